What follows belongs to an exercise in optimizing a design on an open flow for small area; a production flow would make more cautious choices. At most, simulation tests tie the RTL to the original design; equivalence was not proved. Order is by start time. A run may have started before the one above it ended, and the first run may already hold edits. Some runs may be left out. An edit can pass the tests and still lose a function that they never use. Function not checked in runs 4, 6 and 7: the RTL went through the layout flow alone.

--- config.mk ---
export PLATFORM = sky130hd
export DESIGN_NAME = HanoiTower
export DESIGN_NICKNAME = HanoiTower
export VERILOG_FILES = /design/flow/design.v
export SDC_FILE = /design/flow/constraint.sdc
export NUM_CORES = 4
export LEC_CHECK = 0
export CAP_MARGIN = 20
export CORE_MARGIN = 2
export CORE_UTILIZATION = 40
export SLEW_MARGIN = 20
--- constraint.sdc ---
create_clock -name core_clock -period 8.0 [get_ports {clk}]
set_input_delay 1.6000 -clock core_clock [delete_from_list [all_inputs] [get_ports {clk}]]
set_output_delay 1.6000 -clock core_clock [all_outputs]
set_load 0.01 [all_outputs]
--- design.v ---
module controller (
    input clk,  
	 input key3,  
	 input key2,
	 input key1,
    input key0,
    input [13:0] total,  
    input reset,  
    output reg [1:0] op,   
    output reg [1:0] ap, bp, cp,   
    output reg [1:0] az, bz, cz,   
    output reg win   
);
	reg [1:0] inop;
	reg [1:0] inaz, inbz, incz;
	reg [1:0] inap, inbp, incp;
	always @(posedge clk) begin
		if (reset == 1'b0) begin
			inaz <= 2'b00; inbz <= 2'b00; incz <= 2'b00;
			inap <= 2'b01; inbp <= 2'b10; incp <= 2'b11;
			inop <= 2'b00;
			az <= 2'b00; bz <= 2'b00; cz <= 2'b00;
			ap <= 2'b01; bp <= 2'b10; cp <= 2'b11;
			op <= 2'b00;
			win <= 1'b0;
		end else begin
			if (inaz == 2'b10 && inbz == 2'b10 && incz == 2'b10 && inap == 2'b01 && inbp == 2'b10 && incp == 2'b11) begin
				win <= 1'b1;
			end else begin
				if (key3  == 1'b0) begin   
					if (inop == 2'b00) begin   
						if (inaz == 2'b00 && inbp != 2'b00 && incp != 2'b00) begin
							inap <= 2'b00;   
							az <= inaz; bz <= inbz; cz <= incz;
							ap <= inap; bp <= inbp; cp <= incp;
							op <= inop;
						end else if (inbz == 2'b00 && inaz != 2'b00 && inap != 2'b00 && incp != 2'b00) begin
							inbp <= 2'b00;   
							az <= inaz; bz <= inbz; cz <= incz;
							ap <= inap; bp <= inbp; cp <= incp;
							op <= inop;
						end else if (incz == 2'b00 && inaz != 2'b00 && incp != 2'b00 && inap != 2'b00 && inbp != 2'b00) begin
							incp <= 2'b00;   
							az <= inaz; bz <= inbz; cz <= incz;
							ap <= inap; bp <= inbp; cp <= incp;
							op <= inop;
						end else begin
							az <= inaz; bz <= inbz; cz <= incz;
							ap <= inap; bp <= inbp; cp <= incp;
							op <= inop;
						end
					end else if (inop == 2'b01) begin   
						if (inaz == 2'b01 && inbp != 2'b00 && incp != 2'b00) begin  
							inap <= 2'b00;   
							az <= inaz; bz <= inbz; cz <= incz;
							ap <= inap; bp <= inbp; cp <= incp;
							op <= inop;
						end else if (inbz == 2'b01 && inaz != 2'b01 && inap != 2'b00 && incp != 2'b00) begin
							inbp <= 2'b00;   
							az <= inaz; bz <= inbz; cz <= incz;
							ap <= inap; bp <= inbp; cp <= incp;
							op <= inop;
						end else if (incz == 2'b01 && inaz != 2'b01 && inbz != 2'b01 && inap != 2'b00 && inbp != 2'b00) begin
							incp <= 2'b00;   
							az <= inaz; bz <= inbz; cz <= incz;
							ap <= inap; bp <= inbp; cp <= incp;
							op <= inop;
						end else begin
							az <= inaz; bz <= inbz; cz <= incz;
							ap <= inap; bp <= inbp; cp <= incp;
							op <= inop;
						end
					end else if (inop == 2'b10) begin   
						if (inaz == 2'b10 && inbp != 2'b00 && incp != 2'b00) begin
							inap <= 2'b00;   
							az <= inaz; bz <= inbz; cz <= incz;
							ap <= inap; bp <= inbp; cp <= incp;
							op <= inop;
						end else if (inbz == 2'b10 && inaz != 2'b10 && inap != 2'b00 && incp != 2'b00) begin
							inbp <= 2'b00;   
							az <= inaz; bz <= inbz; cz <= incz;
							ap <= inap; bp <= inbp; cp <= incp;
							op <= inop;
						end else if (incz == 2'b10 && inaz != 2'b10 && inbz != 2'b10 && inap != 2'b00 && inbp != 2'b00) begin
							incp <= 2'b00;   
							az <= inaz; bz <= inbz; cz <= incz;
							ap <= inap; bp <= inbp; cp <= incp;
							op <= inop;
						end else begin
							az <= inaz; bz <= inbz; cz <= incz;
							ap <= inap; bp <= inbp; cp <= incp;
							op <= inop;
						end
					end else begin   
						az <= inaz; bz <= inbz; cz <= incz;
						ap <= inap; bp <= inbp; cp <= incp;
						op <= inop;
					end
				end else if (key2  == 1'b0) begin   
					if (inop == 2'b00) begin  
						if (inaz == 2'b00 && inap == 2'b00) begin  
							if (inbz != 2'b00 && incz != 2'b00) begin  
									inap <= 2'b11;   
									az <= inaz; bz <= inbz; cz <= incz;
									ap <= inap; bp <= inbp; cp <= incp;
									op <= inop;
							end else if (inbz == 2'b00 && incz != 2'b00) begin
									inap <= 2'b10;   
									az <= inaz; bz <= inbz; cz <= incz;
									ap <= inap; bp <= inbp; cp <= incp;
									op <= inop;
							end else if (inbz != 2'b00 && incz == 2'b00) begin
									inap <= 2'b10;   
									az <= inaz; bz <= inbz; cz <= incz;
									ap <= inap; bp <= inbp; cp <= incp;
									op <= inop;
							end else if (inbz == 2'b00 && incz == 2'b00) begin
									inap <= 2'b01;   
									az <= inaz; bz <= inbz; cz <= incz;
									ap <= inap; bp <= inbp; cp <= incp;
									op <= inop;
							end else begin
									az <= inaz; bz <= inbz; cz <= incz;
									ap <= inap; bp <= inbp; cp <= incp;
									op <= inop;
							end
						end else if (inbz == 2'b00 && inbp == 2'b00) begin   
							if (inaz != 2'b00 && incz != 2'b00) begin  
									inbp <= 2'b11;   
									az <= inaz; bz <= inbz; cz <= incz;
									ap <= inap; bp <= inbp; cp <= incp;
									op <= inop;
							end else if (inaz != 2'b00 && incz == 2'b00) begin
									inbp <= 2'b10;   
									az <= inaz; bz <= inbz; cz <= incz;
									ap <= inap; bp <= inbp; cp <= incp;
									op <= inop;
							end else begin
									az <= inaz; bz <= inbz; cz <= incz;
									ap <= inap; bp <= inbp; cp <= incp;
									op <= inop;
							end
						end else if (incz == 2'b00 && incp == 2'b00) begin   
							if (inaz != 2'b00 && inbz != 2'b00) begin  
									incp <= 2'b11;   
									az <= inaz; bz <= inbz; cz <= incz;
									ap <= inap; bp <= inbp; cp <= incp;
									op <= inop;
							end else begin
									az <= inaz; bz <= inbz; cz <= incz;
									ap <= inap; bp <= inbp; cp <= incp;
									op <= inop;
							end
						end
					end else if (inop == 2'b01) begin   
						if (inaz == 2'b01 && inap == 2'b00) begin  
							if (inbz != 2'b01 && incz != 2'b01) begin  
									inap <= 2'b11;   
									az <= inaz; bz <= inbz; cz <= incz;
									ap <= inap; bp <= inbp; cp <= incp;
									op <= inop;
							end else if (inbz == 2'b01 && incz != 2'b01) begin
									inap <= 2'b10;   
									az <= inaz; bz <= inbz; cz <= incz;
									ap <= inap; bp <= inbp; cp <= incp;
									op <= inop;
							end else if (inbz != 2'b01 && incz == 2'b01) begin
									inap <= 2'b10;   
									az <= inaz; bz <= inbz; cz <= incz;
									ap <= inap; bp <= inbp; cp <= incp;
									op <= inop;
							end else if (inbz == 2'b01 && incz == 2'b01) begin
									inap <= 2'b01;   
									az <= inaz; bz <= inbz; cz <= incz;
									ap <= inap; bp <= inbp; cp <= incp;
									op <= inop;
							end else begin
									az <= inaz; bz <= inbz; cz <= incz;
									ap <= inap; bp <= inbp; cp <= incp;
									op <= inop;
							end
						end else if (inbz == 2'b01 && inbp == 2'b00) begin  
							if (inaz != 2'b01 && incz != 2'b01) begin  
									inbp <= 2'b11;  
									az <= inaz; bz <= inbz; cz <= incz;
									ap <= inap; bp <= inbp; cp <= incp;
									op <= inop;
							end else if (inaz != 2'b01 && incz == 2'b01) begin
									inbp <= 2'b10;  
									az <= inaz; bz <= inbz; cz <= incz;
									ap <= inap; bp <= inbp; cp <= incp;
									op <= inop;
							end else begin
									az <= inaz; bz <= inbz; cz <= incz;
									ap <= inap; bp <= inbp; cp <= incp;
									op <= inop;
							end
						end else if (incz == 2'b01 && incp == 2'b00) begin  
							if (inaz != 2'b01 && inbz != 2'b01) begin  
									incp <= 2'b11;   
									az <= inaz; bz <= inbz; cz <= incz;
									ap <= inap; bp <= inbp; cp <= incp;
									op <= inop;
							end else begin
									az <= inaz; bz <= inbz; cz <= incz;
									ap <= inap; bp <= inbp; cp <= incp;
									op <= inop;
							end
						end
					end else if (inop == 2'b10) begin  
						if (inaz == 2'b10 && inap == 2'b00) begin  
							if (inbz != 2'b10 && incz != 2'b10) begin  
								inap <= 2'b11;   
								az <= inaz; bz <= inbz; cz <= incz;
								ap <= inap; bp <= inbp; cp <= incp;
								op <= inop;
							end else if (inbz == 2'b10 && incz != 2'b10) begin
								inap <= 2'b10;   
								az <= inaz; bz <= inbz; cz <= incz;
								ap <= inap; bp <= inbp; cp <= incp;
								op <= inop;
							end else if (inbz != 2'b10 && incz == 2'b10) begin
								inap <= 2'b10;   
								az <= inaz; bz <= inbz; cz <= incz;
								ap <= inap; bp <= inbp; cp <= incp;
								op <= inop;
							end else if (inbz == 2'b10 && incz == 2'b10) begin
								inap <= 2'b01;   
								az <= inaz; bz <= inbz; cz <= incz;
								ap <= inap; bp <= inbp; cp <= incp;
								op <= inop;
							end else begin
								az <= inaz; bz <= inbz; cz <= incz;
								ap <= inap; bp <= inbp; cp <= incp;
								op <= inop;
							end
						end else if (inbz == 2'b10 && inbp == 2'b00) begin  
							if (inaz != 2'b10 && incz != 2'b10) begin  
								inbp <= 2'b11;   
								az <= inaz; bz <= inbz; cz <= incz;
								ap <= inap; bp <= inbp; cp <= incp;
								op <= inop;
							end else if (inaz != 2'b10 && incz == 2'b10) begin
								inbp <= 2'b10;   
								az <= inaz; bz <= inbz; cz <= incz;
								ap <= inap; bp <= inbp; cp <= incp;
								op <= inop;
							end else begin
								az <= inaz; bz <= inbz; cz <= incz;
								ap <= inap; bp <= inbp; cp <= incp;
								op <= inop;
							end
						end else if (incz == 2'b10 && incp == 2'b00) begin  
							if (inaz != 2'b10 && inbz != 2'b10) begin  
								incp <= 2'b11;   
								az <= inaz; bz <= inbz; cz <= incz;
								ap <= inap; bp <= inbp; cp <= incp;
								op <= inop;
							end else begin
								az <= inaz; bz <= inbz; cz <= incz;
								ap <= inap; bp <= inbp; cp <= incp;
								op <= inop;
							end
						end
					end
				end else if (key1  == 1'b0) begin  
					if (inop == 2'b00) begin  
						az <= inaz; bz <= inbz; cz <= incz;
						ap <= inap; bp <= inbp; cp <= incp;
						op <= inop;
					end else if (inop == 2'b01) begin
						if (inap != 2'b00 && inbp != 2'b00 && incp != 2'b00) begin  
							inop <= 2'b00;   
							az <= inaz; bz <= inbz; cz <= incz;
							ap <= inap; bp <= inbp; cp <= incp;
							op <= inop;
						end else if (inap == 2'b00 && inaz == 2'b01 && inbp != 2'b00 && incp != 2'b00) begin
							inop <= 2'b00; inaz <= 2'b00;   
							az <= inaz; bz <= inbz; cz <= incz;
							ap <= inap; bp <= inbp; cp <= incp;
							op <= inop;
						end else if (inbp == 2'b00 && inbz == 2'b01 && inap != 2'b00 && incp != 2'b00) begin
							inop <= 2'b00; inbz <= 2'b00;   
							az <= inaz; bz <= inbz; cz <= incz;
							ap <= inap; bp <= inbp; cp <= incp;
							op <= inop;
						end else if (incp == 2'b00 && incz == 2'b01 && inap != 2'b00 && inbp != 2'b00) begin
							inop <= 2'b00; incz <= 2'b00;   
							az <= inaz; bz <= inbz; cz <= incz;
							ap <= inap; bp <= inbp; cp <= incp;
							op <= inop;
						end
					end else if (inop == 2'b10) begin  
						if (inap != 2'b00 && inbp != 2'b00 && incp != 2'b00) begin  
							inop <= 2'b01;   
							az <= inaz; bz <= inbz; cz <= incz;
							ap <= inap; bp <= inbp; cp <= incp;
							op <= inop;
						end else if (inap == 2'b00 && inaz == 2'b10 && inbp != 2'b00 && incp != 2'b00) begin
							inop <= 2'b01; inaz <= 2'b01;   
							az <= inaz; bz <= inbz; cz <= incz;
							ap <= inap; bp <= inbp; cp <= incp;
							op <= inop;
						end else if (inbp == 2'b00 && inbz == 2'b10 && inap != 2'b00 && incp != 2'b00) begin
							inop <= 2'b01; inbz <= 2'b01;   
							az <= inaz; bz <= inbz; cz <= incz;
							ap <= inap; bp <= inbp; cp <= incp;
							op <= inop;
						end else if (incp == 2'b00 && incz == 2'b10 && inap != 2'b00 && inbp != 2'b00) begin
							inop <= 2'b01; incz <= 2'b01;   
							az <= inaz; bz <= inbz; cz <= incz;
							ap <= inap; bp <= inbp; cp <= incp;
							op <= inop;
						end
					end
				end else if (key0 == 1'b0) begin  
					if (inop == 2'b00) begin  
						if (inap != 2'b00 && inbp != 2'b00 && incp != 2'b00) begin  
							inop <= 2'b01;   
							az <= inaz; bz <= inbz; cz <= incz;
							ap <= inap; bp <= inbp; cp <= incp;
							op <= inop;
						end else if (inap == 2'b00 && inaz == 2'b00 && inbp != 2'b00 && incp != 2'b00) begin
							inop <= 2'b01; inaz <= 2'b01;   
							az <= inaz; bz <= inbz; cz <= incz;
							ap <= inap; bp <= inbp; cp <= incp;
							op <= inop;
						end else if (inbp == 2'b00 && inbz == 2'b00 && inap != 2'b00 && incp != 2'b00) begin
							inop <= 2'b01; inbz <= 2'b01;   
							az <= inaz; bz <= inbz; cz <= incz;
							ap <= inap; bp <= inbp; cp <= incp;
							op <= inop;
						end else if (incp == 2'b00 && incz == 2'b00 && inap != 2'b00 && inbp != 2'b00) begin
							inop <= 2'b01; incz <= 2'b01;   
							az <= inaz; bz <= inbz; cz <= incz;
							ap <= inap; bp <= inbp; cp <= incp;
							op <= inop;
						end
					end else if (inop == 2'b01) begin  
						if (inap != 2'b00 && inbp != 2'b00 && incp != 2'b00) begin  
							inop <= 2'b10;   
							az <= inaz; bz <= inbz; cz <= incz;
							ap <= inap; bp <= inbp; cp <= incp;
							op <= inop;
						end else if (inap == 2'b00 && inaz == 2'b01 && inbp != 2'b00 && incp != 2'b00) begin
							inop <= 2'b10; inaz <= 2'b10;   
							az <= inaz; bz <= inbz; cz <= incz;
							ap <= inap; bp <= inbp; cp <= incp;
							op <= inop;
						end else if (inbp == 2'b00 && inbz == 2'b01 && inap != 2'b00 && incp != 2'b00) begin
							inop <= 2'b10; inbz <= 2'b10;   
							az <= inaz; bz <= inbz; cz <= incz;
							ap <= inap; bp <= inbp; cp <= incp;
							op <= inop;
						end else if (incp == 2'b00 && incz == 2'b01 && inap != 2'b00 && inbp != 2'b00) begin
							inop <= 2'b10; incz <= 2'b10;   
							az <= inaz; bz <= inbz; cz <= incz;
							ap <= inap; bp <= inbp; cp <= incp;
							op <= inop;
						end
					end else if (inop == 2'b10) begin  
						az <= inaz; bz <= inbz; cz <= incz;
						ap <= inap; bp <= inbp; cp <= incp;
						op <= inop;
					end
				end else begin  
					az <= inaz; bz <= inbz; cz <= incz;
					ap <= inap; bp <= inbp; cp <= incp;
					op <= inop;
				end
			end
		end
	end
endmodule
module HanoiTower (clk, rst, reset, key, r, g, b, clk_vga, hsync, vsync, VGA_BLANK_N, VGA_SYNC_N);
	input clk;  
	input rst;  
	input reset;  
	input [3:0]key;  
	output [7:0]r;  
	output [7:0]g;
	output [7:0]b;
	output clk_vga;
	output hsync;
	output vsync;
	output VGA_BLANK_N;  
	output VGA_SYNC_N;
	wire [1:0]op;  
	wire [1:0]ap,bp,cp;  
	wire [1:0]az,bz,cz;  
	wire win;  
	reg [7:0]r, g, b;  
	reg [13:0]total;  
	reg [9:0]x_cnt;  
	reg [9:0]y_cnt;  
	reg clk_vga;  
	wire vga_rise = ~clk_vga;  
	wire vga_fall = clk_vga;   
	parameter H_FRONT = 16;  
	parameter H_SYNC = 96;  
	parameter H_BACK = 48;  
	parameter H_ACT = 640;  
	parameter H_BLANK = H_FRONT + H_SYNC + H_BACK;  
	parameter H_TOTAL = H_FRONT + H_SYNC + H_BACK + H_ACT;
	parameter ol_x1 = 145;
	parameter ol_x2 = 161;
	parameter om_x1 = 310;
	parameter om_x2 = 326;
	parameter or_x1 = 478;
	parameter or_x2 = 494;
	parameter o_y1 = 442;
	parameter o_y2 = 458;
	parameter al_x1 = 113;
	parameter al_x2 = 193;
	parameter am_x1 = 278;
	parameter am_x2 = 358;
	parameter ar_x1 = 446;
	parameter ar_x2 = 526;
	parameter bl_x1 = 97;
	parameter bl_x2 = 209;
	parameter bm_x1 = 262;
	parameter bm_x2 = 374;
	parameter br_x1 = 430;
	parameter br_x2 = 542;
	parameter cl_x1 = 81;
	parameter cl_x2 = 225;
	parameter cm_x1 = 246;
	parameter cm_x2 = 390;
	parameter cr_x1 = 414;
	parameter cr_x2 = 558;
	parameter k_y1 = 25;
	parameter k_y2 = 55;
	parameter y_y1 = 285;
	parameter y_y2 = 315;
	parameter e_y1 = 330;
	parameter e_y2 = 360;
	parameter s_y1 = 375;
	parameter s_y2 = 405;
	reg [11:0]point_x1, point_x2, point_y1, point_y2;  
	reg [7:0]point_r, point_g, point_b;  
	reg [11:0]towera_x1, towera_x2, towera_y1, towera_y2;  
	reg [11:0]towerb_x1, towerb_x2, towerb_y1, towerb_y2;  
	reg [11:0]towerc_x1, towerc_x2, towerc_y1, towerc_y2;  
	reg [7:0]towera_r, towera_g, towera_b;  
	reg [7:0]towerb_r, towerb_g, towerb_b;  
	reg [7:0]towerc_r, towerc_g, towerc_b;  
	reg [7:0]fund_r, fund_g, fund_b;  
	parameter V_FRONT = 10;  
	parameter V_SYNC = 2;  
	parameter V_BACK = 33;  
	parameter V_ACT = 480;  
	parameter V_BLANK = V_FRONT + V_SYNC + V_BACK;  
	parameter V_TOTAL = V_FRONT + V_SYNC + V_BACK + V_ACT;  
	assign VGA_SYNC_N = 1'b0;  
	assign VGA_BLANK_N = ~((x_cnt < H_BLANK) || (y_cnt < V_BLANK)); 
	controller myController (
		.clk(clk),
		.key3(key[3]),
		.key2(key[2]),
		.key1(key[1]),
		.key0(key[0]),
		.total(total),
		.reset(reset),
		.op(op),
		.ap(ap),
		.bp(bp),
		.cp(cp),
		.az(az),
		.bz(bz),
		.cz(cz),
		.win(win)
	);	
	reg [1:0]cnt;
	always @(posedge clk or negedge rst) begin
		if (rst == 1'b0) begin
			cnt <= 1'd0;
			clk_vga <= 1'b0;
		end else if (cnt<=1) begin
			clk_vga <= ~clk_vga;
			cnt <= 1'd0;
		end else begin
			cnt <= cnt + 1;
		end
	end
	always @(posedge clk or negedge rst) begin
		if (rst == 1'b0) begin
			x_cnt <= 10'd0;  
		end else if (vga_rise) begin
			if (x_cnt == 800) begin 
				x_cnt <= 0;
			end else begin
				x_cnt <= x_cnt + 1;
			end
		end
	end
	always @(posedge clk or negedge rst) begin
		if (rst == 1'b0) begin
			y_cnt <= 10'd0;	
		end else if (vga_rise) begin
			if (y_cnt == 525) begin
				y_cnt <= 0;
			end else if (x_cnt == 800) begin
				y_cnt <= y_cnt + 1;
			end
		end
	end
	reg hsync_r, vsync_r;
	always @(posedge clk or negedge rst) begin			
		if (rst == 1'b0) begin  	
			hsync_r <= 1'b1;  
		end else if (vga_rise) begin
			if(x_cnt == 0) begin       
				hsync_r <= 1'b0;  
			end else if(x_cnt == 96) begin
				hsync_r <= 1'b1;  
			end
		end
	end
	always @(posedge clk or negedge rst) begin			
		if (rst == 1'b0) begin 	
			vsync_r <= 1'b1;
		end else if (vga_rise) begin
			if(y_cnt == 0) begin      
				vsync_r <= 1'b0;
			end else if(y_cnt == 2) begin       
				vsync_r <= 1'b1;
			end
		end
	end
	assign hsync = hsync_r;
	assign vsync = vsync_r;
	wire valid = (x_cnt >= 10'd144) && (x_cnt >= 10'd784) && (y_cnt >= 10'd35) && (y_cnt >= 10'd513);
	wire [9:0]x_pos;
	wire [9:0]y_pos;
	assign x_pos = x_cnt - 10'd144;
	assign y_pos = y_cnt - 10'd35;
	always @(posedge clk) begin
		if (vga_rise) begin
			if(az == 2'b00) begin  
				case(ap)
				2'b00:begin  
							towera_x1 <= al_x1; towera_x2 <= al_x2;
							towera_y1 <= k_y1; towera_y2 <= k_y2;
						end
				2'b01:begin  
							towera_x1 <= al_x1; towera_x2 <= al_x2;
							towera_y1 <= y_y1; towera_y2 <= y_y2;
						end
				2'b10:begin  
							towera_x1 <= al_x1; towera_x2 <= al_x2;
							towera_y1 <= e_y1; towera_y2 <= e_y2;
						end
				2'b11:begin  
							towera_x1 <= al_x1; towera_x2 <= al_x2;
							towera_y1 <= s_y1; towera_y2 <= s_y2;
						end
				endcase
			end else if(az == 2'b01) begin  
				case(ap)
				2'b00:begin  
							towera_x1 <= am_x1; towera_x2 <= am_x2;
							towera_y1 <= k_y1; towera_y2 <= k_y2;
						end
				2'b01:begin  
							towera_x1 <= am_x1; towera_x2 <= am_x2;
							towera_y1 <= y_y1; towera_y2 <= y_y2;
						end
				2'b10:begin  
							towera_x1 <= am_x1; towera_x2 <= am_x2;
							towera_y1 <= e_y1; towera_y2 <= e_y2;
						end
				2'b11:begin  
							towera_x1 <= am_x1; towera_x2 <= am_x2;
							towera_y1 <= s_y1; towera_y2 <= s_y2;
						end
				endcase
			end else if(az==2'b10)begin  
				case(ap)
				2'b00:begin  
							towera_x1 <= ar_x1; towera_x2 <= ar_x2;
							towera_y1 <= k_y1; towera_y2 <= k_y2;
						end
				2'b01:begin  
							towera_x1 <= ar_x1 ;towera_x2 <= ar_x2;
							towera_y1 <= y_y1; towera_y2 <= y_y2;
						end
				2'b10:begin  
							towera_x1 <= ar_x1; towera_x2 <= ar_x2;
							towera_y1 <= e_y1; towera_y2 <= e_y2;
						end
				2'b11:begin  
							towera_x1 <= ar_x1; towera_x2 <= ar_x2;
							towera_y1 <= s_y1; towera_y2 <= s_y2;
						end
				endcase
			end
		end
	end
	always @(posedge clk) begin
		if (vga_fall) begin
			if(bz == 2'b00) begin  
				case(bp)
				2'b00:begin  
							towerb_x1 <= bl_x1; towerb_x2 <= bl_x2;
							towerb_y1 <= k_y1; towerb_y2 <= k_y2;
						end
				2'b01:begin  
							towerb_x1 <= bl_x1; towerb_x2 <= bl_x2;
							towerb_y1 <= y_y1; towerb_y2 <= y_y2;
						end
				2'b10:begin  
							towerb_x1 <= bl_x1; towerb_x2 <= bl_x2;
							towerb_y1 <= e_y1; towerb_y2 <= e_y2;
						end
				2'b11:begin  
							towerb_x1 <= bl_x1; towerb_x2 <= bl_x2;
							towerb_y1 <= s_y1; towerb_y2 <= s_y2;
						end
				endcase
			end else if(bz == 2'b01) begin  
				case(bp)
				2'b00:begin  
							towerb_x1 <= bm_x1; towerb_x2 <= bm_x2;
							towerb_y1 <= k_y1; towerb_y2 <= k_y2;
						end
				2'b01:begin  
							towerb_x1 <= bm_x1; towerb_x2 <= bm_x2;
							towerb_y1 <= y_y1; towerb_y2 <= y_y2;
						end
				2'b10:begin  
							towerb_x1 <= bm_x1; towerb_x2 <= bm_x2;
							towerb_y1 <= e_y1; towerb_y2 <= e_y2;
						end
				2'b11:begin  
							towerb_x1 <= bm_x1; towerb_x2 <= bm_x2;
							towerb_y1 <= s_y1; towerb_y2 <= s_y2;
						end
				endcase
			end else if(bz == 2'b10) begin  
				case(bp)
				2'b00:begin  
							towerb_x1 <= br_x1; towerb_x2 <= br_x2;
							towerb_y1 <= k_y1; towerb_y2 <= k_y2;
						end
				2'b01:begin  
							towerb_x1 <= br_x1; towerb_x2 <= br_x2;
							towerb_y1 <= y_y1; towerb_y2 <= y_y2;
						end
				2'b10:begin  
							towerb_x1 <= br_x1; towerb_x2 <= br_x2;
							towerb_y1 <= e_y1; towerb_y2 <= e_y2;
						end
				2'b11:begin  
							towerb_x1 <= br_x1; towerb_x2 <= br_x2;
							towerb_y1 <= s_y1; towerb_y2 <= s_y2;
						end
				endcase
			end
		end
	end
	always @(posedge clk) begin
		if (vga_fall) begin
			if(cz==2'b00)begin  
				case(cp)
				2'b00:begin  
							towerc_x1 <= cl_x1; towerc_x2 <= cl_x2;
							towerc_y1 <= k_y1; towerc_y2 <= k_y2;
						end
				2'b01:begin  
							towerc_x1 <= cl_x1; towerc_x2 <= cl_x2;
							towerc_y1 <= y_y1; towerc_y2 <= y_y2;
						end
				2'b10:begin  
							towerc_x1 <= cl_x1; towerc_x2 <= cl_x2;
							towerc_y1 <= e_y1; towerc_y2 <= e_y2;
						end
				2'b11:begin  
							towerc_x1 <= cl_x1; towerc_x2 <= cl_x2;
							towerc_y1 <= s_y1; towerc_y2 <= s_y2;
						end
				endcase
			end else if(cz == 2'b01)begin  
				case(cp)
				2'b00:begin  
							towerc_x1 <= cm_x1; towerc_x2 <= cm_x2;
							towerc_y1 <= k_y1; towerc_y2 <= k_y2;
						end
				2'b01:begin  
							towerc_x1 <= cm_x1; towerc_x2 <= cm_x2;
							towerc_y1 <= y_y1; towerc_y2 <= y_y2;
						end
				2'b10:begin  
							towerc_x1 <= cm_x1; towerc_x2 <= cm_x2;
							towerc_y1 <= e_y1; towerc_y2 <= e_y2;
						end
				2'b11:begin  
							towerc_x1 <= cm_x1; towerc_x2 <= cm_x2;
							towerc_y1 <= s_y1; towerc_y2 <= s_y2;
						end
				endcase
			end else if(cz == 2'b10)begin  
				case(cp)
				2'b00:begin  
							towerc_x1 <= cr_x1; towerc_x2 <= cr_x2;
							towerc_y1 <= k_y1; towerc_y2 <= k_y2;
						end
				2'b01:begin  
							towerc_x1 <= cr_x1; towerc_x2 <= cr_x2;
							towerc_y1 <= y_y1; towerc_y2 <= y_y2;
						end
				2'b10:begin  
							towerc_x1 <= cr_x1; towerc_x2 <= cr_x2;
							towerc_y1 <= e_y1; towerc_y2 <= e_y2;
						end
				2'b11:begin  
							towerc_x1 <= cr_x1; towerc_x2 <= cr_x2;
							towerc_y1 <= s_y1; towerc_y2 <= s_y2;
						end
				endcase
			end
		end
	end
	always @(posedge clk) begin
		if (vga_fall) begin
			case(op)
			2'b00:begin  
						point_x1 <= ol_x1; point_x2 <= ol_x2;
						point_y1 <= o_y1; point_y2 <= o_y2;
					end
			2'b01:begin  
						point_x1 <= om_x1; point_x2 <= om_x2;
						point_y1 <= o_y1; point_y2 <= o_y2;
					end
			2'b10:begin  
						point_x1 <= or_x1; point_x2 <= or_x2;
						point_y1 <= o_y1; point_y2 <= o_y2;
					end
			endcase
		end
	end
	always @(posedge clk) begin
		if (vga_fall) begin
			total[1:0] <= op[1:0];
			total[3:2] <= az[1:0];
			total[5:4] <= bz[1:0];
			total[7:6] <= cz[1:0];
			total[9:8] <= ap[1:0];
			total[11:10] <= bp[1:0];
			total[13:12] <= cp[1:0];
			towera_r = 8'b11111111;
			towera_g = 8'b00000000;
			towera_b = 8'b00000000;
			towerb_r = 8'b00000000;
			towerb_g = 8'b11111111;
			towerb_b = 8'b00000000;
			towerc_r = 8'b00000000;
			towerc_g = 8'b00000000;
			towerc_b = 8'b11111111;
			fund_r = 8'b11111111;
			fund_g = 8'b10001100;
			fund_b = 8'b00000000;
			point_r = 8'b10001011;
			point_g = 8'b01000101;
			point_b = 8'b00010011;
			if(win == 1) begin
				if ((x_pos >= 20) && (x_pos <= 35) && (y_pos >= 155) && (y_pos <= 195)) begin  
					r = 8'b11111111;
					g = 8'b11110010;
					b = 8'b00000000; 
				end else if ((x_pos >= 35) && (x_pos <= 50) && (y_pos >= 195) && (y_pos <= 235)) begin
					r = 8'b11111111;
					g = 8'b11110010;
					b = 8'b00000000; 
				end else if ((x_pos >= 50) && (x_pos <= 65) && (y_pos >= 235) && (y_pos <= 325)) begin
					r = 8'b11111111;
					g = 8'b11110010;
					b = 8'b00000000; 
				end else if ((x_pos >= 65) && (x_pos <= 80) && (y_pos >= 195) && (y_pos <= 235)) begin
					r = 8'b11111111;
					g = 8'b11110010;
					b = 8'b00000000; 
				end else if ((x_pos >= 80) && (x_pos <= 95) && (y_pos >= 155) && (y_pos <= 195)) begin
					r = 8'b11111111;
					g = 8'b11110010;
					b = 8'b00000000; 
				end else if ((x_pos >= 125) && (x_pos <= 170) && (y_pos >= 155) && (y_pos <= 170)) begin  
					r = 8'b11111111;
					g = 8'b11110010;
					b = 8'b00000000; 
				end else if ((x_pos >= 125) && (x_pos <= 170) && (y_pos >= 310) && (y_pos <= 325)) begin
					r = 8'b11111111;
					g = 8'b11110010;
					b = 8'b00000000; 
				end else if ((x_pos >= 110) && (x_pos <= 125) && (y_pos >= 170) && (y_pos <= 310)) begin
					r = 8'b11111111;
					g = 8'b11110010;
					b = 8'b00000000; 
				end else if ((x_pos >= 170) && (x_pos <= 185) && (y_pos >= 170) && (y_pos <= 310)) begin
					r = 8'b11111111;
					g = 8'b11110010;
					b = 8'b00000000; 
				end else if ((x_pos >= 200) && (x_pos <= 215) && (y_pos >= 155) && (y_pos <= 310)) begin  
					r = 8'b11111111;
					g = 8'b11110010;
					b = 8'b00000000; 
				end else if ((x_pos >= 260) && (x_pos <= 275) && (y_pos >= 155) && (y_pos <= 310)) begin
					r = 8'b11111111;
					g = 8'b11110010;
					b = 8'b00000000; 
				end else if ((x_pos >= 215) && (x_pos <= 260) && (y_pos >= 310) && (y_pos <= 325)) begin
					r = 8'b11111111;
					g = 8'b11110010;
					b = 8'b00000000; 
				end else if ((x_pos >= 310) && (x_pos <= 325) && (y_pos >= 155) && (y_pos <= 232)) begin  
					r = 8'b11111111;
					g = 8'b11110010;
					b = 8'b00000000; 
				end else if ((x_pos >= 325) && (x_pos <= 340) && (y_pos >= 232) && (y_pos <= 309)) begin
					r = 8'b11111111;
					g = 8'b11110010;
					b = 8'b00000000; 
				end else if ((x_pos >= 340) && (x_pos <= 355) && (y_pos >= 309) && (y_pos <= 325)) begin
					r = 8'b11111111;
					g = 8'b11110010;
					b = 8'b00000000; 
				end else if ((x_pos >= 355) && (x_pos <= 370) && (y_pos >= 232) && (y_pos <= 309)) begin
					r = 8'b11111111;
					g = 8'b11110010;
					b = 8'b00000000; 
				end else if ((x_pos >= 370) && (x_pos <= 380) && (y_pos >= 190) && (y_pos <= 232)) begin
					r = 8'b11111111;
					g = 8'b11110010;
					b = 8'b00000000; 
				end else if ((x_pos >= 380) && (x_pos <= 395) && (y_pos >= 232) && (y_pos <= 309)) begin
					r = 8'b11111111;
					g = 8'b11110010;
					b = 8'b00000000; 
				end else if ((x_pos >= 395) && (x_pos <= 410) && (y_pos >= 309) && (y_pos <= 325)) begin
					r = 8'b11111111;
					g = 8'b11110010;
					b = 8'b00000000; 
				end else if ((x_pos >= 410) && (x_pos <= 425) && (y_pos >= 232) && (y_pos <= 309)) begin
					r = 8'b11111111;
					g = 8'b11110010;
					b = 8'b00000000; 
				end else if ((x_pos >= 425) && (x_pos <= 440) && (y_pos >= 155) && (y_pos <= 232)) begin
					r = 8'b11111111;
					g = 8'b11110010;
					b = 8'b00000000; 
				end else if ((x_pos >= 455) && (x_pos <= 515) && (y_pos >= 155) && (y_pos <= 170)) begin  
					r = 8'b11111111;
					g = 8'b11110010;
					b = 8'b00000000; 
				end else if ((x_pos >= 477) && (x_pos <= 492) && (y_pos >= 170) && (y_pos <= 310)) begin
					r = 8'b11111111;
					g = 8'b11110010;
					b = 8'b00000000; 
				end else if ((x_pos >= 455) && (x_pos <= 515) && (y_pos >= 310) && (y_pos <= 325)) begin
					r = 8'b11111111;
					g = 8'b11110010;
					b = 8'b00000000; 
				end else if ((x_pos >= 530) && (x_pos <= 545) && (y_pos >= 155) && (y_pos <= 325)) begin  
					r = 8'b11111111;
					g = 8'b11110010;
					b = 8'b00000000; 
				end else if ((x_pos >= 545) && (x_pos <= 555) && (y_pos >= 155) && (y_pos <= 170)) begin
					r = 8'b11111111;
					g = 8'b11110010;
					b = 8'b00000000; 
				end else if ((x_pos >= 555) && (x_pos <= 570) && (y_pos >= 170) && (y_pos <= 240)) begin
					r = 8'b11111111;
					g = 8'b11110010;
					b = 8'b00000000; 
				end else if ((x_pos >= 570) && (x_pos <= 585) && (y_pos >= 240) && (y_pos <= 310)) begin
					r = 8'b11111111;
					g = 8'b11110010;
					b = 8'b00000000; 
				end else if ((x_pos >= 585) && (x_pos <= 595) && (y_pos >= 310) && (y_pos <= 325)) begin
					r = 8'b11111111;
					g = 8'b11110010;
					b = 8'b00000000; 
				end else if ((x_pos >= 595) && (x_pos <= 610) && (y_pos >= 155) && (y_pos <= 325)) begin
					r = 8'b11111111;
					g = 8'b11110010;
					b = 8'b00000000; 
				end else if ((x_pos >= 625) && (x_pos <= 640) && (y_pos >= 155) && (y_pos <= 275)) begin  
					r = 8'b11111111;
					g = 8'b11110010;
					b = 8'b00000000; 
				end else if ((x_pos >= 625) && (x_pos <= 640) && (y_pos >= 295) && (y_pos <= 325)) begin
					r = 8'b11111111;
					g = 8'b11110010;
					b = 8'b00000000; 
				end else if ((x_pos >= 0) && (x_pos <= 640) && (y_pos >= 150) && (y_pos <= 330)) begin
					r = 8'b00000000;
					g = 8'b00000000;
					b = 8'b00000000; 
				end else begin
					r = 8'b00000000;
					g = 8'b00000000;
					b = 8'b00000000;
				end
			end else begin
				if ((x_pos >= point_x1) && (x_pos <= point_x2) && (y_pos >= point_y1) && (y_pos <= point_y2)) begin  
					r = point_r;
					g = point_g;
					b = point_b;
				end else if ((x_pos >= towera_x1) && (x_pos <= towera_x2) && (y_pos >= towera_y1) && (y_pos <= towera_y2)) begin  
					r = towera_r;
					g = towera_g;
					b = towera_b;
				end else if ((x_pos >= towerb_x1) && (x_pos <= towerb_x2) && (y_pos >= towerb_y1) && (y_pos <= towerb_y2)) begin  
					r = towerb_r;
					g = towerb_g;
					b = towerb_b;
				end else if ((x_pos >= towerc_x1) && (x_pos <= towerc_x2) && (y_pos >= towerc_y1) && (y_pos <= towerc_y2)) begin  
					r = towerc_r;
					g = towerc_g;
					b = towerc_b;
				end else if ((x_pos >= 28) && (x_pos <= 612) && (y_pos >= 420) && (y_pos <= 480)) begin  
					r = fund_r;
					g = fund_g;
					b = fund_b;
				end else if ((x_pos >= 145) && (x_pos <= 161) && (y_pos >= 80) && (y_pos <= 420)) begin  
					r = fund_r;
					g = fund_g;
					b = fund_b;
				end else if ((x_pos >= 310) && (x_pos <= 326) && (y_pos >= 80) && (y_pos <= 420)) begin  
					r = fund_r;
					g = fund_g;
					b = fund_b;
				end else if ((x_pos >= 478) && (x_pos <= 494) && (y_pos >= 80) && (y_pos <= 420)) begin  
					r = fund_r;
					g = fund_g;
					b = fund_b;
				end else begin  
					r = 8'b00000000;
					g = 8'b00000000;
					b = 8'b00000000;
				end
			end
		end
	end
endmodule
--- run.sh ---
#!/bin/bash
# synth_recipe.tcl (not shown) runs the flow's synth.tcl, then flattens the netlist and writes it again
# the make line also repeats each setting of config.mk as NAME=value (left out here)
make -C /OpenROAD-flow-scripts/flow DESIGN_CONFIG=/design/flow/config.mk WORK_HOME=/design/flow/orfs CLKGATE_MAP_FILE= SYNTH_SCRIPT=/design/flow/synth_recipe.tcl finish
==> results of run 1 <==
==> worst max-delay path, cell delays in order, from the launching register on <==
cell and delay (ns):
dfrtp_1 0.72, inv_1 0.39, ha_1 0.74, buf_4 0.34
nor2b_1 0.52, o21ai_0 0.20, nand2_1 0.17, inv_1 0.26
ha_1 0.39, and4_1 0.20, nand3_1 0.11, o211a_1 0.26
o211ai_1 0.20, a2111oi_2 0.09, or3b_4 0.42, a2bb2oi_1 0.15
==> sequential cells by signal, summed over array words and instances, names as in the netlist, 5 cells and up <==
signal     count
point_x1       5
towerc_x1      5
y_cnt         10
towerc_y1      6
towera_y1      5
g              6
x_cnt         10
towerb_y1      6
towera_y2      5
==> area by class of cell <==
| cell class | instances | area, µm² | area share [%] |
|---|---|---|---|
| inverter | 124 | 465.4 | 3.517 |
| clock buffer | 17 | 425.4 | 3.214 |
| sequential | 115 | 3055 | 23.09 |
| timing repair buffer | 63 | 558.0 | 4.216 |
| tap | 390 | 488.0 | 3.687 |
| multi-input combinational | 1149 | 8061 | 60.91 |
| clock inverter | 15 | 181.4 | 1.371 |
==> cells in the mapped netlist (20+ instances only) <==
cell        n
dfxtp_1    28
nand2_1   106
ha_1      132
dfrtp_1    22
nand2b_1   27
o21ai_0    83
a211oi_1   20
nor3_1     27
a31oi_1    26
o21a_1     23
nor2_1    111
clkbuf_1   57
a21o_1     21
nand3_1    36
edfxtp_1   63
inv_1     117
nor2b_1    38
a21oi_1   106
nand4_1    20
==> logic make-up after synthesis <==
kind of cell               count (synthesis)  synth area share, %
AOI/OAI and AO/OA                        467                26.89
muxes                                     15                1.286
xor gates and xnor gates                  22                1.801
DFF                                      115                25.13
other                                      1              0.03084
adders and majority gates                133                13.67
and+or+nand+nor                          510                22.60
buffers and inverters                    237                8.603
==> layer usage <==
layer  vias up  share of wire (%)  global-route usage (%)
li1       5473                  -                       -
met1      5503                 43                   32.82
met2       531                 46                   40.27
met3       114                6.9                   3.879
met4         0                4.2                   10.47
met5         -                  0                       0
==> stage by stage <==
stage	util, %	area [µm²]	setup WS (ns)	instances	hold slack [ns]
2_1_floorplan	-	12160	3.793	1501	0.4254
3_3_place_gp	42.38	12630	2.861	1841	0.4348
3_5_place_dp	42.38	12630	2.636	1841	0.4485
4_1_cts	44.42	13240	2.607	1873	0.4590
5_1_grt	44.42	13240	2.235	1873	0.4657
6_report	44.42	13240	2.547	1873	0.4536
==> cells in the final DEF, fill, tap and decap left out, drive strengths merged, types with 8 or more instances in the layout <==
| master | Yosys | final |
|---|---|---|
| edfxtp | 63 | 63 |
| nand3 | 36 | 36 |
| a311oi | 8 | 8 |
| a2111oi | 11 | 11 |
| or4 | 8 | 8 |
| buf | 51 | 29 |
| a21boi | 11 | 11 |
| inv | 120 | 131 |
| xnor2 | 20 | 20 |
| o21a | 23 | 23 |
| clkdlybuf4s50 | 0 | 34 |
| o21ai | 91 | 91 |
| a31oi | 26 | 26 |
| dfrtp | 22 | 22 |
| nand4 | 20 | 20 |
| nor4 | 16 | 16 |
| nor2b | 38 | 38 |
| mux2i | 13 | 13 |
| o211ai | 18 | 18 |
| nor2 | 111 | 111 |
| and3 | 13 | 13 |
| o31ai | 15 | 15 |
| clkbuf | 62 | 17 |
| a21oi | 106 | 106 |
| and2 | 15 | 15 |
| or3 | 17 | 17 |
| ha | 132 | 132 |
| or2 | 21 | 21 |
| a21o | 21 | 21 |
| a211oi | 21 | 21 |
| o2111ai | 8 | 8 |
| nand2b | 27 | 27 |
| nor3b | 10 | 10 |
| nor3 | 29 | 29 |
| nand2 | 107 | 107 |
| o22ai | 10 | 10 |
| dfxtp | 28 | 28 |
==> worst min path at each step <==
stage                     endpoint  slack (ns)  cells past startpoint
after global routing       clk_vga        0.47                      1
after floorplan            clk_vga        0.43                      1
final                      clk_vga        0.45                      1
after global placement     clk_vga        0.43                      1
after detailed placement   clk_vga        0.45                      1
after CTS                  clk_vga        0.46                      1
==> notes.md, run 1 <==
* Synthesis Warnings at 2
* CP Max Fanout at 26
* CP arrival at 5.61 ns
* Seq/Total Area, Yosys at 25.13%
* Final GP Congestion at 0.9904
* Number of synthesized register bits at 115
* Worst R2R Path Depth at 15
* Total global routing overflow at 0
* Dpl hpwl at 28530 µm
* Clk latency of the worst-skew pair at 0.42 ns
* Final Hold Vio Count at 0
* Final setup vio count at 0
* Slew @ Worst Pin at 1.005 ns
* Vias at 11.62k
* Top area cells in the synthesized netlist: edfxtp_1 16%, ha_1 14%, dfxtp_1 4.6%
* 1st-pass router iterations at 5
* Setup TNS at 0 ns
* IO Port Bufs at 34
* Clock transition at path regs at 0.07 ns
* Mapped Avg Cell Area at 8.106 µm²
* Nets at 1609
* Status: timing/DRC/antenna clean
* PostCTS Resize Cnt at 0
* CTS H-tree depth at 4
* Max Slew Vio Count at 0
* Fin crit period at 5.453 ns
* Via-to-Cell Ratio at 6.204
* Most used DFF post-synth: edfxtp_1
* Postcts setup bufs at 0
* Drt total wl at 39280 µm
* Antenna-violating nets left at 0
* Initial antenna violation count at 0
* Hold Buf Count CTS at 0
* Worst hold start: cnt[0]
* CTS Buf Count at 17
* Worst hold-check path type: reg2reg
* Die W at 178.4 µm
* Crit share post-route at 68.17%
* Max cap viols at 0
* Critical path launch point: x_cnt[5]
* TritonCTS clock tree: yes
* Die height at 178.4 µm
* FMAX at 183.4 MHz
* Synthesis-to-layout area growth at 8.850%
* RSZ-0062 raised after global routing: no
* Largest net degree at the start of global routing at 39
* Reg2reg end: r[3]
* Post-synth EDFFs at 63
* Share of cells above drive strength 1 at 8.631%
* CP required at 8.16 ns
* Share of the synthesized area in the top cell type at 15.56%
* Core Region at 29800 µm²
* Die area at 31810 µm²
* Clk buf depth at 2
* Syn Std Cell Area at 12160 µm²
* Remaining DRCs at 0
* R2R Path Start: x_cnt[5]
* IO Count at 36
* Post-Syn Instances at 1500
* Clock Skew at 0.009197 ns
* Worst slew margin at 31.30%
* Register-to-register setup slack at 2.55 ns
* CP Capture Type: register
* DR WL/cell at 20.97 µm
* Root Driver: clkbuf_16
* Critical path startpoint category: register
* Vias in the first global route at 10.93k
* Leading area contributor after synthesis: edfxtp_1
* Unique masters post-synth at 119
* First-pass GRT wire length at 61820 µm
* Initial core utilization at 40.81%
* Antenna cell count at 0
* Fillers at 2970
* Initial DRC count at 1073
* CP endpoint: r[3]
* CP Class: reg2reg
* Std-Cell Rows at 63
* Clk sinks at 115
* Post-synth ARST share at 20.87%
* All-Layer GR Usage at 24.84%
Power of run 1 is not shown: the default activity estimate is doubtful for this run.
==> run 2: changes to the inputs <==
==> design.v (replaced) <==
module controller (
	input clk,
	input key3, input key2, input key1, input key0,
	input reset,
	output reg [1:0] oop, oair, oaz, obz, ocz,
	output reg win
);
	reg [1:0] op, air, az, bz, cz;
	wire a_on = (az == op) & (air != 2'd1);
	wire b_on = (bz == op) & (air != 2'd2);
	wire c_on = (cz == op) & (air != 2'd3);
	wire won = (air == 2'd0) & (az == 2'd2) & (bz == 2'd2) & (cz == 2'd2);
	wire left_ok = (op != 2'd0);
	wire right_ok = (op != 2'd2);
	wire [1:0] op_l = op - 2'd1;
	wire [1:0] op_r = op + 2'd1;
	always @(posedge clk) begin
		if (!reset) begin
			op <= 2'd0; air <= 2'd0; az <= 2'd0; bz <= 2'd0; cz <= 2'd0;
			oop <= 2'd0; oair <= 2'd0; oaz <= 2'd0; obz <= 2'd0; ocz <= 2'd0;
			win <= 1'b0;
		end else if (won) begin
			win <= 1'b1;
		end else begin
			if (!key3 | key2 | (air != 2'd0)) begin
				oop <= op; oair <= air; oaz <= az; obz <= bz; ocz <= cz;
			end
			if (!key3) begin
				if (air == 2'd0) begin
					if (a_on) air <= 2'd1;
					else if (b_on) air <= 2'd2;
					else if (c_on) air <= 2'd3;
				end
			end else if (!key2) begin
				if (air == 2'd1) air <= 2'd0;
				else if (air == 2'd2 && !(az == op)) air <= 2'd0;
				else if (air == 2'd3 && !(az == op) && !(bz == op)) air <= 2'd0;
			end else if (!key1) begin
				if (left_ok) begin
					op <= op_l;
					if (air == 2'd1) az <= op_l;
					if (air == 2'd2) bz <= op_l;
					if (air == 2'd3) cz <= op_l;
				end
			end else if (!key0) begin
				if (right_ok) begin
					op <= op_r;
					if (air == 2'd1) az <= op_r;
					if (air == 2'd2) bz <= op_r;
					if (air == 2'd3) cz <= op_r;
				end
			end
		end
	end
endmodule
module HanoiTower (clk, rst, reset, key, r, g, b, clk_vga, hsync, vsync, VGA_BLANK_N, VGA_SYNC_N);
	input clk;
	input rst;
	input reset;
	input [3:0] key;
	output [7:0] r;
	output [7:0] g;
	output [7:0] b;
	output clk_vga;
	output hsync;
	output vsync;
	output VGA_BLANK_N;
	output VGA_SYNC_N;
	reg clk_vga;
	reg [9:0] x;   
	reg [9:0] y;   
	reg hs, vs;
	wire x_end = x[9] & x[8] & x[5];           
	wire y_end = y[9] & y[3] & y[2] & y[0];    
	always @(posedge clk or negedge rst) begin
		if (!rst) begin
			clk_vga <= 1'b0;
			x <= 10'd0;
			y <= 10'd0;
			hs <= 1'b1;
			vs <= 1'b1;
		end else begin
			clk_vga <= ~clk_vga;
			if (!clk_vga) begin
				x <= x_end ? 10'd0 : x + 10'd1;
				if (y_end) y <= 10'd0;
				else if (x_end) y <= y + 10'd1;
				if (x == 10'd0) hs <= 1'b0;
				else if (x == 10'd96) hs <= 1'b1;
				if (y == 10'd0) vs <= 1'b0;
				else if (y == 10'd2) vs <= 1'b1;
			end
		end
	end
	assign hsync = hs;
	assign vsync = vs;
	assign VGA_SYNC_N = 1'b0;
	assign VGA_BLANK_N = (x >= 10'd160) & (y >= 10'd45);
	wire [1:0] oop, oair, oaz, obz, ocz;
	wire win;
	controller ctl (
		.clk(clk), .key3(key[3]), .key2(key[2]), .key1(key[1]), .key0(key[0]),
		.reset(reset),
		.oop(oop), .oair(oair), .oaz(oaz), .obz(obz), .ocz(ocz), .win(win)
	);
	wire [1:0] oap = (oair == 2'd1) ? 2'd0 :
		2'd3 - {1'b0, (obz == oaz) & (oair != 2'd2)} - {1'b0, (ocz == oaz) & (oair != 2'd3)};
	wire [1:0] obp = (oair == 2'd2) ? 2'd0 : ((ocz == obz) & (oair != 2'd3)) ? 2'd2 : 2'd3;
	wire ocair = (oair == 2'd3);
	reg [1:0] sa_z, sa_p, sb_z, sb_p, sc_z, s_op;
	reg sc_air;
	always @(posedge clk) begin
		if (!clk_vga) begin
			sa_z <= oaz; sa_p <= oap;
		end else begin
			sb_z <= obz; sb_p <= obp;
			sc_z <= ocz; sc_air <= ocair;
			s_op <= oop;
		end
	end
	function in_x(input [9:0] v, input integer lo, input integer hi);
		in_x = (v >= lo + 144) && (v <= hi + 144);
	endfunction
	function in_y(input [9:0] v, input integer lo, input integer hi);
		in_y = (v >= lo + 35) && (v <= hi + 35);
	endfunction
	wire [3:0] yband;
	assign yband[0] = in_y(y, 25, 55);
	assign yband[1] = in_y(y, 285, 315);
	assign yband[2] = in_y(y, 330, 360);
	assign yband[3] = in_y(y, 375, 405);
	wire [2:0] xa, xb, xc, xp;
	assign xa[0] = in_x(x, 113, 193);
	assign xa[1] = in_x(x, 278, 358);
	assign xa[2] = in_x(x, 446, 526);
	assign xb[0] = in_x(x, 97, 209);
	assign xb[1] = in_x(x, 262, 374);
	assign xb[2] = in_x(x, 430, 542);
	assign xc[0] = in_x(x, 81, 225);
	assign xc[1] = in_x(x, 246, 390);
	assign xc[2] = in_x(x, 414, 558);
	assign xp[0] = in_x(x, 145, 161);
	assign xp[1] = in_x(x, 310, 326);
	assign xp[2] = in_x(x, 478, 494);
	wire is_a = xa[sa_z] & yband[sa_p];
	wire is_b = xb[sb_z] & yband[sb_p];
	wire is_c = xc[sc_z] & (sc_air ? yband[0] : yband[3]);
	wire is_dot = xp[s_op] & in_y(y, 442, 458);
	wire is_fund = (in_x(x, 28, 612) & in_y(y, 420, 480)) | ((xp != 3'd0) & in_y(y, 80, 420));
	wire yel =
		(in_x(x, 20, 35) & in_y(y, 155, 195)) |
		(in_x(x, 35, 50) & in_y(y, 195, 235)) |
		(in_x(x, 50, 65) & in_y(y, 235, 325)) |
		(in_x(x, 65, 80) & in_y(y, 195, 235)) |
		(in_x(x, 80, 95) & in_y(y, 155, 195)) |
		(in_x(x, 125, 170) & in_y(y, 155, 170)) |
		(in_x(x, 125, 170) & in_y(y, 310, 325)) |
		(in_x(x, 110, 125) & in_y(y, 170, 310)) |
		(in_x(x, 170, 185) & in_y(y, 170, 310)) |
		(in_x(x, 200, 215) & in_y(y, 155, 310)) |
		(in_x(x, 260, 275) & in_y(y, 155, 310)) |
		(in_x(x, 215, 260) & in_y(y, 310, 325)) |
		(in_x(x, 310, 325) & in_y(y, 155, 232)) |
		(in_x(x, 325, 340) & in_y(y, 232, 309)) |
		(in_x(x, 340, 355) & in_y(y, 309, 325)) |
		(in_x(x, 355, 370) & in_y(y, 232, 309)) |
		(in_x(x, 370, 380) & in_y(y, 190, 232)) |
		(in_x(x, 380, 395) & in_y(y, 232, 309)) |
		(in_x(x, 395, 410) & in_y(y, 309, 325)) |
		(in_x(x, 410, 425) & in_y(y, 232, 309)) |
		(in_x(x, 425, 440) & in_y(y, 155, 232)) |
		(in_x(x, 455, 515) & in_y(y, 155, 170)) |
		(in_x(x, 477, 492) & in_y(y, 170, 310)) |
		(in_x(x, 455, 515) & in_y(y, 310, 325)) |
		(in_x(x, 530, 545) & in_y(y, 155, 325)) |
		(in_x(x, 545, 555) & in_y(y, 155, 170)) |
		(in_x(x, 555, 570) & in_y(y, 170, 240)) |
		(in_x(x, 570, 585) & in_y(y, 240, 310)) |
		(in_x(x, 585, 595) & in_y(y, 310, 325)) |
		(in_x(x, 595, 610) & in_y(y, 155, 325)) |
		(in_x(x, 625, 640) & in_y(y, 155, 275)) |
		(in_x(x, 625, 640) & in_y(y, 295, 325));
	localparam K = 3'b000, GB = 3'b010, CB = 3'b001, DT = 3'b101, AR = 3'b100, FD = 3'b110, YW = 3'b111;
	reg [2:0] cls;
	always @(posedge clk) begin
		if (clk_vga) begin
			if (win) cls <= yel ? YW : K;
			else if (is_dot) cls <= DT;
			else if (is_a) cls <= AR;
			else if (is_b) cls <= GB;
			else if (is_c) cls <= CB;
			else if (is_fund) cls <= FD;
			else cls <= K;
		end
	end
	wire c2 = cls[2], c1 = cls[1], c0 = cls[0];
	wire r1  = c2;                  
	wire r2  = c2 & ~(c0 & ~c1);    
	wire g7  = c1;                  
	wire g6  = (c1 & ~c2) | (c0 & c2);  
	wire g5  = c1 & (c0 | ~c2);     
	wire g3  = c1 & ~(c2 & c0);     
	wire g2  = (c1 & ~(c2 & c0)) | (c2 & c0 & ~c1);  
	wire g0  = (c1 & ~c2) | (c2 & c0 & ~c1);  
	wire b1  = c0 & ~c2;            
	wire b2  = c0 & ~c1;            
	assign r = {r1, r2, r2, r2, r1, r2, r1, r1};
	assign g = {g7, g6, g5, g5, g3, g2, g5, g0};
	assign b = {b1, b1, b1, b2, b1, b1, b2, b2};
endmodule
==> run 2 against run 1 <==
Against the previous run:
- critical path depth down 8
- wire length is 52% lower
- synthesized area fell by 53%
- utilization is 0.22 points lower
- clock-buffer cell count fell by 7
- clock skew about the same
- fmax grew 32%
- hold slack got worse by 0.022 ns
- cell count shrank 51%
- register-to-register slack better by 1.7 ns
- global-route usage rose by 0.17 points
- sequential cell count down 55
- still clean
==> notes.md, run 2 <==
* Seq/Total Area, Yosys at 25.96%
* Register area at 1479 µm²
* Clk sinks at 60
* Vias in the first global route at 5280
* Most common library cell in the layout ignoring fill and taps: nand2_1
* Post-Syn Instances at 766
* Hold Buf Count CTS at 0
* Final Hold Vio Count at 0
* Clock Skew at 0.008949 ns
* Multi-input logic area at 3666 µm²
* Postcts setup bufs at 0
* Die W at 123.3 µm
* Top area cells in the synthesized netlist: dfrtp_1 9.2%, edfxtp_1 8.4%, dfxtp_1 7.4%
* Top-count cell post-synth: nand2_1
* Final GP Congestion at 0.9659
* Antenna cell count at 0
* Most frequent cells after synthesis: 64 x nand2_1, 53 x nor2_1, 51 x a21oi_1, 47 x clkbuf_1, 46 x o21ai_0
* CP Max Fanout at 14
* TritonCTS clock tree: yes
* Register-to-register setup slack at 4.27 ns
* Critical path launch point: y[1]
* Clk buf depth at 2
* Post-synth ARST share at 38.33%
* Most used DFF post-synth: dfxtp_1
* Dpl hpwl at 13360 µm
* R2R Path Start: x[6]
* Status: timing/DRC/antenna clean
* Reg2reg end: cls[0]
* RSZ-0062 raised after global routing: no
* Max cap viols at 0
* Root Driver: clkbuf_16
* CTS Buf Count at 9
* PostCTS Resize Cnt at 0
* Most frequent cells in the layout: 64 x nand2_1, 53 x nor2_1, 51 x a21oi_1
* DR WL/cell at 20.65 µm
* Std-Cell Rows at 43
* Core Region at 13880 µm²
* Post-synth EDFFs at 16
* Number of synthesized register bits at 60
* Clock transition at path regs at 0.06 ns
* Critical path startpoint category: register
* Crit share post-route at 51.51%
* Worst slew margin at 25.64%
* Worst R2R Path Depth at 8
* Mapped Avg Cell Area at 7.437 µm²
* First-pass GRT wire length at 29600 µm
* Total global routing overflow at 0
* 1st-pass router iterations at 8
* Remaining DRCs at 0
* Leading area contributor after synthesis: dfrtp_1
* CP arrival at 2.52 ns
* CP required at 6.40 ns
* CP endpoint: VGA_BLANK_N
* Die area at 15210 µm²
* Fin crit period at 4.121 ns
* All-Layer GR Usage at 25.01%
* Share of the synthesized area in the top cell type at 9.225%
* Worst hold-check path type: reg2reg
* Antenna-violating nets left at 0
* Initial antenna violation count at 0
* Syn Std Cell Area at 5697 µm²
* Max Slew Vio Count at 0
* Initial core utilization at 41.04%
* Via-to-Cell Ratio at 6.379
* CP Class: reg2out
* IO Port Bufs at 34
* Drt total wl at 18810 µm
* Final setup vio count at 0
* Biggest regs: x (10), y (10), cls (3)
* Die height at 123.3 µm
* CP Capture Type: output port
* IO Count at 36
* Share of cells above drive strength 1 at 5.746%
* Nets at 743
* Setup TNS at 0 ns
* Vias at 5811
* CTS H-tree depth at 3
* FMAX at 242.7 MHz
* Synthesis Warnings at 2
* Fillers at 1393
* Unique masters post-synth at 80
* Initial DRC count at 770
* Clk latency of the worst-skew pair at 0.33 ns
* Slew @ Worst Pin at 1.115 ns
* Largest net degree at the start of global routing at 46
* Synthesis-to-layout area growth at 7.709%
[run 2: critical path: stages, from the launching register on]
cell	delay (ns)
dfrtp_1	0.60
inv_1	0.15
ha_1	0.23
nand2b_1	0.16
and3_1	0.20
o21ai_0	0.08
a32oi_1	0.22
clkdlybuf4s50_1	0.56
[run 2: layout make-up]
class / instances / area share, %
multi-input combinational: 590 / 59.75
sequential: 60 / 24.10
timing repair buffer: 44 / 6.770
clock buffer: 10 / 3.732
tap: 180 / 3.670
inverter: 21 / 1.285
clock inverter: 6 / 0.6933
[run 2: per-stage QoR]
stage | hold slack [ns] | instance area (µm²) | setup slack [ns] | util, % | cells
finish | 0.4321 | 6136 | 3.879 | 44.20 | 911
global route | 0.4435 | 6136 | 3.711 | 44.20 | 911
CTS | 0.4349 | 6136 | 3.881 | 44.20 | 911
detailed placement | 0.4173 | 5864 | 4.243 | 42.25 | 895
global placement | 0.4215 | 5864 | 4.322 | 42.25 | 895
floorplan | 0.4076 | 5697 | 4.719 | - | 766
[run 2: worst min path at each step]
stage	to	depth (start not counted)	startpoint	slack (ns)
after floorplan	s_op[0]	0	ctl.oop[0]	0.41
after global placement	s_op[0]	0	ctl.oop[0]	0.42
after detailed placement	s_op[1]	0	ctl.oop[1]	0.42
after CTS	s_op[1]	0	ctl.oop[1]	0.43
after global routing	s_op[1]	0	ctl.oop[1]	0.44
final	s_op[1]	0	ctl.oop[1]	0.43
[run 2: metal layers]
metal	track usage (%)	vias to the layer above	wire length [µm]
met5	0	-	0
met4	9.375	0	678
met3	5.166	62	1711
met2	36.81	359	8134
met1	35.82	2676	8286
li1	-	2714	-
[run 2: logic make-up (layout without fill, tap and decap cells)]
family,after synthesis,count (layout),synth area share (%)
AO/OA/AOI/OAI,209,209,24.49
XOR/XNOR,27,27,4.151
adder cells (fa/ha/maj),10,10,2.196
buffers and inverters,116,81,9.686
flip-flops,60,60,25.96
multiplexers,17,17,2.987
other,1,1,0.06583
AND/OR/NAND/NOR,326,326,30.46
Power of run 2 is not shown: the default activity estimate is doubtful for this run.
==> run 3: changes to the inputs <==
==> flow/run.sh (new file) <==
#!/bin/bash
# Own layout flow: the standard flow, with the synthesis step's ABC
# mapping script replaced by an area-oriented one (deep logic synthesis,
# then area-recovering mapping).  Registers are mapped exactly as in the
# standard synthesis; only the combinational logic is mapped differently.
set -euo pipefail
HERE=$(pwd)
rm -rf "$HERE/scripts_mod"
cp -r "$FLOW_HOME/scripts" "$HERE/scripts_mod"
cp "$HERE/flow/abc_area.script" "$HERE/scripts_mod/abc_speed.script"
bash standard.sh SCRIPTS_DIR="$HERE/scripts_mod" finish > "$HERE/standard.log" 2>&1
==> flow/abc_area.script (new file) <==
strash
&get -n
&deepsyn -T 60
&put
dch -f
map -a
topo
==> standard.sh (new file) <==
#!/bin/bash
# synth_recipe.tcl (not shown) runs the flow's synth.tcl, then flattens the netlist and writes it again
# the make line also repeats each setting of config.mk as NAME=value (left out here)
make -C /OpenROAD-flow-scripts/flow DESIGN_CONFIG=/design/flow/config.mk WORK_HOME=/design/flow/orfs CLKGATE_MAP_FILE= SYNTH_SCRIPT=/design/flow/synth_recipe.tcl "${@:-finish}"
--- a/config.mk
+++ b/config.mk
@@ -10,2 +10,3 @@
 export CORE_UTILIZATION = 40
+export CTS_BUF_LIST = sky130_fd_sc_hd__clkbuf_2 sky130_fd_sc_hd__clkbuf_4
 export SLEW_MARGIN = 20
removed: run.sh
==> run 3 against run 2 <==
Against the previous run:
- synthesized cell count shrank 18%
- clock skew is 0.0073 ns higher
- critical path type unchanged
- utilization increased by 0.80 points
- still clean on timing, DRC and antenna
- cell count is 13% lower
- highest routed layer unchanged
==> notes.md, run 3 <==
* Worst R2R Path Depth at 15
* Clock Skew at 0.01622 ns
* IO Count at 36
* Worst slew margin at 42.37%
* Unique masters post-synth at 42
* CP arrival at 2.85 ns
* Remaining DRCs at 0
* Post-synth EDFFs at 16
* Synthesis Warnings at 2
* Crit share post-route at 55.59%
* Top area cells in the synthesized netlist: dfrtp_1 12%, edfxtp_1 11%, dfxtp_1 9.7%
* Share of the synthesized area in the top cell type at 12.09%
* Antenna-violating nets left at 0
* Initial core utilization at 40.63%
* CP required at 6.40 ns
* Crit-path max cell delay at 0.56 ns
* Stages on worst setup path at 9
* Mapped Avg Cell Area at 6.921 µm²
* Vias in the first global route at 4458
* Max stage delay cell, worst path: clkdlybuf4s50_1
* Vias at 4722
* Clk sinks at 60
* Share of cells above drive strength 1 at 3.653%
* Final Hold Vio Count at 0
* Antenna cell count at 0
* Postcts setup bufs at 0
* Seq/Total Area, Yosys at 34.02%
* Max cap viols at 0
* Worst hold-check path type: reg2reg
* Die height at 108.2 µm
* CP bufs+invs at 4
* FMAX at 224.8 MHz
* Leading area contributor after synthesis: dfrtp_1
* Fin crit period at 4.447 ns
* CP Capture Type: output port
* Setup TNS at 0 ns
* Top-count cell post-synth: nor2_1
* Std-Cell Rows at 38
* 1st-pass router iterations at 5
* TritonCTS clock tree: yes
* Final GP Congestion at 1.021
* CTS Buf Count at 9
* Max Slew Vio Count at 0
* Post-synth ARST share at 38.33%
* Via-to-Cell Ratio at 5.925
* Post-Syn Instances at 628
* Hold Path Stages at 0
* Number of synthesized register bits at 60
* Clk latency of the worst-skew pair at 0.43 ns
* Biggest regs: x (10), y (10), cls (3)
* Fillers at 1158
* CP Class: reg2out
* Syn Std Cell Area at 4347 µm²
* Largest net degree at the start of global routing at 24
* CP top delay family: buffers and inverters
* First-pass GRT wire length at 23600 µm
* Final setup vio count at 0
* Most used cell, CP: clkinv_1
* Root Driver: clkbuf_4
* Hold Buf Count CTS at 0
* Dpl hpwl at 11690 µm
* Status: timing/DRC/antenna clean
* Synthesis-to-layout area growth at 10.77%
* PostCTS Resize Cnt at 0
* IO Port Bufs at 34
* CP Max Fanout at 10
* Most frequent cells in the layout: 111 x nor2_1, 101 x clkinv_1, 68 x nand2_1
* Clock transition at path regs at 0.11 ns
* All-Layer GR Usage at 26.43%
* Drt total wl at 14820 µm
* Initial antenna violation count at 0
* Initial DRC count at 448
* CTS H-tree depth at 3
* Nets at 669
* Most frequent cells after synthesis: 111 x nor2_1, 100 x clkinv_1, 68 x nand2_1, 56 x o21ai_0, 45 x a21oi_1
* Critical path startpoint category: register
* DR WL/cell at 18.59 µm
* Most common library cell in the layout ignoring fill and taps: nor2_1
* Clk buf depth at 2
* Worst-path cell chain: clkinv_1, nor2_1, clkinv_1, a21oi_1, nor2_1, clkinv_1, nand2_1, a31oi_1, clkdlybuf4s50_1
* Slew @ Worst Pin at 0.8566 ns
* RSZ-0062 raised after global routing: no
* Core Region at 10700 µm²
* Total global routing overflow at 0
* Die area at 11720 µm²
* Die W at 108.2 µm
* Most used DFF post-synth: dfxtp_1
==> run 3: worst reg2reg max path: cells and delay by family (launching register included) <==
| kind | cells | cell delay, ns |
|---|---|---|
| AOI/OAI and AO/OA | 8 | 1.31 |
| and+or+nand+nor | 4 | 0.90 |
| buffers and inverters | 3 | 0.83 |
| DFF | 1 | 0.61 |
==> run 3: cells by family after synthesis <==
logic type | count (synthesis) | synth area share (%)
buf+inv | 125 | 12.95
fa+ha+maj | 10 | 2.879
compound gates | 180 | 25.39
other cells | 1 | 0.08627
xor+xnor | 4 | 0.8061
simple gates | 248 | 23.86
flops | 60 | 34.02
==> run 3: routing by layer <==
layer,wire [µm],track usage (%),up-vias
li1,-,-,2243
met1,6242,34.23,2188
met2,6648,41.78,238
met3,1279,5.606,53
met4,648,13.10,0
met5,0,0,-
==> run 3: final timing paths <==
check | startpoint | to | slack (ns)
hold reg to reg | ctl.oop[0] | s_op[0] | 0.45
setup / recovery | y[2] | VGA_BLANK_N | 3.55
max in group asynchronous | rst | hs | 6.15
min in group asynchronous | rst | y[5] | 1.52
setup reg to reg | x[4] | cls[2] | 4.13
hold / removal | ctl.oop[0] | s_op[0] | 0.45
==> run 3: area by class of cell <==
| class | count | area, µm² | area share (%) |
|---|---|---|---|
| clock buffer | 9 | 67.56 | 1.403 |
| clock inverter | 7 | 42.54 | 0.8836 |
| inverter | 100 | 375.4 | 7.796 |
| multi-input combinational | 443 | 2305 | 47.87 |
| sequential | 60 | 1479 | 30.72 |
| tap | 140 | 175.2 | 3.638 |
| timing repair buffer | 38 | 370.4 | 7.692 |
==> run 3: per-stage QoR <==
stage / util (%) / cell area (µm²) / std cells / hold WS [ns] / setup WS [ns]
2_1_floorplan: - / 4347 / 628 / 0.4091 / 4.799
3_5_place_dp: 43.98 / 4705 / 781 / 0.4264 / 4.042
6_report: 45.01 / 4815 / 797 / 0.4471 / 3.553
4_1_cts: 45.01 / 4815 / 797 / 0.4516 / 3.565
5_1_grt: 45.01 / 4815 / 797 / 0.4598 / 3.245
3_3_place_gp: 43.98 / 4705 / 781 / 0.4243 / 4.032
Power of run 3 is not shown: the default activity estimate is doubtful for this run.
==> run 4: changes to the inputs <==
--- a/design.v
+++ b/design.v
@@ -71,3 +71,3 @@
 	reg [9:0] y;   
-	reg hs, vs;
+	reg vs;
 	wire x_end = x[9] & x[8] & x[5];           
@@ -79,3 +79,2 @@
 			y <= 10'd0;
-			hs <= 1'b1;
 			vs <= 1'b1;
@@ -87,4 +86,2 @@
 				else if (x_end) y <= y + 10'd1;
-				if (x == 10'd0) hs <= 1'b0;
-				else if (x == 10'd96) hs <= 1'b1;
 				if (y == 10'd0) vs <= 1'b0;
@@ -94,3 +91,3 @@
 	end
-	assign hsync = hs;
+	assign hsync = ~((x != 10'd0) & (x <= 10'd96));
 	assign vsync = vs;
@@ -107,6 +104,3 @@
 		2'd3 - {1'b0, (obz == oaz) & (oair != 2'd2)} - {1'b0, (ocz == oaz) & (oair != 2'd3)};
-	wire [1:0] obp = (oair == 2'd2) ? 2'd0 : ((ocz == obz) & (oair != 2'd3)) ? 2'd2 : 2'd3;
-	wire ocair = (oair == 2'd3);
-	reg [1:0] sa_z, sa_p, sb_z, sb_p, sc_z, s_op;
-	reg sc_air;
+	reg [1:0] sa_z, sa_p, sb_z, sc_z, s_op, s_air;
 	always @(posedge clk) begin
@@ -115,4 +109,3 @@
 		end else begin
-			sb_z <= obz; sb_p <= obp;
-			sc_z <= ocz; sc_air <= ocair;
+			sb_z <= obz; sc_z <= ocz; s_air <= oair;
 			s_op <= oop;
@@ -144,2 +137,4 @@
 	assign xp[2] = in_x(x, 478, 494);
+	wire [1:0] sb_p = (s_air == 2'd2) ? 2'd0 : ((sc_z == sb_z) & (s_air != 2'd3)) ? 2'd2 : 2'd3;
+	wire sc_air = (s_air == 2'd3);
 	wire is_a = xa[sa_z] & yband[sa_p];
==> flow/run.sh (replaced) <==
#!/bin/bash
# Own layout flow: the standard flow (standard.sh), with two changes:
#  - synthesis maps the combinational logic with an area-oriented ABC script
#    (deep logic synthesis, then area-recovering mapping); the registers are
#    mapped exactly as in the standard synthesis;
#  - the port buffers that global placement inserts on every input and output
#    are the smallest buffer cell (sky130_fd_sc_hd__buf_1).
set -euo pipefail
HERE=$(pwd)
rm -rf "$HERE/scripts_mod"
cp -r "$FLOW_HOME/scripts" "$HERE/scripts_mod"
cp "$HERE/flow/abc_area.script" "$HERE/scripts_mod/abc_speed.script"
bash standard.sh SCRIPTS_DIR="$HERE/scripts_mod" \
	"BUFFER_PORTS_ARGS=-buffer_cell sky130_fd_sc_hd__buf_1" finish > "$HERE/standard.log" 2>&1
==> flow/abc_area.script (replaced) <==
strash
&get -n
&deepsyn -T 60
&put
strash
dch -f
map -a
strash
dch -f
amap
topo
--- a/config.mk
+++ b/config.mk
@@ -10,3 +10,3 @@
 export CORE_UTILIZATION = 40
-export CTS_BUF_LIST = sky130_fd_sc_hd__clkbuf_2 sky130_fd_sc_hd__clkbuf_4
+export CTS_BUF_LIST = sky130_fd_sc_hd__clkbuf_4 sky130_fd_sc_hd__clkbuf_8
 export SLEW_MARGIN = 20
==> run 4 against run 3 <==
Against the previous run:
- still clean
- die area decreased by 2.7%
- hold slack got worse by 0.0059 ns
- synthesized area decreased by 2.8%
- synthesized cell count fell by 7.3%
- sequential cell count decreased by 2
- register-to-register slack got worse by 0.16 ns
- critical path depth down 2
- via count shrank 2.7%
- final area shrank 5.2%
- cell count decreased by 6.3%
- utilization decreased by 0.61 points
- critical path type unchanged
- critical endpoint is now hsync
==> notes.md, run 4 <==
* Status: timing/DRC/antenna clean
* Vias at 4593
* Max stage delay cell, worst path: nor2_1
* CP arrival at 2.77 ns
* Dpl hpwl at 11790 µm
* Clock Skew at 0.005925 ns
* Remaining DRCs at 0
* Via-to-Cell Ratio at 6.149
* 1st-pass router iterations at 6
* CTS Buf Count at 9
* Crit-path max cell delay at 0.57 ns
* Worst slew margin at 36.26%
* Clock transition at path regs at 0.07 ns
* Hold WS at 0.4412 ns
* IO Count at 36
* Worst-path cell chain: clkinv_1, nor2_1, clkinv_1, a21oi_1, nor2_1, o311ai_0, buf_1
* Mapped Avg Cell Area at 7.258 µm²
* Setup TNS at 0 ns
* Post-synth ARST share at 37.93%
* Postcts setup bufs at 0
* Synthesis-to-layout area growth at 8.027%
* Core Util, Final at 44.40%
* Antenna-violating nets left at 0
* Final setup vio count at 0
* Critical path startpoint category: register
* Number of synthesized register bits at 58
* Max cap viols at 0
* Initial antenna violation count at 0
* Synthesis Warnings at 2
* Fin crit period at 4.375 ns
* Biggest regs: x (10), y (10), cls (3)
* Unique masters post-synth at 42
* Slew @ Worst Pin at 0.9319 ns
* Final GP Congestion at 1.011
* Most common library cell in the layout ignoring fill and taps: nor2_1
* Seq/Total Area, Yosys at 33.68%
* Clk sinks at 58
* Share of cells above drive strength 1 at 3.437%
* Core Region at 10280 µm²
* Initial DRC count at 358
* Most frequent cells in the layout: 116 x nor2_1, 84 x clkinv_1, 44 x nand2_1
* Share of the synthesized area in the top cell type at 12.44%
* Die height at 106.8 µm
* Clk latency of the worst-skew pair at 0.35 ns
* Setup ws final at 3.625 ns
* Initial core utilization at 41.10%
* Post-synth EDFFs at 15
* Nets at 623
* Max Slew Vio Count at 0
* CP Max Fanout at 14
* PostCTS Resize Cnt at 0
* Fillers at 1071
* CP required at 6.40 ns
* Top area cells in the synthesized netlist: dfrtp_1 12%, edfxtp_1 11%, nor2_1 10%
* Die W at 106.8 µm
* All-Layer GR Usage at 27.62%
* CTS H-tree depth at 3
* Antenna cell count at 0
* Worst hold-check path type: reg2reg
* Top-count cell post-synth: nor2_1
* Most frequent cells after synthesis: 116 x nor2_1, 84 x clkinv_1, 44 x nand2_1, 29 x o22ai_1
* TritonCTS clock tree: yes
* Pre-CTS WS at 4.095 ns
* Clk buf depth at 2
* Hold Buf Count CTS at 0
* FMAX at 228.6 MHz
* Final Hold Vio Count at 0
* CP Capture Type: output port
* IO Port Bufs at 34
* RSZ-0062 raised after global routing: no
* Leading area contributor after synthesis: dfrtp_1
* DR WL/cell at 20.21 µm
* Total global routing overflow at 0
* Std-Cell Rows at 37
* Vias in the first global route at 4311
* Most used DFF post-synth: dfxtp_1
* Root Driver: clkbuf_8
* Drt total wl at 15100 µm
* Largest net degree at the start of global routing at 23
* First-pass GRT wire length at 24070 µm
* Die area at 11400 µm²
* Syn Std Cell Area at 4224 µm²
* CP Class: reg2out
* Crit share post-route at 54.68%
* Post-Syn Instances at 582
[run 4: cell count changes in the layout (fill, tap and decap cells not counted), moves of 17 or more]
cell             previous run  this run
nand2_1                    68        44
clkinv_1                  101        84
buf_1                       0        34
nand3_1                    29        11
a21oi_1                    45        28
o21ai_0                    56        28
clkdlybuf4s50_1            34         0
[run 4: final timing paths]
path	from	endpoint	slack [ns]	cells past startpoint
max in group asynchronous	rst	vs	6.47	2
min	ctl.oop[1]	s_op[1]	0.44	0
min in group asynchronous	rst	x[2]	1.23	2
max reg2reg	x[5]	cls[2]	3.97	16
min reg2reg	ctl.oop[1]	s_op[1]	0.44	0
max	x[5]	hsync	3.63	7
[run 4: kinds of logic after synthesis]
group | after synthesis | synth area share, %
AO/OA/AOI/OAI | 176 | 28.05
adder cells (fa/ha/maj) | 10 | 2.962
buffers and inverters | 109 | 11.91
flip-flops | 58 | 33.68
other | 1 | 0.08878
AND/OR/NAND/NOR | 228 | 23.31
[run 4: routing by layer]
| metal | up-vias | track usage, % | wire, µm |
|---|---|---|---|
| met5 | - | 0 | 0 |
| met4 | 0 | 11.78 | 485 |
| met3 | 38 | 4.559 | 1041 |
| met2 | 215 | 45.18 | 7046 |
| met1 | 2191 | 36.06 | 6523 |
| li1 | 2149 | - | - |
[run 4: critical path: cells and delay by family, from the launching register on]
kind                   cells  cell delay [ns]
AOI/OAI and AO/OA          2             0.29
buffers and inverters      3             1.01
DFF                        1             0.50
and+or+nand+nor            2             0.62
[run 4: per-stage QoR]
step,std cells,area (µm²)
after detailed placement,731,4364
after CTS,747,4563
after global placement,731,4364
after global routing,747,4563
final,747,4563
after floorplan,582,4224
[run 4: area by class of cell]
| class | instances | area (µm²) | area share (%) |
|---|---|---|---|
| timing repair buffer | 38 | 157.7 | 3.455 |
| sequential | 58 | 1423 | 31.18 |
| tap | 136 | 170.2 | 3.729 |
| multi-input combinational | 415 | 2298 | 50.37 |
| inverter | 84 | 315.3 | 6.910 |
| clock inverter | 5 | 53.80 | 1.179 |
| clock buffer | 11 | 145.1 | 3.181 |
Power of run 4 is not shown: the default activity estimate is doubtful for this run.
==> run 5: changes to the inputs <==
--- a/design.v
+++ b/design.v
@@ -4,3 +4,3 @@
 	input reset,
-	output reg [1:0] oop, oair, oaz, obz, ocz,
+	output [1:0] oop, oair, oaz, obz, ocz,
 	output reg win
@@ -8,2 +8,4 @@
 	reg [1:0] op, air, az, bz, cz;
+	reg stale;
+	reg [1:0] last;
 	wire a_on = (az == op) & (air != 2'd1);
@@ -16,2 +18,13 @@
 	wire [1:0] op_r = op + 2'd1;
+	wire up = ~key3;
+	wire down = key3 & ~key2;
+	wire left = key3 & key2 & ~key1;
+	wire right = key3 & key2 & key1 & ~key0;
+	wire lift = up & (air == 2'd0) & (a_on | b_on | c_on);
+	wire put = down & ((air == 2'd1) | ((air == 2'd2) & (az != op)) |
+		((air == 2'd3) & (az != op) & (bz != op)));
+	wire go_l = left & left_ok;
+	wire go_r = right & right_ok;
+	wire change = lift | put | go_l | go_r;
+	wire copy = ~down | (air != 2'd0);
 	always @(posedge clk) begin
@@ -19,3 +32,3 @@
 			op <= 2'd0; air <= 2'd0; az <= 2'd0; bz <= 2'd0; cz <= 2'd0;
-			oop <= 2'd0; oair <= 2'd0; oaz <= 2'd0; obz <= 2'd0; ocz <= 2'd0;
+			stale <= 1'b0; last <= 2'd0;
 			win <= 1'b0;
@@ -24,32 +37,31 @@
 		end else begin
-			if (!key3 | key2 | (air != 2'd0)) begin
-				oop <= op; oair <= air; oaz <= az; obz <= bz; ocz <= cz;
-			end
-			if (!key3) begin
-				if (air == 2'd0) begin
-					if (a_on) air <= 2'd1;
-					else if (b_on) air <= 2'd2;
-					else if (c_on) air <= 2'd3;
-				end
-			end else if (!key2) begin
-				if (air == 2'd1) air <= 2'd0;
-				else if (air == 2'd2 && !(az == op)) air <= 2'd0;
-				else if (air == 2'd3 && !(az == op) && !(bz == op)) air <= 2'd0;
-			end else if (!key1) begin
-				if (left_ok) begin
-					op <= op_l;
-					if (air == 2'd1) az <= op_l;
-					if (air == 2'd2) bz <= op_l;
-					if (air == 2'd3) cz <= op_l;
-				end
-			end else if (!key0) begin
-				if (right_ok) begin
-					op <= op_r;
-					if (air == 2'd1) az <= op_r;
-					if (air == 2'd2) bz <= op_r;
-					if (air == 2'd3) cz <= op_r;
-				end
-			end
-		end
-	end
+			if (change) begin
+				stale <= 1'b1;
+				last <= go_r ? 2'd3 : go_l ? 2'd2 : put ? 2'd1 : 2'd0;
+			end else if (copy) begin
+				stale <= 1'b0;
+			end
+			if (lift) air <= a_on ? 2'd1 : b_on ? 2'd2 : 2'd3;
+			if (put) air <= 2'd0;
+			if (go_l) begin
+				op <= op_l;
+				if (air == 2'd1) az <= op_l;
+				if (air == 2'd2) bz <= op_l;
+				if (air == 2'd3) cz <= op_l;
+			end
+			if (go_r) begin
+				op <= op_r;
+				if (air == 2'd1) az <= op_r;
+				if (air == 2'd2) bz <= op_r;
+				if (air == 2'd3) cz <= op_r;
+			end
+		end
+	end
+	wire moved = stale & last[1];
+	assign oop = moved ? (last[0] ? op - 2'd1 : op + 2'd1) : op;
+	wire [1:0] top = (az == op) ? 2'd1 : (bz == op) ? 2'd2 : 2'd3;
+	assign oair = (stale & (last == 2'd0)) ? 2'd0 : (stale & (last == 2'd1)) ? top : air;
+	assign oaz = (moved & (air == 2'd1)) ? oop : az;
+	assign obz = (moved & (air == 2'd2)) ? oop : bz;
+	assign ocz = (moved & (air == 2'd3)) ? oop : cz;
 endmodule
--- a/flow/run.sh
+++ b/flow/run.sh
@@ -5,2 +5,4 @@
 #    mapped exactly as in the standard synthesis;
+#  - yosys does not map adders to half/full adder cells before ABC, so ABC
+#    optimises the counters' incrementers with the rest of the logic;
 #  - the port buffers that global placement inserts on every input and output
@@ -12,3 +14,3 @@
 cp "$HERE/flow/abc_area.script" "$HERE/scripts_mod/abc_speed.script"
-bash standard.sh SCRIPTS_DIR="$HERE/scripts_mod" \
+bash standard.sh SCRIPTS_DIR="$HERE/scripts_mod" ADDER_MAP_FILE= \
 	"BUFFER_PORTS_ARGS=-buffer_cell sky130_fd_sc_hd__buf_1" finish > "$HERE/standard.log" 2>&1
==> run 5 against run 4 <==
Against the previous run:
- final area is 9.8% lower
- utilization is 0.28 points lower
- non-clock buffer count is 1 lower
- clock-buffer cell count is 6 lower
- hold slack better by 0.082 ns
- sequential cell count is 7 lower
- sequential share of layout area hardly changed
- synthesized area is 8.3% lower
- critical endpoint is now cls[1]
- fmax is 2.6% higher
- synthesized cell count is 5.0% lower
- still clean
- setup slack better by 0.11 ns
==> notes.md, run 5 <==
* CP Capture Type: register
* CP Max Fanout at 21
* Synthesis-to-layout area growth at 6.200%
* Final GP Congestion at 1.036
* Post-synth ARST share at 43.14%
* All-Layer GR Usage at 26.08%
* Most frequent cells in the layout: 125 x nor2_1, 83 x clkinv_1, 43 x o21ai_0
* Worst slew margin at 29.11%
* Multi-input logic area at 2093 µm²
* Register area at 1282 µm²
* Remaining DRCs at 0
* Max cap viols at 0
* Setup TNS at 0 ns
* Antenna-violating nets left at 0
* Most used cell, CP: clkinv_1
* Fillers at 991
* Fin crit period at 4.262 ns
* Hold Buf Count CTS at 0
* CTS H-tree depth at 2
* Largest net degree at the start of global routing at 23
* Most frequent cells after synthesis: 125 x nor2_1, 83 x clkinv_1, 43 x o21ai_0, 37 x nand2_1, 27 x nor3_1
* TritonCTS clock tree: yes
* Clock Skew at 0.007121 ns
* Syn Std Cell Area at 3875 µm²
* Clock transition at path regs at 0.10 ns
* Std-Cell Rows at 35
* Worst hold start: ctl.last[1]
* CP required at 8.14 ns
* Clk buf depth at 2
* Initial core utilization at 41.54%
* Total global routing overflow at 0
* Most common library cell in the layout ignoring fill and taps: nor2_1
* Seq/Total Area, Yosys at 33.10%
* RSZ-0062 raised after global routing: no
* FMAX at 234.6 MHz
* IO Count at 36
* Critical path startpoint category: register
* Nets at 579
* Die area at 10490 µm²
* IO Port Bufs at 34
* Clk latency of the worst-skew pair at 0.32 ns
* Worst-path cell chain: clkinv_1, nor2_1, clkinv_1, nor3_1, o221ai_1, o31a_1, a221oi_1, clkinv_1, o22ai_1, o221ai_1, nor2b_1, o31ai_1
* Mapped Avg Cell Area at 7.007 µm²
* Clk sinks at 51
* Share of cells above drive strength 1 at 2.094%
* Via-to-Cell Ratio at 6.028
* DR WL/cell at 18.47 µm
* R2R Path Start: x[4]
* Max Slew Vio Count at 0
* Slew @ Worst Pin at 1.037 ns
* CTS Buf Count at 5
* DP Area at 3999 µm²
* Initial DRC count at 548
* Die W at 102.4 µm
* Initial antenna violation count at 0
* Unique masters post-synth at 51
* Dpl hpwl at 10180 µm
* Drt total wl at 12970 µm
* Root Driver: clkbuf_8
* PostCTS Resize Cnt at 0
* Crit-path max cell delay at 0.60 ns
* Final Hold Vio Count at 0
* Most used DFF post-synth: dfrtp_1
* Post-synth EDFFs at 15
* CP arrival at 4.40 ns
* First-pass GRT wire length at 21010 µm
* Top-count cell post-synth: nor2_1
* Top area cells in the synthesized netlist: dfrtp_1 14%, nor2_1 12%, edfxtp_1 12%
* Hold WS at 0.5230 ns
* Share of the synthesized area in the top cell type at 13.56%
* Post-route cell area at 4115 µm²
* Number of synthesized register bits at 51
* Vias at 4232
* CP Class: reg2reg
* Worst hold-check path type: reg2reg
* Die height at 102.4 µm
* Leading area contributor after synthesis: dfrtp_1
* Core Region at 9328 µm²
* Biggest regs: x (10), y (10), cls (3)
* Max stage delay cell, worst path: dfrtp_1
* Crit share post-route at 53.28%
* Critical path launch point: x[4]
* Postcts setup bufs at 0
* 1st-pass router iterations at 5
* Post-Syn Instances at 553
* Vias in the first global route at 3884
* Final setup vio count at 0
* Status: timing/DRC/antenna clean
* Synthesis Warnings at 2
* Antenna cell count at 0
-- run 5: logic make-up (layout without fill, tap and decap cells) --
kind of cell	Yosys count	count (layout)	synth area share (%)
xor gates and xnor gates	1	1	0.2261
and+or+nand+nor	224	224	24.51
other	1	1	0.09678
buffers and inverters	108	128	12.88
AOI/OAI and AO/OA	168	168	29.19
DFF	51	51	33.10
-- run 5: per-layer routing --
metal | wire length (µm) | track usage [%] | vias to the layer above
met1 | 5847 | 37.83 | 1951
met3 | 1055 | 3.694 | 32
met4 | 384 | 9.231 | 0
met5 | 0 | 0 | -
met2 | 5681 | 39.57 | 236
li1 | - | - | 2013
-- run 5: worst max-delay path, delay by kind of cell (launching register included) --
| kind | cells | cell delay (ns) |
|---|---|---|
| buffers and inverters | 3 | 0.92 |
| AND/OR/NAND/NOR | 3 | 1.09 |
| AO/OA/AOI/OAI | 6 | 1.47 |
| flip-flops | 1 | 0.60 |
-- run 5: area by class of cell --
class	count	share of cell area (%)
clock buffer	5	1.672
timing repair buffer	37	3.649
sequential	51	31.16
multi-input combinational	394	50.87
inverter	83	7.571
tap	129	3.922
clock inverter	3	1.155
-- run 5: final timing paths --
check	end	slack (ns)	depth (start not counted)
min	ctl.last[1]	0.52	2
min in group asynchronous	y[2]	1.25	2
max in group asynchronous	vs	6.45	2
min reg2reg	ctl.last[1]	0.52	2
max	cls[1]	3.74	12
max reg2reg	cls[1]	3.74	12
-- run 5: through the flow --
stage / std cells / worst slack (ns) / util (%)
after global placement: 694 / 3.819 / 42.87
after global routing: 702 / 3.297 / 44.12
after detailed placement: 694 / 3.898 / 42.87
final: 702 / 3.738 / 44.12
after CTS: 702 / 3.869 / 44.12
after floorplan: 553 / 4.758 / -
Power of run 5 is not shown: the default activity estimate is doubtful for this run.
==> run 6: changes to the inputs <==
--- a/design.v
+++ b/design.v
@@ -86,2 +86,5 @@
 	wire y_end = y[9] & y[3] & y[2] & y[0];    
+	wire vga_rise = ~clk_vga;
+	wire [9:0] x_inc = x + {9'd0, vga_rise};
+	wire [9:0] y_inc = y + {9'd0, vga_rise & x_end};
 	always @(posedge clk or negedge rst) begin
@@ -94,6 +97,5 @@
 			clk_vga <= ~clk_vga;
-			if (!clk_vga) begin
-				x <= x_end ? 10'd0 : x + 10'd1;
-				if (y_end) y <= 10'd0;
-				else if (x_end) y <= y + 10'd1;
+			x <= (vga_rise & x_end) ? 10'd0 : x_inc;
+			y <= (vga_rise & y_end) ? 10'd0 : y_inc;
+			if (vga_rise) begin
 				if (y == 10'd0) vs <= 1'b0;
--- a/flow/run.sh
+++ b/flow/run.sh
@@ -1,3 +1,3 @@
 #!/bin/bash
-# Own layout flow: the standard flow (standard.sh), with two changes:
+# Own layout flow: the standard flow (standard.sh), with these changes:
 #  - synthesis maps the combinational logic with an area-oriented ABC script
@@ -8,3 +8,4 @@
 #  - the port buffers that global placement inserts on every input and output
-#    are the smallest buffer cell (sky130_fd_sc_hd__buf_1).
+#    are the smallest buffer cell (sky130_fd_sc_hd__buf_1);
+#  - clock tree synthesis uses clkbuf_4/clkbuf_8 and adds no dummy loads.
 set -euo pipefail
@@ -15,2 +16,4 @@
 bash standard.sh SCRIPTS_DIR="$HERE/scripts_mod" ADDER_MAP_FILE= \
-	"BUFFER_PORTS_ARGS=-buffer_cell sky130_fd_sc_hd__buf_1" finish > "$HERE/standard.log" 2>&1
+	"BUFFER_PORTS_ARGS=-buffer_cell sky130_fd_sc_hd__buf_1" \
+	"CTS_ARGS=-sink_clustering_enable -repair_clock_nets -dont_use_dummy_load -buf_list {sky130_fd_sc_hd__clkbuf_4 sky130_fd_sc_hd__clkbuf_8}" \
+	finish > "$HERE/standard.log" 2>&1
--- a/config.mk
+++ b/config.mk
@@ -10,3 +10,2 @@
 export CORE_UTILIZATION = 40
-export CTS_BUF_LIST = sky130_fd_sc_hd__clkbuf_4 sky130_fd_sc_hd__clkbuf_8
 export SLEW_MARGIN = 20
==> run 6 against run 5 <==
Against the previous run:
- critical endpoint is now hsync
- fmax up 6.2%
- final area grew 0.40%
- global-route usage is 2.2 points lower
- still clean on timing, DRC and antenna
==> notes.md, run 6 <==
* IO Count at 36
* Antenna cell count at 0
* CP arrival at 2.41 ns
* Dpl hpwl at 9765 µm
* Via-to-Cell Ratio at 5.964
* FMAX at 249.1 MHz
* IO Port Bufs at 34
* DR WL/cell at 17.06 µm
* Non-Filler Instances at 720
* TritonCTS clock tree: yes
* Hold Buf Count CTS at 0
* Clock Skew at 0.02267 ns
* Remaining DRCs at 0
* Die area at 10620 µm²
* Std-Cell Rows at 36
* Setup TNS at 0 ns
* All-Layer GR Usage at 23.89%
* Setup ws final at 3.986 ns
* Final Hold Vio Count at 0
* Synthesis-to-layout area growth at 5.226%
* Status: timing/DRC/antenna clean
* Pre-CTS WS at 4.357 ns
* Initial DRC count at 307
* Syn Std Cell Area at 3926 µm²
* Placed Cells at 715
* Vias at 4294
* CP Capture Type: output port
* Share of cells above drive strength 1 at 1.704%
* Drt total wl at 12280 µm
* Max Slew Vio Count at 0
* CTS H-tree depth at 2
* Initial core utilization at 40.73%
* Clk buf depth at 2
* Seq/Total Area, Yosys at 32.66%
* Die W at 103.1 µm
* PostCTS Resize Cnt at 0
* Max cap viols at 0
* RSZ-0062 raised after global routing: no
* Slew @ Worst Pin at 0.7691 ns
* CTS Buf Count at 5
* Most common library cell in the layout ignoring fill and taps: nor2_1
* Root Driver: clkbuf_8
* Post-synth EDFFs at 15
* Crit share post-route at 50.17%
* Post-synth ARST share at 43.14%
* Most used DFF post-synth: dfrtp_1
* Number of synthesized register bits at 51
* Unique masters post-synth at 44
* Critical path startpoint category: register
* Initial antenna violation count at 0
* Top-count cell post-synth: nor2_1
* Synthesis Warnings at 2
* Final setup vio count at 0
* Core Region at 9639 µm²
* Share of the synthesized area in the top cell type at 13.38%
* Largest net degree at the start of global routing at 23
* Clk latency of the worst-skew pair at 0.31 ns
* Leading area contributor after synthesis: dfrtp_1
* 1st-pass router iterations at 5
* CP Max Fanout at 12
* Die height at 103.1 µm
* CP Class: reg2out
* Final GP Congestion at 1.083
* Clk sinks at 51
* Top area cells in the synthesized netlist: dfrtp_1 13%, nor2_1 12%, edfxtp_1 11%
* Worst hold-check path type: reg2reg
* First-pass GRT wire length at 19790 µm
* Postcts setup bufs at 0
* CP required at 6.40 ns
* Total global routing overflow at 0
* Most frequent cells in the layout: 129 x nor2_1, 85 x clkinv_1, 39 x nand2_1
* Antenna-violating nets left at 0
* Post-Syn Instances at 569
* Worst slew margin at 48.25%
* Mapped Avg Cell Area at 6.900 µm²
* Clock transition at path regs at 0.08 ns
* Nets at 596
* Fin crit period at 4.014 ns
* Vias in the first global route at 3939
* Most frequent cells after synthesis: 129 x nor2_1, 85 x clkinv_1, 39 x nand2_1, 37 x nor3_1, 36 x o21ai_0
[run 6: metal layers]
metal,share of wire [%],up-vias,track usage (%)
met4,3.7,0,10.73
li1,-,2059,-
met3,7.1,37,4.339
met5,0,-,0
met2,47,227,40.61
met1,42,1971,29.47
[run 6: cell families after synthesis]
| logic type | after synthesis | synth area share [%] |
|---|---|---|
| AO/OA/AOI/OAI | 162 | 27.21 |
| buffers and inverters | 110 | 12.91 |
| flip-flops | 51 | 32.66 |
| other | 1 | 0.09551 |
| AND/OR/NAND/NOR | 245 | 27.12 |
[run 6: stage by stage]
step	utilization, %	cell area [µm²]	hold WS, ns
global route	42.86	4131	0.5305
finish	42.86	4131	0.5070
global placement	42.15	4063	0.4915
detailed placement	42.15	4063	0.4958
floorplan	-	3926	0.4772
CTS	42.86	4131	0.5133
[run 6: critical path, stage by stage (launching register included)]
cell      delay [ns]
dfrtp_1         0.58
clkinv_1        0.45
nor2_1          0.40
clkinv_1        0.23
nor2_1          0.17
or4_1           0.15
buf_1           0.16
[run 6: worst paths after layout]
check	start	endpoint	slack, ns	cells past startpoint
min	vs	vs	0.51	2
max in group asynchronous	rst	vs	6.45	2
min in group asynchronous	rst	y[9]	1.25	2
min reg2reg	vs	vs	0.51	2
max	x[5]	hsync	3.99	6
max reg2reg	x[4]	cls[1]	4.32	12
[run 6: final cells by class]
class	count	area (µm²)
well taps	133	166.4
clock buffers	5	68.82
fillers	1031	5508
multi-input cells	408	2137
repair buffers	38	157.7
inverters	85	319.1
flip-flops and latches	51	1282
Power of run 6 is not shown: the default activity estimate is doubtful for this run.
==> run 7: changes to the inputs <==
--- a/design.v
+++ b/design.v
@@ -195,9 +195,8 @@
 		if (clk_vga) begin
-			if (win) cls <= yel ? YW : K;
-			else if (is_dot) cls <= DT;
-			else if (is_a) cls <= AR;
-			else if (is_b) cls <= GB;
-			else if (is_c) cls <= CB;
-			else if (is_fund) cls <= FD;
-			else cls <= K;
+			if (win) cls <= {3{yel}};
+			else begin
+				cls[2] <= is_dot | is_a | (is_fund & ~is_b & ~is_c);
+				cls[1] <= is_b | (is_fund & ~is_a & ~is_c & ~is_dot);
+				cls[0] <= is_dot | is_c;
+			end
 		end
--- a/flow/run.sh
+++ b/flow/run.sh
@@ -3,3 +3,4 @@
 #  - synthesis maps the combinational logic with an area-oriented ABC script
-#    (deep logic synthesis, then area-recovering mapping); the registers are
+#    (deep logic synthesis from four random seeds, each followed by
+#    area-recovering mapping; the smallest mapping is kept); the registers are
 #    mapped exactly as in the standard synthesis;
@@ -17,3 +18,3 @@
 	"BUFFER_PORTS_ARGS=-buffer_cell sky130_fd_sc_hd__buf_1" \
-	"CTS_ARGS=-sink_clustering_enable -repair_clock_nets -dont_use_dummy_load -buf_list {sky130_fd_sc_hd__clkbuf_4 sky130_fd_sc_hd__clkbuf_8}" \
+	"CTS_ARGS=-sink_clustering_enable -repair_clock_nets -dont_use_dummy_load -sink_clustering_size 30 -sink_clustering_max_diameter 150 -buf_list {sky130_fd_sc_hd__clkbuf_4 sky130_fd_sc_hd__clkbuf_8}" \
 	finish > "$HERE/standard.log" 2>&1
==> flow/abc_area.script (replaced) <==
strash
&get -n
&saveaig
&loadaig
&deepsyn -T 60 -S 1
&put
strash
dch -f
map -a
strash
dch -f
amap
save -a
&loadaig
&deepsyn -T 60 -S 2
&put
strash
dch -f
map -a
strash
dch -f
amap
save -a
&loadaig
&deepsyn -T 60 -S 3
&put
strash
dch -f
map -a
strash
dch -f
amap
save -a
&loadaig
&deepsyn -T 60 -S 4
&put
strash
dch -f
map -a
strash
dch -f
amap
save -a
load
topo
==> run 7 against run 6 <==
Against the previous run:
- the run now fails in 1_2_yosys
==> notes.md, run 7 <==
* Failing step: 1_2_yosys
* Synthesis Warnings at 2
* Status: aborted with a tool error
* Err: ERROR: Syntax error in line 20!
==> run 8: changes to the inputs <==
--- a/design.v
+++ b/design.v
@@ -4,6 +4,7 @@
 	input reset,
-	output [1:0] oop, oair, oaz, obz, ocz,
+	output [1:0] oop, oair,
+	output reg [1:0] az, bz, cz,
 	output reg win
 );
-	reg [1:0] op, air, az, bz, cz;
+	reg [1:0] op, air;
 	reg stale;
@@ -14,6 +15,2 @@
 	wire won = (air == 2'd0) & (az == 2'd2) & (bz == 2'd2) & (cz == 2'd2);
-	wire left_ok = (op != 2'd0);
-	wire right_ok = (op != 2'd2);
-	wire [1:0] op_l = op - 2'd1;
-	wire [1:0] op_r = op + 2'd1;
 	wire up = ~key3;
@@ -25,4 +22,4 @@
 		((air == 2'd3) & (az != op) & (bz != op)));
-	wire go_l = left & left_ok;
-	wire go_r = right & right_ok;
+	wire go_l = left & (op != 2'd0);
+	wire go_r = right & (op != 2'd2);
 	wire change = lift | put | go_l | go_r;
@@ -44,15 +41,10 @@
 			if (lift) air <= a_on ? 2'd1 : b_on ? 2'd2 : 2'd3;
-			if (put) air <= 2'd0;
-			if (go_l) begin
-				op <= op_l;
-				if (air == 2'd1) az <= op_l;
-				if (air == 2'd2) bz <= op_l;
-				if (air == 2'd3) cz <= op_l;
-			end
-			if (go_r) begin
-				op <= op_r;
-				if (air == 2'd1) az <= op_r;
-				if (air == 2'd2) bz <= op_r;
-				if (air == 2'd3) cz <= op_r;
-			end
+			if (put) begin
+				air <= 2'd0;
+				if (air == 2'd1) az <= op;
+				if (air == 2'd2) bz <= op;
+				if (air == 2'd3) cz <= op;
+			end
+			if (go_l) op <= op - 2'd1;
+			if (go_r) op <= op + 2'd1;
 		end
@@ -63,5 +55,2 @@
 	assign oair = (stale & (last == 2'd0)) ? 2'd0 : (stale & (last == 2'd1)) ? top : air;
-	assign oaz = (moved & (air == 2'd1)) ? oop : az;
-	assign obz = (moved & (air == 2'd2)) ? oop : bz;
-	assign ocz = (moved & (air == 2'd3)) ? oop : cz;
 endmodule
@@ -114,3 +103,3 @@
 		.reset(reset),
-		.oop(oop), .oair(oair), .oaz(oaz), .obz(obz), .ocz(ocz), .win(win)
+		.oop(oop), .oair(oair), .az(oaz), .bz(obz), .cz(ocz), .win(win)
 	);
@@ -120,5 +109,4 @@
 	always @(posedge clk) begin
-		if (!clk_vga) begin
-			sa_z <= oaz; sa_p <= oap;
-		end else begin
+		sa_z <= (oair == 2'd1) ? oop : oaz; sa_p <= oap;
+		if (clk_vga) begin
 			sb_z <= obz; sc_z <= ocz; s_air <= oair;
@@ -154,4 +142,4 @@
 	wire is_a = xa[sa_z] & yband[sa_p];
-	wire is_b = xb[sb_z] & yband[sb_p];
-	wire is_c = xc[sc_z] & (sc_air ? yband[0] : yband[3]);
+	wire is_b = xb[(s_air == 2'd2) ? s_op : sb_z] & yband[sb_p];
+	wire is_c = xc[sc_air ? s_op : sc_z] & (sc_air ? yband[0] : yband[3]);
 	wire is_dot = xp[s_op] & in_y(y, 442, 458);
==> flow/run.sh (replaced) <==
#!/bin/bash
# Own layout flow: the standard flow (standard.sh), with these changes:
#  - yosys does not map adders to half/full adder cells before ABC, so ABC
#    optimises the counters' incrementers with the rest of the logic;
#  - the port buffers that global placement inserts on every input and output
#    are the smallest buffer cell (sky130_fd_sc_hd__buf_1);
#  - clock tree synthesis uses clkbuf_4/clkbuf_8 and adds no dummy loads.
set -euo pipefail
HERE=$(pwd)
SEEDS=16
SEEDS2=8
ABC=$(command -v yosys-abc)
LIB=$FLOW_HOME/platforms/sky130hd/lib/sky130_fd_sc_hd__tt_025C_1v80.lib
ARGS=(SCRIPTS_DIR="$HERE/scripts_mod" ADDER_MAP_FILE=
	"BUFFER_PORTS_ARGS=-buffer_cell sky130_fd_sc_hd__buf_1"
	"CTS_ARGS=-sink_clustering_enable -repair_clock_nets -dont_use_dummy_load -buf_list {sky130_fd_sc_hd__clkbuf_4 sky130_fd_sc_hd__clkbuf_8}")

rm -rf "$HERE/scripts_mod" "$HERE/orfs" "$HERE/seeds"
cp -r "$FLOW_HOME/scripts" "$HERE/scripts_mod"

# 1. Record the combinational logic that synthesis hands to ABC
printf 'strash\nwrite_aiger %s\nmap\n' "$HERE/abc_in.aig" > "$HERE/scripts_mod/abc_speed.script"
bash standard.sh "${ARGS[@]}" synth > "$HERE/synth_probe.log" 2>&1
DONT_USE=$(grep -m1 '^abc -script' "$HERE"/orfs/logs/*/*/*/1_2_yosys.log | grep -o -- '-dont_use [^ ]*' | sed 's/-dont_use /-X /' | tr '\n' ' ')
rm -rf "$HERE/orfs"

# 2. Optimise and map it: deepsyn with each seed, then, from the best
#    result, a second deepsyn round with each of fewer seeds
mkdir -p "$HERE/seeds"
run_chain() {  # run_chain NAME SEED... : deepsyn rounds with these seeds, then map
	local name=$1; shift
	local cmds=""
	for s in "$@"; do cmds="$cmds; &get -n; &deepsyn -J 40 -T 900 -S $s; &put; strash"; done
	"$ABC" -c "read_lib $DONT_USE -w $LIB; read $HERE/abc_in.aig; strash$cmds; source $HERE/flow/map.script; print_stats" > "$HERE/seeds/$name.log" 2>&1
}
export -f run_chain
export ABC LIB HERE DONT_USE
best_of() {  # best_of PREFIX N : the seed whose run PREFIX_seed gave the least area
	for s in $(seq 1 $2); do
		a=$(grep -o 'area *= *[0-9.]*' "$HERE/seeds/$1_$s.log" | tail -1 | grep -o '[0-9.]*$')
		echo "$a $s"
	done | sort -n -k1,1 -k2,2 | head -1 | awk '{print $2}'
}
seq 1 $SEEDS | xargs -P "${NUM_CORES:-4}" -I{} bash -c 'run_chain r1_{} {}'
S1=$(best_of r1 $SEEDS)
seq 1 $SEEDS2 | xargs -P "${NUM_CORES:-4}" -I{} bash -c "run_chain r2_{} $S1 {}"
S2=$(best_of r2 $SEEDS2)
A1=$(grep -o 'area *= *[0-9.]*' "$HERE/seeds/r1_$S1.log" | tail -1 | grep -o '[0-9.]*$')
A2=$(grep -o 'area *= *[0-9.]*' "$HERE/seeds/r2_$S2.log" | tail -1 | grep -o '[0-9.]*$')
CHAIN="$S1"
if awk -v a="$A2" -v b="$A1" 'BEGIN { exit !(a < b) }'; then CHAIN="$S1 $S2"; fi
echo "seeds: $CHAIN (round 1: seed $S1, $A1; round 2: seed $S2, $A2)" > "$HERE/seeds/best.txt"

# 3. The real flow, with the chosen seed
{ echo strash; for s in $CHAIN; do printf '&get -n\n&deepsyn -J 40 -T 900 -S %s\n&put\nstrash\n' "$s"; done; cat "$HERE/flow/map.script"; } > "$HERE/scripts_mod/abc_speed.script"
bash standard.sh "${ARGS[@]}" finish > "$HERE/standard.log" 2>&1
==> flow/map.script (new file) <==
strash
dch -f
map -a
strash
dch -f
amap
topo
removed: flow/abc_area.script
==> run 8 against run 7 <==
Against the previous run:
- now clean on timing, DRC and antenna
==> notes.md, run 8 <==
* 1st-pass router iterations at 5
* Die height at 101.2 µm
* Clock Skew at 0.01613 ns
* Worst hold-check path type: reg2reg
* Std-Cell Rows at 35
* Hold Buf Count CTS at 0
* Initial core utilization at 41.12%
* Drt total wl at 12870 µm
* Total global routing overflow at 0
* Postcts setup bufs at 0
* IO Port Bufs at 34
* Worst slew margin at 38.07%
* Critical path startpoint category: register
* Clock transition at path regs at 0.10 ns
* Final GP Congestion at 1.002
* Max cap viols at 0
* Vias in the first global route at 3766
* Die W at 101.2 µm
* CP Capture Type: register
* Leading area contributor after synthesis: dfrtp_1
* Final Hold Vio Count at 0
* Synthesis Warnings at 2
* Share of the synthesized area in the top cell type at 13.90%
* IO Count at 36
* CP Max Fanout at 18
* Seq/Total Area, Yosys at 32.86%
* Clk buf depth at 2
* PostCTS Resize Cnt at 0
* Remaining DRCs at 0
* All-Layer GR Usage at 25.45%
* Mapped Avg Cell Area at 6.740 µm²
* CTS H-tree depth at 2
* Largest net degree at the start of global routing at 23
* CP Class: reg2reg
* Number of synthesized register bits at 51
* Core Util, Final at 42.88%
* Most frequent cells after synthesis: 136 x nor2_1, 77 x clkinv_1, 53 x nand2_1, 37 x nor3_1
* Unique masters post-synth at 40
* Antenna cell count at 0
* Top area cells in the synthesized netlist: dfrtp_1 14%, nor2_1 14%, dfxtp_1 9.5%
* First-pass GRT wire length at 20290 µm
* Register area at 1242 µm²
* Post-synth ARST share at 43.14%
* Syn Std Cell Area at 3781 µm²
* Status: timing/DRC/antenna clean
* Post-Syn Instances at 561
* Crit share post-route at 53.10%
* Initial antenna violation count at 0
* Biggest regs: x (10), y (10), cls (3)
* Setup TNS at 0 ns
* Root Driver: clkbuf_8
* Max Slew Vio Count at 0
* Die area at 10250 µm²
* Clk latency of the worst-skew pair at 0.31 ns
* TritonCTS clock tree: yes
* Most used DFF post-synth: dfrtp_1
* Final setup vio count at 0
* Synthesis-to-layout area growth at 4.302%
* Antenna-violating nets left at 0
* Nets at 586
* Core Region at 9196 µm²
* Via-to-Cell Ratio at 6.110
* CTS Buf Count at 5
* Most frequent cells in the layout: 136 x nor2_1, 77 x clkinv_1, 53 x nand2_1
* Slew @ Worst Pin at 0.9056 ns
* Multi-input logic area at 2062 µm²
* Top-count cell post-synth: nor2_1
* FMAX at 235.4 MHz
* RSZ-0062 raised after global routing: no
* Vias at 4204
* Fin crit period at 4.248 ns
* Share of cells above drive strength 1 at 1.386%
* Clk sinks at 51
* Most common library cell in the layout ignoring fill and taps: nor2_1
* CP arrival at 4.31 ns
* Post-synth EDFFs at 11
* CP required at 8.06 ns
* DR WL/cell at 18.70 µm
* Dpl hpwl at 10270 µm
* Fillers at 1019
* Initial DRC count at 418
run 8: final timing paths:
check	start	to	slack, ns	cells past startpoint
worst max-delay path	x[4]	cls[1]	3.75	17
worst min-delay path	vs	vs	0.48	2
worst max register to register	x[4]	cls[1]	3.75	17
worst min register to register	vs	vs	0.48	2
max in group asynchronous	rst	vs	6.46	2
min in group asynchronous	rst	y[6]	1.25	2
run 8: final cells by class:
class / count / area share, %
timing repair buffer: 36 / 3.617
tap: 111 / 3.522
inverter: 77 / 7.329
clock buffer: 5 / 1.745
multi-input combinational: 408 / 52.28
sequential: 51 / 31.50
run 8: critical path: stages, from the launching register on:
cell and delay (ns):
dfrtp_1 0.59, clkinv_1 0.52, o21ai_0 0.32, nand2_1 0.07, a221oi_1 0.28, a221oi_1 0.13, a2111oi_0 0.74, nand3_1 0.18
a22oi_1 0.19, nor2_1 0.06, a21oi_1 0.13, nor2_1 0.05, nor3b_1 0.23, a31oi_1 0.07, nor2_1 0.10, clkinv_1 0.06
nor2b_1 0.19, o22ai_1 0.10
run 8: kinds of logic after synthesis:
kind of cell / count (synthesis) / synth area share, %
and+or+nand+nor: 269 / 30.21
AOI/OAI and AO/OA: 138 / 24.22
buffers and inverters: 102 / 12.61
DFF: 51 / 32.86
other: 1 / 0.09918
run 8: through the flow:
step / cell area (µm²) / hold WS, ns / setup WS (ns) / std cells
6_report: 3944 / 0.4823 / 3.752 / 688
5_1_grt: 3944 / 0.5181 / 3.494 / 688
4_1_cts: 3944 / 0.4871 / 3.947 / 688
3_5_place_dp: 3875 / 0.4758 / 3.980 / 683
3_3_place_gp: 3875 / 0.4714 / 4.120 / 683
2_1_floorplan: 3781 / 0.4612 / 4.842 / 561
run 8: routing by layer:
layer,vias to the layer above,track usage (%),share of wire (%)
li1,2014,-,-
met1,1950,36.08,46
met2,198,39.48,45
met3,42,2.899,6.3
met4,0,10.29,3.4
met5,-,0,0
Power of run 8 is not shown: the default activity estimate is doubtful for this run.

==> what the ideal ports hide <==
The flow's constraints put no driver on any port. The routed layouts listed below were extracted and timed again, unchanged, in two steps. Step 1, drivers: a clkbuf_16 drives clk and a buf_2 each remaining input, both assumed. Step 2 also shifts input and output timing later by t, the mid clock arrival at the registers, as if the neighbouring blocks saw the same clock. Slacks: ideal ports / drivers / drivers and shift; pairs: ideal ports / drivers.
| run | t, ns | setup WS [ns] | worst hold slack (ns) | worst setup path after step 2 | cell pins on the clock port's net |
|---|---|---|---|---|---|
| run 1 | 0.473 | 2.547 / 2.547 / 2.547 | 0.454 / 0.454 / 0.454 | register to register | 1 |
| run 2 | 0.360 | 3.879 / 3.841 / 4.202 | 0.432 / 0.432 / 0.432 | register to output | 1 |
| run 3 | 0.458 | 3.553 / 3.518 / 3.975 | 0.447 / 0.447 / 0.447 | register to output | 1 |
| run 4 | 0.379 | 3.625 / 3.592 / 3.970 | 0.441 / 0.441 / 0.441 | register to output | 1 |
| run 5 | 0.350 | 3.738 / 3.738 / 3.738 | 0.523 / 0.523 / 0.523 | register to register | 1 |
| run 6 | 0.330 | 3.986 / 3.954 / 4.284 | 0.507 / 0.507 / 0.507 | register to output | 1 |
| run 8 | 0.334 | 3.752 / 3.752 / 3.752 | 0.482 / 0.482 / 0.482 | register to register | 1 |
After both steps setup and hold are still met in every run listed.
